Source: an optimization exercise on an open RTL-to-GDS flow (aim: small area). Production flows keep margins and buffers that such runs may drop. RTL that was checked went through simulation tests only; none was proved equivalent to the original. Runs are listed by start time; runs that overlapped did not see each other's results, and the first one shown may already differ from the original design. The series may have gaps, and a smaller design here may also do less where the tests do not look. Only the layout flow was run in runs 1 and 2; the RTL was not checked for function there. Power figures rest on the tool's default switching activity, not on a simulated workload.

File: design/flow/design.v
module flag (
	input [31:0] busOut, busA, busB, 
	input carryOut, 
	output z, o, c, n
);
	assign z = ~|busOut[31:0];
	assign o = (busA[31]~^busB[31]) && (busA[31]^busOut[31]);
	assign c = carryOut;
	assign n = busOut[31];
endmodule
module addition (busADD, busA, busB, zADD, oADD, cADD, nADD);
	output [31:0] busADD;
	input  [31:0] busA, busB;
	output zADD, oADD, cADD, nADD;
	wire carryOut;
	assign {carryOut, busADD} = busA + busB;
	flag test(busADD, busA, busB, carryOut, zADD, oADD, cADD, nADD);
endmodule
module subtract (busSUB, busA, busB, zSUB, oSUB, cSUB, nSUB);
	output [31:0] busSUB;
	input  [31:0] busA, busB;
	output zSUB, oSUB, cSUB, nSUB;
	wire carryOut;
	assign {carryOut, busSUB} = busA - busB;
	flag test(busSUB, busA, busB, carryOut, zSUB, oSUB, cSUB, nSUB);
endmodule
module andGate (busAND, busA, busB, zAND, oAND, cAND, nAND);
	output [31:0] busAND;
	input  [31:0] busA, busB;
	output zAND, oAND, cAND, nAND;
	assign busAND = busA & busB;
	wire o_;
	flag test(busAND, busA, busB, 1'b0, zAND, o_, cAND, nAND);
	assign oAND = 1'b0;
endmodule
module orGate (busOR,  busA, busB, zOR, oOR, cOR, nOR);
	output [31:0] busOR;
	input  [31:0] busA, busB;
	output zOR, oOR, cOR, nOR;
	assign busOR = busA | busB;
	wire o_;
	flag test(busOR, busA, busB, 1'b0, zOR, o_, cOR, nOR);
	assign oOR = 1'b0;
endmodule
module xorGate (busXOR, busA, busB, zXOR, oXOR, cXOR, nXOR);
	output [31:0] busXOR;
	input  [31:0] busA, busB;
	output zXOR, oXOR, cXOR, nXOR;
	assign busXOR = busA ^ busB;
	wire o_;
	flag test(busXOR, busA, busB, 1'b0, zXOR, o_, cXOR, nXOR);
	assign oXOR = 1'b0;
endmodule
module setLT (busSLT, busA, busB, zSLT, oSLT, cSLT, nSLT);
	output [31:0] busSLT;
	input  [31:0] busA, busB;
	output zSLT, oSLT, cSLT, nSLT;
	assign busSLT = (busA < busB) ? 32'b1:32'b0;
	assign zSLT = ~busSLT[0];
	assign oSLT = 1'b0;
	assign cSLT = 1'b0;
	assign nSLT = 1'b0;
endmodule
module shiftll (busSLL, busA, sel, zSLL, oSLL, cSLL, nSLL);
	output [31:0] busSLL;
	input  [31:0] busA, sel;
    output zSLL, nSLL;
    output reg oSLL, cSLL;
    assign busSLL = busA << sel[2:0];
    assign zSLL = ~|busSLL[31:0];
    assign nSLL = busSLL[31];
    always @(*) begin
    	if (sel[2:0] == 3'b0) begin
    		cSLL = 1'b0;
    		oSLL = 1'b0;
    	end else if (sel[2:0] == 3'b1) begin
    		cSLL = busSLL[31];
    		oSLL = busSLL[31];
    	end else if (sel[2:0] == 3'b10) begin
    		cSLL = busSLL[30];
            oSLL = |busSLL[31:30];
        end else if (sel[2:0] == 3'b11) begin
            cSLL = busSLL[29];
            oSLL = |busSLL[31:29];
        end else if (sel[2:0] == 3'b100) begin
            cSLL = busSLL[28];
            oSLL = |busSLL[31:28];
        end else if (sel[2:0] == 3'b101) begin
            cSLL = busSLL[27];
            oSLL = |busSLL[31:27];
        end else if (sel[2:0] == 3'b110) begin
            cSLL = busSLL[26];
            oSLL = |busSLL[31:26];
    	end	else begin
    		cSLL = busSLL[25];
    		oSLL = |busSLL[31:25];
    	end
    end
endmodule
module mux2_1(out, i0, i1, sel);
		output out;
		input i0, i1, sel;
		wire out1, out2, NOTsel;
		not n(NOTsel, sel);
		and a1(out1, i1, sel);
		and a2(out2, i0, NOTsel);
		or o(out, out1, out2);
endmodule
module mux4_1(out, i00, i01, i10, i11, sel0, sel1);
		output out;
		input i00, i01, i10, i11, sel0, sel1;
		wire v0, v1;
		mux2_1 m0(.out(v0), .i0(i00), .i1(i01), .sel(sel0));
		mux2_1 m1(.out(v1), .i0(i10), .i1(i11), .sel(sel0));
		mux2_1 m(.out(out), .i0(v0) , .i1(v1) , .sel(sel1));
endmodule 
module mux8_1(out, i000, i001, i010, i011, i100, i101, i110, i111, sel0, sel1, sel2);
		output out;
		input i000, i001, i010, i011, i100, i101, i110, i111;
		input sel0, sel1, sel2;
		wire v0, v1;
		mux4_1 m0(.out(v0), .i00(i000), .i01(i001), .i10(i010), .i11(i011), .sel0(sel0), .sel1(sel1));
		mux4_1 m1(.out(v1), .i00(i100), .i01(i101), .i10(i110), .i11(i111), .sel0(sel0), .sel1(sel1));
		mux2_1 m(.out(out), .i0(v0) , .i1(v1) , .sel(sel2));
endmodule 
module mux32_1 (
	output out,
	input [31:0] in,
	input [4:0] sel
);
	wire v0, v1, v2, v3;
	mux8_1 m0(v0, in[0], in[1], in[2], in[3], in[4], in[5], in[6], in[7], sel[0], sel[1], sel[2]);
	mux8_1 m1(v1, in[8], in[9], in[10], in[11], in[12], in[13], in[14], in[15], sel[0], sel[1], sel[2]);
	mux8_1 m2(v2, in[16], in[17], in[18], in[19], in[20], in[21], in[22], in[23], sel[0], sel[1], sel[2]);
	mux8_1 m3(v3, in[24], in[25], in[26], in[27], in[28], in[29], in[30], in[31], sel[0], sel[1], sel[2]);
	mux4_1 m(.out(out), .i00(v0), .i01(v1), .i10(v2), .i11(v3), .sel0(sel[3]), .sel1(sel[4]));
endmodule
module mux32bit4_1 (
	output reg [31:0] out,
	input [31:0] i00, i01, i10, i11,
	input [1:0] sel
);
	always @(sel or i00 or i01 or i10 or i11) begin
		case (sel)
			2'b00	: out = i00;
			2'b01	: out = i01;
			2'b10	: out = i10;
			2'b11	: out = i11;
			default : out = 32'bx;
		endcase
	end
endmodule 
module DFlipFlop(q, qBar, D, clk, rst);
	input D, clk, rst;
	output q, qBar;
	reg q;
	not n1 (qBar, q);
	always@ (negedge rst or posedge clk)
	begin
		if(!rst)
			q <= 0;
		else
			q <= D;
	end
endmodule
module registerSingle (
	input clk,
	input rst,     
	input writeEnable,  
	input writeData,  
	output readData
);
	wire qBar;
	wire ns;
	mux2_1 mux(ns, writeData, readData, writeEnable);
	DFlipFlop register (readData, qBar, ns, clk, rst);
endmodule
module register (
	input clk,
	input rst,     
	input writeEnable,  
	input [31:0] writeData,   
	output [31:0] readData
);
	genvar j;
	generate
		for (j = 0; j < 32; j = j + 1) begin: registerLoop
			registerSingle register (clk, rst, writeEnable, writeData[j], readData[j]);
		end
	endgenerate
endmodule
module decoder5_32 (
	input [4:0] in,  
	output [31:0] notOut
);
	wire [31:0] out;
	wire [4:0] no;
	genvar i, j;
	generate		
		for (i = 0; i < 5; i = i + 1) begin: notLineLoop
			not n1(no[i], in[i]);
		end
	endgenerate
	and n00000(out[0], no[0], no[1], no[2], no[3], no[4]);
	and n10000(out[1], in[0], no[1], no[2], no[3], no[4]);
	and n01000(out[2], no[0], in[1], no[2], no[3], no[4]);
	and n11000(out[3], in[0], in[1], no[2], no[3], no[4]);
	and n00100(out[4], no[0], no[1], in[2], no[3], no[4]);
	and n10100(out[5], in[0], no[1], in[2], no[3], no[4]);
	and n01100(out[6], no[0], in[1], in[2], no[3], no[4]);
	and n11100(out[7], in[0], in[1], in[2], no[3], no[4]);
	and n00010(out[8], no[0], no[1], no[2], in[3], no[4]);
	and n10010(out[9], in[0], no[1], no[2], in[3], no[4]);
	and n01010(out[10], no[0], in[1], no[2], in[3], no[4]);	
	and n11010(out[11], in[0], in[1], no[2], in[3], no[4]);	
	and n00110(out[12], no[0], no[1], in[2], in[3], no[4]);
	and n10110(out[13], in[0], no[1], in[2], in[3], no[4]);	
	and n01110(out[14], no[0], in[1], in[2], in[3], no[4]);	
	and n11110(out[15], in[0], in[1], in[2], in[3], no[4]);
	and n00001(out[16], no[0], no[1], no[2], no[3], in[4]);
	and n10001(out[17], in[0], no[1], no[2], no[3], in[4]);
	and n01001(out[18], no[0], in[1], no[2], no[3], in[4]);
	and n11001(out[19], in[0], in[1], no[2], no[3], in[4]);
	and n00101(out[20], no[0], no[1], in[2], no[3], in[4]);
	and n10101(out[21], in[0], no[1], in[2], no[3], in[4]);
	and n01101(out[22], no[0], in[1], in[2], no[3], in[4]);
	and n11101(out[23], in[0], in[1], in[2], no[3], in[4]);
	and n00011(out[24], no[0], no[1], no[2], in[3], in[4]);
	and n10011(out[25], in[0], no[1], no[2], in[3], in[4]);
	and n01011(out[26], no[0], in[1], no[2], in[3], in[4]);	
	and n11011(out[27], in[0], in[1], no[2], in[3], in[4]);	
	and n00111(out[28], no[0], no[1], in[2], in[3], in[4]);
	and n10111(out[29], in[0], no[1], in[2], in[3], in[4]);	
	and n01111(out[30], no[0], in[1], in[2], in[3], in[4]);	
	and n11111(out[31], in[0], in[1], in[2], in[3], in[4]);	
	generate
		for (j = 0; j < 32; j = j + 1) begin: outLineLoop
			not n2(notOut[j], out[j]);
		end
	endgenerate
endmodule
module registerFile (
	input clk, 
	input [4:0] read0, read1, write,
	input wrEn,  
	input [31:0] writeData, 
	output [31:0] readOutput0, readOutput1
);
	wire regReadIndex;
	wire [31:0] wrEnDecoded;
	wire  [31:0] written;
	wire [31:0] RF [31:0];
	wire rst = 1'b0;
	decoder5_32 writeDecode(write, wrEnDecoded);
	genvar i;
	generate
		for (i = 0; i < 32; i = i + 1) begin: writtenEnableLoop
			or writtenEnableAnd(written[i], wrEn, wrEnDecoded[i]);
		end
	endgenerate
	register reg0(clk, rst, written[0], 32'b0, RF[0]);
	genvar j;
	generate
		for (j = 1; j < 32; j = j + 1) begin: registerLoopj
			register regj (clk, ~rst, written[j], writeData, RF[j]);
		end
	endgenerate
	genvar k, l;
	generate
		for (l = 0; l < 32; l = l + 1) begin: muxLoop
			wire [31:0] bitCompare;
			for (k = 0; k < 32; k = k + 1) begin: formARow
				buf e1(bitCompare[k], RF[k][l]);
			end
			mux32_1 mux (readOutput0[l], bitCompare, read0);
		end
	endgenerate
	generate
		for (l = 0; l < 32; l = l + 1) begin: muxLoop2
			wire [31:0] bitCompare;
			for (k = 0; k < 32; k = k + 1) begin: formARow
				buf e1(bitCompare[k], RF[k][l]);
			end
			mux32_1 mux (readOutput1[l], bitCompare, read1);
		end
	endgenerate
endmodule
module ProgCountReg (clk, reset, jAdx, JRAdx, brAdx, j, JR, br, z, out, PCWr);
	input clk, reset, j, JR, br, z, PCWr;
	input [31:0] jAdx, JRAdx, brAdx;
	output [6:0] out;
	reg [6:0] prgCount;
	wire [31:0] r0, r1, r2, r3, r4;
	wire z0, o0, c0, n0, z1, o1, c1, n1, brT, nCon;
	assign out = r3[5:0];
	addition prgAdd(r4, r3, 1, z0, o0, c0, n0);
	addition branchAdd(r1, {25'b0, prgCount}, brAdx, z1, o1, c1, n1);
	assign r0 = JR ? JRAdx : jAdx;
	assign brT = br & ~z;
	assign r2 = brT ? r1 : r0;
	assign nCon = j | JR | brT;
	assign r3 =  nCon ? r2 : {25'b0, prgCount};
	always @(posedge clk) begin
		if(reset)
			prgCount <= 0;
		else if(PCWr)
			prgCount <= r4[6:0];
	end
endmodule
module IFIDReg (clk,flush,IFIDWr,instr, progCD, progCQ, instrReg);
  input clk,flush,IFIDWr;
  input [31:0] instr;
  input [6:0] progCD;
  output reg [6:0] progCQ;
  output reg [31:0] instrReg;
  always @(posedge clk)
  begin
	progCQ <= progCD;
    if(flush)
      instrReg<=0;
    else if(IFIDWr)
      instrReg <= instr;
  end
endmodule
module IDEXReg (clk,Rs, Rt,Rd, WB, M, EX, busA, busB, imd,
  RsReg, RtReg,RdReg,WBReg,MReg,EXReg, busAReg, busBReg, imdReg);
  input clk;
  input [1:0] WB;  
  input [2:0] M;
  input [3:0] EX;
  input [4:0] Rs, Rt, Rd;
  input [31:0] busA, busB, imd;  
  output reg [1:0] WBReg;
  output reg [2:0] MReg;
  output reg [3:0] EXReg;
  output reg [4:0] RsReg,RtReg,RdReg;
  output reg [31:0] busAReg, busBReg, imdReg;
  always @(posedge clk) begin
  WBReg <= WB;
  MReg <= M;
  EXReg <= EX;
  RsReg <= Rs;
  RtReg <= Rt;
  RdReg <= Rd;
  busAReg <= busA;
  busBReg <= busB;
  imdReg <= imd;
  end
endmodule
module EXMEMReg(clk,WB, M, DataIn,ALURes,RdRt,
  WBReg, MReg, DataOut,ALUReg, RdRtReg);
  input clk;
  input [1:0] WB;
  input [2:0] M;
  input [4:0] RdRt;
  input [31:0] DataIn,ALURes;
  output reg [1:0] WBReg;
  output reg [2:0] MReg;
  output reg [4:0] RdRtReg;
  output reg [31:0] DataOut,ALUReg;
  always @(posedge clk)
  begin  
    WBReg <= WB;
    MReg <= M;
    ALUReg <= ALURes;
    DataOut <= DataIn;
    RdRtReg <= RdRt;
  end
endmodule
module MEMWBReg (clk,WB,Rd, MemOut, ALURes,WBReg,RdReg,MemReg,ALUReg);
  input clk;
  input [1:0] WB;
  input [4:0] Rd;
  input [31:0] MemOut, ALURes;
  output reg [1:0] WBReg;
  output reg [4:0] RdReg;
  output reg [31:0] MemReg, ALUReg;
  always @(posedge clk)
  begin
  WBReg <= WB;
  RdReg <= Rd;
  MemReg <= MemOut;
  ALUReg <= ALURes;
  end
endmodule
module InstrucDecoder (instr, j, br, Mem2Reg, ALUop, MemWrEn, ALUsrc, RegDst, regWR, JR);
input [31:26] instr;
output reg regWR, j, br, Mem2Reg, MemWrEn, ALUsrc, RegDst, JR;
output reg [1:0] ALUop;
parameter nop=6'b101100,add=6'b100000, sub=6'b100010, AND=6'b100100, OR=6'b100101, XOR=6'b100110, slt=6'b101010,
				sll=6'b000000, lw=6'b100011, sw=6'b101011, jmp=6'b000010, jr=6'b001000, bne=6'b000101;
always @(*)
	begin
		case(instr)
			nop:	begin
						RegDst = 1;
						j = 0; 
						br = 0;
						Mem2Reg = 0;
						ALUop = 2;
						MemWrEn = 1;
						ALUsrc = 0;
						regWR = 0;
						JR = 0;
						end
			add:	begin
						RegDst = 1;
						j = 0;
						br = 0;
						Mem2Reg = 0;
						ALUop = 2;
						MemWrEn = 1;
						ALUsrc = 0;
						regWR = 0;
						JR = 0;
						end			
			sub:	begin
						RegDst = 1;
						j = 0;
						br = 0;
						Mem2Reg = 0;
						ALUop = 2;
						MemWrEn = 1;
						ALUsrc = 0;
						regWR = 0;
						JR = 0;
						end
			AND:	begin
						RegDst = 1;
						j = 0;
						br = 0;
						Mem2Reg = 0;
						ALUop = 2;
						MemWrEn = 1;
						ALUsrc = 0;
						regWR = 0;
						JR = 0;
						end
			OR:		begin
						RegDst = 1;
						j = 0;
						br = 0;
						Mem2Reg = 0;
						ALUop = 2;
						MemWrEn = 1;
						ALUsrc = 0;
						regWR = 0;
						JR = 0;
						end
			XOR:	begin
						RegDst = 1;
						j = 0;
						br = 0;
						Mem2Reg = 0;
						ALUop = 2;
						MemWrEn = 1;
						ALUsrc = 0;
						regWR = 0;
						JR = 0;
						end
			slt:	begin
						RegDst = 1;
						j = 0;
						br = 0;
						Mem2Reg = 0;
						ALUop = 2;
						MemWrEn = 1;
						ALUsrc = 0;
						regWR = 0;
						JR = 0;
						end
			sll:	begin
						RegDst = 1;
						j = 0;
						br = 0;
						Mem2Reg = 0;
						ALUop = 2;
						MemWrEn = 1;
						ALUsrc = 0;
						regWR = 0;
						JR = 0;
						end
			lw:		begin
						RegDst = 0;
						j = 0;
						br = 0;
						Mem2Reg = 1;
						ALUop = 0;
						MemWrEn = 1;
						ALUsrc = 1;
						regWR = 0;
						JR = 0;
						end
			sw:		begin
						RegDst = 0;
						j = 0;
						br = 0;
						Mem2Reg = 1;
						ALUop = 0;
						MemWrEn = 0;
						ALUsrc = 1;
						regWR = 1;
						JR = 0;
						end
			jmp:		begin
						RegDst = 0;
						j = 1;
						br = 0;
						Mem2Reg = 1;
						ALUop = 0;
						MemWrEn = 1;
						ALUsrc = 1;
						regWR = 1;
						JR = 0;
						end
			jr:		begin
						RegDst = 0;
						j = 1;
						br = 0;
						Mem2Reg = 1;
						ALUop = 2;
						MemWrEn = 1;
						ALUsrc = 1;
						regWR = 1;
						JR = 1;
						end
			bne:	begin
						RegDst = 0;
						j = 0;
						br = 1;
						Mem2Reg = 1;
						ALUop = 1;
						MemWrEn = 1;
						ALUsrc = 0;
						regWR = 0;
						JR = 0;
						end
			default: begin 
						RegDst = 1'b0;
						j = 1'b0;
						br = 1'b0;
						Mem2Reg = 1'b0;
						ALUop = 1'b0;
						MemWrEn = 1'b1;
						ALUsrc = 1'b0;
						regWR = 1'b1;
						JR = 0;
						end 
		endcase
	end
endmodule
module ALUcontrol (ALUop, instr, ALUin);
	input [1:0] ALUop;
	input [5:0] instr;
	output reg [2:0] ALUin;
	parameter [2:0] NOP = 3'b000, ADD = 3'b001, SUB = 3'b010, AND = 3'b011, OR = 3'b100, XOR = 3'b101, SLT = 3'b110, SLL = 3'b111;
	always @(*) begin
		if (ALUop[1]) begin
			case (instr)
				6'b100000: ALUin = ADD;
				6'b100010: ALUin = SUB;
				6'b100100: ALUin = AND;
				6'b100101: ALUin = OR;
				6'b100110: ALUin = XOR;
				6'b101010: ALUin = SLT;
				6'b000000: ALUin = SLL;
				default :  ALUin = NOP;
			endcase
		end else begin
			if(ALUop[0])
				ALUin = SUB;
			else
				ALUin = ADD;
		end
	end
endmodule
module ALUnit (
	input [2:0]  control,
	input [31:0] busA, busB,
	output [31:0] busOut,
	output zero, overflow, carryout, negative
);
	parameter [31:0] nul = 32'b0;  
	parameter [2:0] NOP = 3'b000, ADD = 3'b001, SUB = 3'b010, AND = 3'b011, OR = 3'b100, XOR = 3'b101, SLT = 3'b110, SLL = 3'b111;
	wire [31:0] busADD, busSUB, busAND, busOR, busXOR, busSLT, busSLL;
	wire zADD, oADD, cADD, nADD;
	wire zSUB, oSUB, cSUB, nSUB;
	wire zAND, oAND, cAND, nAND;
	wire zOR,  oOR,  cOR,  nOR ;
	wire zXOR, oXOR, cXOR, nXOR;
	wire zSLT, oSLT, cSLT, nSLT;
	wire zSLL, oSLL, cSLL, nSLL;
	reg zns, ons, cns, nns;
	reg [31:0] outps, outns;
	assign zero = zns;
	assign overflow = ons;
	assign carryout = cns;
	assign negative = nns;
	assign busOut = outns;
	addition add1  (busADD, busA, busB, zADD, oADD, cADD, nADD);
	subtract sub1  (busSUB, busA, busB, zSUB, oSUB, cSUB, nSUB);
	andGate  and1  (busAND, busA, busB, zAND, oAND, cAND, nAND);
	orGate   or1   (busOR,  busA, busB, zOR,  oOR,  cOR,  nOR );
	xorGate  xor1  (busXOR, busA, busB, zXOR, oXOR, cXOR, nXOR);
	setLT    slt1  (busSLT, busA, busB, zSLT, oSLT, cSLT, nSLT);  
	shiftll  sll1  (busSLL, busA, busB, zSLL, oSLL, cSLL, nSLL);  
	always @(*) begin
		if (control == NOP) begin
			zns = 1'b1;
			ons = 1'b0;
			cns = 1'b0;
			nns = 1'b0;
			outns = nul;
		end else if (control == ADD) begin
			zns = zADD;
			ons = oADD;
			cns = cADD;
			nns = nADD;
			outns = busADD;
		end else if (control == SUB) begin
			zns = zSUB;
			ons = oSUB;
			cns = cSUB;
			nns = nSUB;
			outns = busSUB;
		end else if (control == AND) begin
			zns = zAND;
			ons = oAND;
			cns = cAND;
			nns = nAND;
			outns = busAND;
		end else if (control == OR) begin
			zns = zOR;
			ons = oOR;
			cns = cOR;
			nns = nOR;
			outns = busOR;
		end else if (control == XOR) begin
			zns = zXOR;
			ons = oXOR;
			cns = cXOR;
			nns = nXOR;
			outns = busXOR;
		end else if (control == SLT) begin
			zns = zSLT;
			ons = oSLT;
			cns = cSLT;
			nns = nSLT;
			outns = busSLT;
		end else if (control == SLL) begin
			zns = zSLL;
			ons = oSLL;
			cns = cSLL;
			nns = nSLL;
			outns = busSLL;
		end else begin
			zns = 1'b0;
			ons = 1'b0;
			cns = 1'b0;
			nns = 1'b0;
			outns = nul;
		end
	end
endmodule
module hazardDetectU(IFIDRegRs,IFIDRegRt,IDEXRegRt,IDEXMemRead,IFIDWr,PCWr,hazCtrl);
  input [4:0]IFIDRegRs,IFIDRegRt,IDEXRegRt;
  input IDEXMemRead;
  output reg IFIDWr,PCWr, hazCtrl;
  always @(IFIDRegRs,IFIDRegRt,IDEXRegRt,IDEXMemRead)
    if (~IDEXMemRead & ((IDEXRegRt == IFIDRegRs) | (IDEXRegRt == IFIDRegRt)))
      begin
        IFIDWr = 0;
        PCWr = 0;
        hazCtrl = 1;
      end
    else
      begin
        IFIDWr = 1;
        PCWr = 1;
        hazCtrl= 0;
      end
endmodule
module forwardUnit (IDEXRs, IDEXRt, EXMEMRd, MEMWBRd, EXMEMRegWrite, MEMWBRegWrite,ForwardA, ForwardB);
	input [4:0] IDEXRs, IDEXRt, EXMEMRd, MEMWBRd;
	input EXMEMRegWrite, MEMWBRegWrite;
	output reg [1:0] ForwardA, ForwardB;
	always @(EXMEMRegWrite or MEMWBRegWrite or EXMEMRd or MEMWBRd or IDEXRs)
		begin
			if (EXMEMRegWrite && (EXMEMRd != 0) && (EXMEMRd == IDEXRs))
				ForwardA = 2'b10;
			else if (MEMWBRegWrite && (MEMWBRd != 0) &&  ~(EXMEMRegWrite && (EXMEMRd != 0) && (EXMEMRd == IDEXRs)) && (MEMWBRd == IDEXRs))
				ForwardA = 2'b01;
			else
				ForwardA = 2'b00;
		end
	always @(EXMEMRegWrite or MEMWBRegWrite or EXMEMRd or MEMWBRd or IDEXRt)
		begin
			if (EXMEMRegWrite && (EXMEMRd != 0) && (EXMEMRd == IDEXRt))
				ForwardB = 2'b10;
			else if (MEMWBRegWrite && (MEMWBRd != 0) &&  ~(EXMEMRegWrite && (EXMEMRd != 0) && (EXMEMRd == IDEXRt)) && (MEMWBRd == IDEXRt))
				ForwardB = 2'b01;
			else
				ForwardB = 2'b00;
		end
endmodule
module pipes (clk, rst, imem_addr, imem_data, dmem_addr, dmem_we, dmem_wdata, dmem_rdata);
	input clk;
	input rst;
	output [5:0] imem_addr;
	input [31:0] imem_data;
	output [10:0] dmem_addr;
	output dmem_we;
	output [15:0] dmem_wdata;
	input [15:0] dmem_rdata;
	wire [31:0] jAdx, JRAdx, brAdx, instrD, instrQ, IDbusA, IDbusB, writeData, EXbusA, EXbusB, EXbusOut, ALUB, busA, busB, busALU, WrData, busALUWB;
	wire [15:0] IDimd, EXimd, data, ReadData;
	wire [6:0] prgCD, prgCQ;
	wire [4:0] RsID, RtID, RdID, RsEX, RtEX, RdEX, dstReg, RdRtEX, RdRtME;
	wire [3:0] IDEX, EX;
	wire [2:0] control;
	wire [1:0] ALUop, IDWB, WBEX, WBME, WB, fwdA, fwdB;
	wire IFIDWr, PCWr, hazCtrl, flush, JR, regWR, RegDst, ALUsrc, MemWrEn, Mem2Reg, br, j, IDM, MEX, ME, zero, overflow, carryout, negative;
	assign flush = rst;
	assign jAdx = instrQ[25:0];
	assign JRAdx = IDbusA;
	assign brAdx = {{16{instrQ[15]}}, instrQ[15:0]};
	hazardDetectU hazItAll(instrQ[25:21], instrQ[20:16], RtEX, ME, IFIDWr, PCWr, hazCtrl);
	ProgCountReg pc(clk, rst, jAdx, JRAdx, brAdx, j, JR, br, zero, prgCD, PCWr);
	assign imem_addr = prgCD[5:0];
	assign instrD = imem_data;
	IFIDReg IFID (clk, flush, IFIDWr, instrD, prgCD, prgCQ, instrQ);
	registerFile regs(clk, instrQ[25:21], instrQ[20:16], dstReg, WB[0], writeData, IDbusA, IDbusB);
	InstrucDecoder decoder(instrQ[31:26], j, br, Mem2Reg, ALUop, MemWrEn, ALUsrc, RegDst, regWR, JR);
	assign {IDWB, IDM, IDEX} = hazCtrl ? 7'b0110000 : {{Mem2Reg, regWR}, MemWrEn, {ALUop, ALUsrc, RegDst}};
	assign RsID  = instrQ[25:21];
	assign RtID  = instrQ[20:16];
	assign RdID  = instrQ[15:11];
	assign IDimd = instrQ[15:0];
	IDEXReg IDEXReg (clk, RsID, RtID, RdID, IDWB, IDM, IDEX, IDbusA, IDbusB, IDimd, 
							 RsEX, RtEX, RdEX, WBEX, MEX, EX,   EXbusA, EXbusB, EXimd);
	assign ALUB = (ALUsrc) ? EXimd : busB;
	assign RdRtEX = EX[0] ? RdEX : RtEX;
	mux32bit4_1 busAfwd(busA, EXbusA, writeData, busALU, 0, fwdA);
	mux32bit4_1 busBfwd(busB, EXbusB, writeData, busALU, 0, fwdB);
	forwardUnit movinFWD(RsEX, RtEX, RdRtME, dstReg, ~WBME[0], ~WB[0], fwdA, fwdB);
	ALUcontrol translate(EX[3:2], EXimd[5:0], control);
	ALUnit logicUnit(control, busA, ALUB, EXbusOut, zero, overflow, carryout, negative);
	EXMEMReg EXMEM(clk, WBEX, MEX, busB, EXbusOut, RdRtEX, WBME, ME, WrData, busALU, RdRtME);
	assign data = ME ? dmem_rdata : WrData[15:0];
	assign dmem_addr = busALU[10:0];
	assign dmem_we = ~ME;
	assign dmem_wdata = WrData[15:0];
	MEMWBReg MEMWB(clk, WBME, RdRtME, data, busALU, WB, dstReg, ReadData, busALUWB);
	assign writeData = WB[1] ? {{16{ReadData[15]}}, ReadData[15:0]} : busALUWB;
endmodule
File: design/flow/run.sh
#!/bin/bash
# synth_recipe.tcl (not shown) runs the flow's synth.tcl, then flattens the netlist and writes it again
# the make line also repeats each setting of config.mk as NAME=value (left out here)
make -C /OpenROAD-flow-scripts/flow DESIGN_CONFIG=/design/flow/config.mk WORK_HOME=/design/flow/orfs CLKGATE_MAP_FILE= SYNTH_SCRIPT=/design/flow/synth_recipe.tcl finish
File: design/flow/config.mk
export PLATFORM = sky130hd
export DESIGN_NAME = pipes
export DESIGN_NICKNAME = pipes
export VERILOG_FILES = /design/flow/design.v
export SDC_FILE = /design/flow/constraint.sdc
export NUM_CORES = 4
export LEC_CHECK = 0
export CAP_MARGIN = 20
export CORE_MARGIN = 2
export CORE_UTILIZATION = 40
export PLACE_DENSITY = 0.6
export SLEW_MARGIN = 20
File: design/flow/constraint.sdc
create_clock -name core_clock -period 9.0 [get_ports {clk}]
set_input_delay 1.8000 -clock core_clock [delete_from_list [all_inputs] [get_ports {clk}]]
set_output_delay 1.8000 -clock core_clock [all_outputs]
set_load 0.01 [all_outputs]
==> flow_metrics.env, run 1 <==
export IMPL_power_internal_mw=12.0
export IMPL_fin_crit_sh_pct=97.9
export IMPL_min_delay_path_class="flip-flop to flip-flop"
export IMPL_dp_hpwl_um=132000
export IMPL_r2r_start="EXMEM.RdRtReg[2]$_DFF_P_"
export IMPL_drive_gt1_share_pct=33.3
export IMPL_crit_fanout=7
export IMPL_core_mm2=0.154
export IMPL_syn2layout_area_growth_pct=15.9
export IMPL_ant_nets=0
export IMPL_drtPass1Iterations=6
export IMPL_cts_root_buf="clkbuf_16"
export IMPL_place_area_mm2=0.0669
export IMPL_synth_cell_types=96
export IMPL_maxClockFrequency_mhz=113
export IMPL_die_area_mm2=0.159
export IMPL_synth_edff_count=992
export IMPL_finalSetupViolations=0
export IMPL_clockBufferDepth=3
export IMPL_design_area_mm2=0.0722
export IMPL_crit_path_start_kind="flip-flop"
export IMPL_synthTopCellsByArea="edfxtp_1 48%, mux4_2 21%, dfxtp_1 8.2%"
export IMPL_synthArstFlopShare_pct=0
export IMPL_hold_viol_final=0
export IMPL_yosys_warnings=22
export IMPL_syn_inst=4050
export IMPL_fin_cells=6408
export IMPL_synth_top_cells_by_count="992 x edfxtp_1, 580 x mux4_2, 254 x dfxtp_1, 197 x clkbuf_1, 177 x nor2_1"
export IMPL_filler_cell_count=13300
export IMPL_cp_arrival_ps=7020
export IMPL_clkPwrFrac_pct=31.6
export IMPL_ir_worst_vdd_v=0.000190
export IMPL_clock_sinks=1246
export IMPL_syn_avg_cell_area_um2=15.4
export IMPL_dp_cells=6124
export IMPL_synth_seq_area_share_pct=55.9
export IMPL_drtIter0Drc=4866
export IMPL_min_period_ps=8820
export IMPL_grt_pass1_vias=40300
export IMPL_drc=0
export IMPL_clock_skew_final_ps=34.3
export IMPL_grt_max_degree=90
export IMPL_tightest_slew_ps=1240
export IMPL_p_comb_share_pct=26.4
export IMPL_net_switching_power_mw=5.60
export IMPL_grt_first_pass_wirelength_um=297000
export IMPL_max_slew_margin_pct=17.1
export IMPL_initial_utilization_pct=40.4
export IMPL_tritoncts="done"
export IMPL_maxCapViolations=0
export IMPL_seqCellArea_mm2=0.0349
export IMPL_status="timing/DRC/antenna clean"
export IMPL_htree_num_levels=4
export IMPL_power_mw=17.6
export IMPL_power_leakage_nw=24.0
export IMPL_synth_largest_area_cell="edfxtp_1"
export IMPL_crit_start="EXMEM.RdRtReg[2]$_DFF_P_"
export IMPL_die_h_um=399
export IMPL_synth_top_area_share_pct=47.8
export IMPL_antenna_found_initial=5
export IMPL_required_ps=7200
export IMPL_vias=40800
export IMPL_layout_nets=4388
export IMPL_std_cell_rows=144
export IMPL_clk_transition_reported_paths_ps=60
export IMPL_crit_path_end_kind="output pin"
export IMPL_synth_fp_nets=4185
export IMPL_pwr_density_cell_mw_per_mm2=244
export IMPL_criticalPathCategory="flip-flop to output pin"
export IMPL_report_final_slew_viol_count=0
export IMPL_viasPerCell=6.37
export IMPL_ios=84
export IMPL_routedWlPerCell_um=32.8
export IMPL_yosys_register_bits=1246
export IMPL_portBuffers=83
export IMPL_grt_overflow=0
export IMPL_wl_um=210000
export IMPL_multi_input_area_mm2=0.0268
export IMPL_p_seq_share_pct=42.0
export IMPL_p_sw_share_pct=31.8
export IMPL_yosysMostFrequentCell="edfxtp_1"
export IMPL_place_gp_congestion=0.994
export IMPL_hold_buffers=0
export IMPL_cts_made_buffers=136
export IMPL_fp_dieW_um=399
export IMPL_min_delay_start="IDEXReg.WBReg[1]$_SDFF_PP0_"
export IMPL_grt_total_usage_pct=26.2
export IMPL_worst_skew_pair_late_latency_ps=790
export IMPL_syn_area_mm2=0.0623
export IMPL_synth_flop_cell="edfxtp_1"
## what timing repair did
item / CTS / global route
setup endpoints to repair: 6 / 6
cloned: 1 / 0
pin swaps: 13 / 30
gates resized for setup: 69 / 82
buffers inserted: 14 / 20
## critical path, cell delays in order, from the launching register on
cell           delay, ps
dfxtp_2              350
or4_4                570
o21bai_4             190
nor3_4               100
buf_4                150
buf_4                130
o311ai_4             480
nand2_2              170
ha_4                 330
nor2_1                50
a211oi_2             260
o21a_1               240
a41oi_4              140
a31o_4               280
o311ai_4             390
a211oi_2             130
a311o_1              330
or4_4                560
nor4_4               360
and3_4               250
a31oi_4              140
mux2_4               340
dlygate4sd2_1        280
## placed cells by master (no fill, tap or decap), types with 15 or more instances in the layout
cell / instances
edfxtp_1: 992
mux4_2: 580
buf_4: 268
dfxtp_1: 238
mux2_2: 164
nand2_1: 156
a21oi_1: 151
nor2_1: 144
clkbuf_16: 144
o21ai_0: 128
inv_1: 113
nor3_1: 108
mux2i_1: 99
clkdlybuf4s50_1: 76
ha_1: 70
a22o_1: 66
nand4_1: 57
xnor2_1: 51
clkbuf_1: 41
xor2_1: 36
nor2_4: 31
nand3_1: 30
a21o_1: 23
o211ai_1: 23
or2_2: 20
nor4_1: 20
a211oi_1: 19
o21ai_2: 18
o31ai_1: 18
clkinv_2: 18
clkbuf_8: 17
nor2b_1: 15
o22ai_1: 15
## stage by stage
stage | setup TNS, ps | hold WS, ps | setup slack (ps) | util (%)
2_1_floorplan | 0 | 310 | 476 | -
3_3_place_gp | 0 | 312 | 141 | 43.3
3_5_place_dp | 0 | 312 | 118 | 43.3
4_1_cts | 0 | 332 | 53.0 | 46.4
5_1_grt | -58.5 | 334 | -27.5 | 46.8
6_report | 0 | 327 | 185 | 46.8
## path summary, 6_finish.rpt
kind | to | slack (ps) | depth (start not counted)
hold reg to reg | EXMEM.WBReg[1]$_DFF_P_ | 330 | 0
setup reg to reg | pc.prgCount[2]$_SDFFE_PP0N_ | 2560 | 23
hold / removal | EXMEM.WBReg[1]$_DFF_P_ | 330 | 0
setup / recovery | imem_addr[4] | 180 | 22
## cell type report
type | instances | area share, %
antenna | 3 | 0.0104
clock buffer | 202 | 5.53
clock inverter | 44 | 0.565
inverter | 118 | 0.613
multi-input combinational | 2382 | 37.1
sequential | 1246 | 48.3
tap | 2044 | 3.54
timing repair buffer | 369 | 4.35
## routing by layer
| layer | global-route usage (%) | wire, µm | vias up |
|---|---|---|---|
| li1 | - | - | 16900 |
| met1 | 34.6 | 81700 | 21400 |
| met2 | 43.4 | 102000 | 2149 |
| met3 | 4.64 | 17500 | 369 |
| met4 | 9.41 | 8270 | 2 |
| met5 | 0 | 11 | - |
## power by group through the flow
stage	sequential [mW]	combinational [mW]	clock (mW)
after floorplan	7.35	2.59	0
after global placement	7.50	4.34	0
after detailed placement	7.50	4.33	0
after CTS	7.39	4.43	5.64
after global routing	7.41	4.89	5.85
final	7.39	4.64	5.55
## kinds of logic (layout without fill, tap and decap cells)
kind of cell	count (synthesis)	in the layout	share of synthesized area [%]
flops	1246	1246	55.9
mux	849	849	25.6
simple gates	688	688	5.41
compound gates	667	667	7.31
buf+inv	422	733	2.69
xor+xnor	92	92	1.29
fa+ha+maj	86	86	1.76
other cells	0	3	0
==> run 2, diff against run 1 <==
==> design/flow/design.v (replaced) <==
module pipes (clk, rst, imem_addr, imem_data, dmem_addr, dmem_we, dmem_wdata, dmem_rdata);
	input clk;
	input rst;
	output [5:0] imem_addr;
	input [31:0] imem_data;
	output [10:0] dmem_addr;
	output dmem_we;
	output [15:0] dmem_wdata;
	input [15:0] dmem_rdata;
	reg [6:0]  pc;           
	reg [31:0] ir;           
	reg [4:0]  ex_rs, ex_rt;
	reg [15:0] ex_imm;       
	reg [31:0] ex_a, ex_b;   
	reg        ex_we;        
	reg        ex_st;        
	reg        ex_m2r;       
	reg [1:0]  ex_aluop;
	reg        ex_rdst;      
	reg [31:0] me_alu;
	reg [15:0] me_wd;
	reg [4:0]  me_dst;
	reg        me_we, me_st, me_m2r;
	reg [31:0] wb_val;
	reg [4:0]  wb_dst;
	reg        wb_we;
	wire [5:0] op = ir[31:26];
	wire [4:0] rs = ir[25:21];
	wire [4:0] rt = ir[20:16];
	wire [4:0] rd = ir[15:11];
	wire d_bne  = ~op[5] & op[0];
	wire d_jmp  = ~op[5] & (op[1] | op[3]);           
	wire d_jr   = ~op[5] & op[3];
	wire d_st   = op[3] & op[0];
	wire d_src  = (op[1] & (op[0] | ~op[5])) | d_jr;  
	wire d_rdst = ~(op[0] & (op[1] | ~op[5]));        
	wire d_wr   = op[5] ? ~(op[3] & op[0]) : ~(op[1] | op[3]);
	wire d_m2r  = op[0] & (op[1] | ~op[5]);           
	wire d_alu1 = op[5] ? ~(op[1] & op[0]) : ~(op[1] | op[0]);  
	wire [4:0] d_dst = d_rdst ? rd : rt;
	wire [31:0] rf_a, rf_b;
	wire [31:0] rf_q [0:31];
	assign rf_q[0] = 32'b0;
	genvar gi;
	generate
		for (gi = 1; gi < 32; gi = gi + 1) begin: rfr
			reg [31:0] q;
			wire wen  = wb_we & (wb_dst == gi);
			wire keep = ~wen;
			always @(posedge clk)
				q <= (q & {32{keep}}) | (wb_val & {32{wen}});
			assign rf_q[gi] = q;
		end
	endgenerate
	wire [31:0] sel_a, sel_b;
	generate
		for (gi = 0; gi < 32; gi = gi + 1) begin: rfdec
			assign sel_a[gi] = (rs == gi);
			assign sel_b[gi] = (rt == gi);
		end
	endgenerate
	reg [31:0] ra, rb;
	integer k;
	always @(*) begin
		ra = 32'b0;
		rb = 32'b0;
		for (k = 1; k < 32; k = k + 1) begin
			ra = ra | (rf_q[k] & {32{sel_a[k]}});
			rb = rb | (rf_q[k] & {32{sel_b[k]}});
		end
	end
	assign rf_a = ra;
	assign rf_b = rb;
	wire stall = me_st & ((ex_rt == rs) | (ex_rt == rt));
	wire fa_me = me_we & (me_dst == ex_rs);
	wire fa_wb = wb_we & (wb_dst == ex_rs);
	wire fb_me = me_we & (me_dst == ex_rt);
	wire fb_wb = wb_we & (wb_dst == ex_rt);
	wire [31:0] A  = fa_me ? me_alu : fa_wb ? wb_val : ex_a;
	wire [31:0] Bf = fb_me ? me_alu : fb_wb ? wb_val : ex_b;
	wire [31:0] B  = d_src ? {16'b0, ex_imm} : Bf;
	wire [5:0] fn = ex_imm[5:0];
	wire f_add = ex_aluop[1] ? (fn == 6'b100000) : ~ex_aluop[0];
	wire f_sub = ex_aluop[1] ? (fn == 6'b100010) :  ex_aluop[0];
	wire f_and = ex_aluop[1] & (fn == 6'b100100);
	wire f_or  = ex_aluop[1] & (fn == 6'b100101);
	wire f_xor = ex_aluop[1] & (fn == 6'b100110);
	wire f_slt = ex_aluop[1] & (fn == 6'b101010);
	wire f_sll = ex_aluop[1] & (fn == 6'b000000);
	wire sub = f_sub | f_slt;
	wire [32:0] sum = {1'b0, A} + {1'b0, B ^ {32{sub}}} + {32'b0, sub};
	wire [31:0] shl = A << B[2:0];
	wire [31:0] alu = ({32{f_add | f_sub}} & sum[31:0])
	                | ({32{f_and}} & (A & B))
	                | ({32{f_or}}  & (A | B))
	                | ({32{f_xor}} & (A ^ B))
	                | ({32{f_sll}} & shl)
	                | {31'b0, f_slt & ~sum[32]};
	wire zero = ~|alu;
	wire brT = d_bne & ~zero;
	wire [6:0] jt = d_jr ? rf_a[6:0] : ir[6:0];
	wire [6:0] bt = pc + ir[6:0];
	wire [6:0] fa = brT ? bt : d_jmp ? jt : pc;
	assign imem_addr = fa[5:0];
	assign dmem_addr  = me_alu[10:0];
	assign dmem_we    = me_st;
	assign dmem_wdata = me_wd;
	always @(posedge clk) begin
		if (rst)
			pc <= 7'd0;
		else if (!stall)
			pc <= fa + 7'd1;
		if (rst)
			ir <= 32'b0;
		else if (!stall)
			ir <= imem_data;
		ex_rs    <= rs;
		ex_rt    <= rt;
		ex_imm   <= ir[15:0];
		ex_a     <= rf_a;
		ex_b     <= rf_b;
		ex_we    <= ~stall & d_wr & (d_dst != 5'd0);
		ex_st    <= ~stall & d_st;
		ex_m2r   <= d_m2r;
		ex_aluop <= stall ? 2'b00 : {d_alu1, d_bne};
		ex_rdst  <= ~stall & d_rdst;
		me_alu <= alu;
		me_wd  <= Bf[15:0];
		me_dst <= ex_rdst ? ex_imm[15:11] : ex_rt;
		me_we  <= ex_we;
		me_st  <= ex_st;
		me_m2r <= ex_m2r;
		wb_val <= me_m2r ? {{16{dmem_rdata[15]}}, dmem_rdata} : me_alu;
		wb_dst <= me_dst;
		wb_we  <= me_we;
	end
endmodule
==> run 2 against run 1 <==
Compared with the run above: synthesized cell count increased by 8.2%; global-route usage is 9.9 points higher; register-to-register slack lost 760 ps; largest power group unchanged.
==> flow_metrics.env, run 2 <==
export IMPL_status="timing/DRC/antenna clean"
export IMPL_synth_seq_area_share_pct=62.6
export IMPL_grt_pass1_vias=44200
export IMPL_design_area_mm2=0.0642
export IMPL_clock_sinks=1218
export IMPL_grt_first_pass_wirelength_um=352000
export IMPL_grt_total_usage_pct=36.0
export IMPL_synth_edff_count=992
export IMPL_clockBufferDepth=3
export IMPL_routedWlPerCell_um=40.4
export IMPL_yosysMostFrequentCell="edfxtp_1"
export IMPL_p_comb_share_pct=20.0
export IMPL_yosys_warnings=1
export IMPL_min_period_ps=8750
export IMPL_die_area_mm2=0.140
export IMPL_ant_nets=0
export IMPL_synth_largest_area_cell="edfxtp_1"
export IMPL_power_internal_mw=11.2
export IMPL_fin_crit_sh_pct=97.2
export IMPL_syn2layout_area_growth_pct=17.1
export IMPL_required_ps=7200
export IMPL_crit_path_end_kind="output pin"
export IMPL_dp_cells=6201
export IMPL_place_area_mm2=0.0594
export IMPL_clk_transition_reported_paths_ps=60
export IMPL_hold_viol_final=0
export IMPL_crit_fanout=7
export IMPL_drc=0
export IMPL_synth_cell_types=91
export IMPL_clock_skew_final_ps=49.9
export IMPL_maxCapViolations=0
export IMPL_layout_nets=4722
export IMPL_tritoncts="done"
export IMPL_synth_top_area_share_pct=54.4
export IMPL_critical_path_top_delay_family="simple AND/OR/NAND/NOR gates"
export IMPL_ios=84
export IMPL_p_sw_share_pct=30.1
export IMPL_net_switching_power_mw=4.84
export IMPL_core_mm2=0.136
export IMPL_syn_inst=4383
export IMPL_drtPass1Iterations=12
export IMPL_dp_hpwl_um=146000
export IMPL_std_cell_rows=135
export IMPL_viasPerCell=7.23
export IMPL_cts_made_buffers=130
export IMPL_filler_cell_count=12000
export IMPL_min_delay_path_class="flip-flop to flip-flop"
export IMPL_fin_cells=6460
export IMPL_power_mw=16.1
export IMPL_p_seq_share_pct=44.6
export IMPL_crit_path_frequent_cell="buf_4"
export IMPL_antenna_found_initial=12
export IMPL_crit_slowest_cell="or4_1"
export IMPL_drtIter0Drc=11300
export IMPL_layout_common_cells="992 x edfxtp_1, 745 x a22oi_1, 320 x nand2_1"
export IMPL_initial_utilization_pct=40.4
export IMPL_synth_top_cells_by_count="992 x edfxtp_1, 746 x a22oi_1, 320 x nand2_1, 247 x clkbuf_1, 235 x nor2_1"
export IMPL_synthTopCellsByArea="edfxtp_1 54%, a22oi_1 10%, dfxtp_1 8.3%"
export IMPL_syn_avg_cell_area_um2=12.5
export IMPL_htree_num_levels=4
export IMPL_drive_gt1_share_pct=15.0
export IMPL_grt_max_degree=57
export IMPL_yosys_register_bits=1218
export IMPL_tightest_slew_ps=1260
export IMPL_regToRegSetupSlack_ps=1800
export IMPL_slowest_delay_ps=550
export IMPL_ir_worst_vdd_v=0.000218
export IMPL_holdWs_ps=326
export IMPL_wl_um=261000
export IMPL_cts_root_buf="clkbuf_16"
export IMPL_vias=46700
export IMPL_cp_arrival_ps=6950
export IMPL_portBuffers=81
export IMPL_mostFrequentLayoutCell="edfxtp_1"
export IMPL_fp_dieW_um=374
export IMPL_pwr_density_cell_mw_per_mm2=250
export IMPL_grt_overflow=0
export IMPL_power_leakage_nw=22.1
export IMPL_synth_fp_nets=4537
export IMPL_syn_area_mm2=0.0548
export IMPL_path_buf_inv=5
export IMPL_crit_path_start_kind="flip-flop"
export IMPL_synthArstFlopShare_pct=0
export IMPL_hold_buffers=0
export IMPL_criticalPathCategory="flip-flop to output pin"
export IMPL_max_slew_margin_pct=15.5
export IMPL_clkPwrFrac_pct=35.4
export IMPL_place_gp_congestion=0.991
export IMPL_report_final_slew_viol_count=0
export IMPL_finalSetupViolations=0
export IMPL_maxClockFrequency_mhz=114
export IMPL_die_h_um=374
export IMPL_synth_flop_cell="edfxtp_1"
export IMPL_worst_skew_pair_late_latency_ps=790
-- run 2: changes by cell type in the layout (fill, tap and decap cells not counted), moves of 60 or more --
cell / delta
a22oi_1: +736
mux4_2: -580
nand2_1: +164
mux2_2: -140
nor3_1: -83
a221oi_1: +82
nand3_1: +76
nand4_1: +74
a222oi_1: +63
nor2_4: +60
-- run 2: layout make-up --
cell class,instances,area (µm²),area share [%]
Multi-Input combinational cell,2724,19600,30.5
Timing Repair Buffer,378,3100,4.83
Clock inverter,76,955,1.49
Clock buffer,164,3510,5.47
Antenna cell,3,7.51,0.0117
Sequential cell,1218,34300,53.5
Tap cell,1781,2230,3.47
Inverter,116,440,0.686
-- run 2: repair_timing --
action                                  CTS  global route
gates cloned                              0             1
pin swaps                                 7            10
gates resized for setup                  38            30
buffers inserted                          9             6
endpoints found under the setup margin    6             6
-- run 2: cell families after synthesis --
logic type / Yosys count / share of synthesized area, %
compound gates: 1414 / 19.2
xor+xnor: 87 / 1.40
fa+ha+maj: 104 / 2.40
buf+inv: 441 / 3.23
flops: 1218 / 62.6
mux: 114 / 2.14
simple gates: 1005 / 8.99
-- run 2: per-layer routing --
| layer | part of all wire (%) | routed length, µm | track usage (%) |
|---|---|---|---|
| met5 | 0.15 | 380 | 0.515 |
| met3 | 18 | 46100 | 16.8 |
| met1 | 34 | 87700 | 44.2 |
| met4 | 8.0 | 21000 | 22.7 |
| met2 | 41 | 106000 | 50.9 |
-- run 2: worst register-to-register path: cells and delay by family, from the launching register on --
family          cells  cell delay (ps)
simple gates       10             2280
compound gates     10             2200
buf+inv             4              680
fa+ha+maj           2              640
xor+xnor            3              540
flops               1              370
mux                 2              350
-- run 2: through the flow --
step | util [%] | setup WS, ps | setup TNS, ps
final | 47.3 | 254 | 0
after detailed placement | 43.8 | 384 | 0
after global routing | 47.3 | -43.6 | -78.8
after floorplan | - | 1420 | 0
after CTS | 47.2 | 32.8 | 0
after global placement | 43.8 | 394 | 0
-- run 2: worst paths after layout --
path,startpoint,endpoint,cells past startpoint
hold / removal,ex_st$_DFF_P_,me_st$_DFF_P_,0
setup / recovery,wb_dst[0]$_DFF_P_,imem_addr[5],26
setup reg to reg,wb_dst[0]$_DFF_P_,pc[4]$_SDFFE_PP0N_,31
hold reg to reg,ex_st$_DFF_P_,me_st$_DFF_P_,0
-- run 2: power groups by stage --
stage | sequential (mW) | combinational, mW | clock (mW)
global placement | 7.25 | 3.00 | 0
floorplan | 7.35 | 1.43 | 0
global route | 7.17 | 3.36 | 5.90
CTS | 7.13 | 3.05 | 5.66
detailed placement | 7.25 | 3.01 | 0
finish | 7.15 | 3.21 | 5.69
==> run 3, diff against run 2 <==
--- a/design/flow/design.v
+++ b/design/flow/design.v
@@ -9,7 +9,7 @@
 	input [15:0] dmem_rdata;
 	reg [6:0]  pc;           
 	reg [31:0] ir;           
-	reg [4:0]  ex_rs, ex_rt;
+	reg [4:0]  ex_rt;
 	reg [15:0] ex_imm;       
 	reg [31:0] ex_a, ex_b;   
 	reg        ex_we;        
@@ -24,6 +24,7 @@
 	reg [31:0] wb_val;
 	reg [4:0]  wb_dst;
 	reg        wb_we;
+	reg        wb_keep;      
 	wire [5:0] op = ir[31:26];
 	wire [4:0] rs = ir[25:21];
 	wire [4:0] rt = ir[20:16];
@@ -46,7 +47,7 @@
 		for (gi = 1; gi < 32; gi = gi + 1) begin: rfr
 			reg [31:0] q;
 			wire wen  = wb_we & (wb_dst == gi);
-			wire keep = ~wen;
+			wire keep = wb_keep | (wb_dst != gi);
 			always @(posedge clk)
 				q <= (q & {32{keep}}) | (wb_val & {32{wen}});
 			assign rf_q[gi] = q;
@@ -72,12 +73,9 @@
 	assign rf_a = ra;
 	assign rf_b = rb;
 	wire stall = me_st & ((ex_rt == rs) | (ex_rt == rt));
-	wire fa_me = me_we & (me_dst == ex_rs);
-	wire fa_wb = wb_we & (wb_dst == ex_rs);
-	wire fb_me = me_we & (me_dst == ex_rt);
-	wire fb_wb = wb_we & (wb_dst == ex_rt);
-	wire [31:0] A  = fa_me ? me_alu : fa_wb ? wb_val : ex_a;
-	wire [31:0] Bf = fb_me ? me_alu : fb_wb ? wb_val : ex_b;
+	wire [4:0] ex_dst = ex_rdst ? ex_imm[15:11] : ex_rt;
+	wire [31:0] A  = ex_a;
+	wire [31:0] Bf = ex_b;
 	wire [31:0] B  = d_src ? {16'b0, ex_imm} : Bf;
 	wire [5:0] fn = ex_imm[5:0];
 	wire f_add = ex_aluop[1] ? (fn == 6'b100000) : ~ex_aluop[0];
@@ -97,6 +95,11 @@
 	                | ({32{f_sll}} & shl)
 	                | {31'b0, f_slt & ~sum[32]};
 	wire zero = ~|alu;
+	wire [31:0] wb_next = me_m2r ? {{16{dmem_rdata[15]}}, dmem_rdata} : me_alu;
+	wire fa_me = ex_we & (ex_dst == rs);
+	wire fa_wb = me_we & (me_dst == rs);
+	wire fb_me = ex_we & (ex_dst == rt);
+	wire fb_wb = me_we & (me_dst == rt);
 	wire brT = d_bne & ~zero;
 	wire [6:0] jt = d_jr ? rf_a[6:0] : ir[6:0];
 	wire [6:0] bt = pc + ir[6:0];
@@ -114,11 +117,10 @@
 			ir <= 32'b0;
 		else if (!stall)
 			ir <= imem_data;
-		ex_rs    <= rs;
 		ex_rt    <= rt;
 		ex_imm   <= ir[15:0];
-		ex_a     <= rf_a;
-		ex_b     <= rf_b;
+		ex_a     <= fa_me ? alu : fa_wb ? wb_next : rf_a;
+		ex_b     <= fb_me ? alu : fb_wb ? wb_next : rf_b;
 		ex_we    <= ~stall & d_wr & (d_dst != 5'd0);
 		ex_st    <= ~stall & d_st;
 		ex_m2r   <= d_m2r;
@@ -126,12 +128,13 @@
 		ex_rdst  <= ~stall & d_rdst;
 		me_alu <= alu;
 		me_wd  <= Bf[15:0];
-		me_dst <= ex_rdst ? ex_imm[15:11] : ex_rt;
+		me_dst <= ex_dst;
 		me_we  <= ex_we;
 		me_st  <= ex_st;
 		me_m2r <= ex_m2r;
-		wb_val <= me_m2r ? {{16{dmem_rdata[15]}}, dmem_rdata} : me_alu;
+		wb_val <= wb_next;
 		wb_dst <= me_dst;
 		wb_we  <= me_we;
+		wb_keep <= ~me_we;
 	end
 endmodule
==> run 3 against run 2 <==
Compared with the run above: clock power decreased by 3.9%; clock skew increased by 43 ps; sequential power increased by 13%; synthesized cell count increased by 30%; first-iteration DRC count increased by 35%; routed wire length increased by 23%; combinational power increased by about 10%; maximum frequency increased by 1.7%; sequential share of layout area decreased by 14 points; final cell count increased by 14%; die area decreased by 0.52%; critical path depth decreased by 4.
==> flow_metrics.env, run 3 <==
export IMPL_status="timing/DRC/antenna clean"
export IMPL_syn_area_mm2=0.0545
export IMPL_wl_um=322000
export IMPL_portBuffers=81
export IMPL_yosysMostFrequentCell="dfxtp_1"
export IMPL_dp_cells=7116
export IMPL_rsz0062_at_grt="false"
export IMPL_min_period_ps=8600
export IMPL_synthArstFlopShare_pct=0
export IMPL_largest_register="rfr.q"
export IMPL_core_mm2=0.135
export IMPL_synth_top_cells_by_count="1,214 x dfxtp_1, 1,116 x a22o_1, 663 x a22oi_1, 534 x clkbuf_1, 316 x nor2_1"
export IMPL_clockBufferDepth=3
export IMPL_place_worst_setup_slack_ps=823
export IMPL_grt_first_pass_wirelength_um=433000
export IMPL_grt_total_usage_pct=43.9
export IMPL_post_cts_setup_buffers=0
export IMPL_drc=0
export IMPL_std_cell_rows=135
export IMPL_syn_inst=5682
export IMPL_htree_num_levels=3
export IMPL_initial_utilization_pct=40.3
export IMPL_synth_largest_area_cell="dfxtp_1"
export IMPL_drtIter0Drc=15200
export IMPL_fin_cells=7375
export IMPL_place_gp_congestion=0.992
export IMPL_ios=84
export IMPL_holdWs_ps=327
export IMPL_synth_cell_types=79
export IMPL_worst_skew_pair_late_latency_ps=820
export IMPL_cts_root_buf="clkbuf_16"
export IMPL_mostFrequentLayoutCell="dfxtp_1"
export IMPL_grt_overflow=0
export IMPL_clkPwrFrac_pct=32.0
export IMPL_yosys_register_bits=1214
export IMPL_largest_reg_flops=992
export IMPL_maxClockFrequency_mhz=116
export IMPL_clk_transition_reported_paths_ps=60
export IMPL_die_area_mm2=0.139
export IMPL_yosys_warnings=1
export IMPL_tritoncts="done"
export IMPL_synth_fa_ha_area_share_pct=2.42
export IMPL_crit_fanout=9
export IMPL_synth_mux_area_share_pct=2.18
export IMPL_dp_hpwl_um=176000
export IMPL_crit_path_end_kind="output pin"
export IMPL_filler_cell_count=12800
export IMPL_finalSetupViolations=0
export IMPL_synth_simple_area_share_pct=8.76
export IMPL_maxCapViolations=0
export IMPL_finalSetupTns_ps=0
export IMPL_syn_avg_cell_area_um2=9.59
export IMPL_fin_crit_sh_pct=95.6
export IMPL_pwr_density_cell_mw_per_mm2=276
export IMPL_criticalPathCategory="flip-flop to output pin"
export IMPL_cts_made_buffers=120
export IMPL_synth_xor_area_share_pct=1.45
export IMPL_power_internal_mw=11.1
export IMPL_ir_worst_vdd_v=0.000187
export IMPL_required_ps=7200
export IMPL_crit_path_start_kind="flip-flop"
export IMPL_grt_max_degree=65
export IMPL_synth_seq_area_share_pct=44.6
export IMPL_p_comb_share_pct=20.6
export IMPL_drive_gt1_share_pct=10.3
export IMPL_viasPerCell=8.06
export IMPL_min_delay_path_class="flip-flop to flip-flop"
export IMPL_fin_ws_ps=398
export IMPL_ant_nets=0
export IMPL_design_area_mm2=0.0618
export IMPL_report_final_slew_viol_count=0
export IMPL_layout_nets=5613
export IMPL_p_sw_share_pct=35.1
export IMPL_synth_top_family_by_area="compound AO/OA/AOI/OAI gates"
export IMPL_cp_arrival_ps=6800
export IMPL_p_seq_share_pct=47.4
export IMPL_tightest_slew_ps=1350
export IMPL_synth_flop_cell="dfxtp_1"
export IMPL_synthTopCellsByArea="dfxtp_1 45%, a22o_1 18%, a22oi_1 9.1%"
export IMPL_syn2layout_area_growth_pct=13.5
export IMPL_synth_top_area_share_pct=44.6
export IMPL_clock_skew_final_ps=92.6
export IMPL_die_h_um=373
export IMPL_place_area_mm2=0.0574
export IMPL_layout_common_cells="1,188 x dfxtp_1, 1,116 x a22o_1, 663 x a22oi_1"
export IMPL_vias=59400
export IMPL_fp_dieW_um=373
export IMPL_synth_edff_count=0
export IMPL_synth_compound_area_share_pct=35.4
export IMPL_clock_sinks=1214
export IMPL_max_slew_margin_pct=10.0
export IMPL_power_leakage_nw=24.4
export IMPL_routedWlPerCell_um=43.7
export IMPL_net_switching_power_mw=6.00
export IMPL_drtPass1Iterations=15
export IMPL_synth_fp_nets=5836
export IMPL_hold_buffers=0
export IMPL_hold_viol_final=0
export IMPL_antenna_found_initial=36
export IMPL_grt_pass1_vias=52800
-- run 3: metal layers --
| metal | track usage, % | vias up | part of all wire [%] |
|---|---|---|---|
| met5 | 0.769 | - | 0.16 |
| met4 | 33.8 | 42 | 10 |
| met3 | 24.7 | 2482 | 18 |
| met2 | 57.7 | 7133 | 37 |
| met1 | 52.0 | 28000 | 34 |
| li1 | - | 21800 | - |
-- run 3: cell families (layout without fill, tap and decap cells) --
kind of cell,after synthesis,after routing
buffers and inverters,726,601
AO/OA/AOI/OAI,2419,2419
flip-flops,1214,1214
XOR/XNOR,90,90
adder cells (fa/ha/maj),104,104
multiplexers,117,117
other,0,37
AND/OR/NAND/NOR,1012,1012
-- run 3: worst paths after layout --
kind | slack (ps) | start | to | cells past startpoint
worst max-delay path | 400 | ir[26]$_SDFFE_PP0N_ | imem_addr[3] | 22
worst max register to register | 2740 | ir[26]$_SDFFE_PP0N_ | pc[4]$_SDFFE_PP0N_ | 26
worst min-delay path | 330 | ex_st$_DFF_P_ | me_st$_DFF_P_ | 0
worst min register to register | 330 | ex_st$_DFF_P_ | me_st$_DFF_P_ | 0
-- run 3: cell type report --
class	instances	area, µm²	share of cell area [%]
inverters	119	447	0.722
well taps	1781	2230	3.60
flip-flops and latches	1214	24300	39.4
clock inverters	43	727	1.18
clock buffers	177	3480	5.62
repair buffers	262	2210	3.57
multi-input cells	3742	28300	45.8
diodes	37	92.6	0.150
-- run 3: repair_timing --
action,4_1_cts,5_1_grt
setup endpoints to repair,2,6
resized for setup,1,11
pin swaps,0,0
-- run 3: power groups by stage --
| stage | registers (mW) | clock network (mW) | logic (mW) |
|---|---|---|---|
| CTS | 7.97 | 5.41 | 3.33 |
| finish | 8.10 | 5.47 | 3.53 |
| global placement | 8.08 | 0 | 3.27 |
| detailed placement | 8.06 | 0 | 3.31 |
| global route | 8.17 | 5.62 | 3.68 |
| floorplan | 7.29 | 0 | 2.50 |
-- run 3: per-stage QoR --
step / total power, mW / util (%)
finish: 17.1 / 45.7
global route: 17.5 / 45.6
CTS: 16.7 / 45.6
detailed placement: 11.4 / 42.4
global placement: 11.3 / 42.4
floorplan: 9.79 / -
-- run 3: critical path: stages, from the launching register on --
cell and delay (ps):
dfxtp_1 470, nand2_1 250, nand2_4 190, buf_4 210, mux2i_2 320, xnor2_1 180, ha_1 360, a21oi_1 280
o21ai_0 190, a2111oi_0 430, buf_4 210, a2111oi_0 100, or3_1 460, a31oi_1 300, xnor2_1 100, a21oi_1 280
nand3_1 110, nor3_1 200, buf_4 220, a21o_1 190, buf_4 180, mux2i_1 190, clkdlybuf4s50_1 590
==> run 4, diff against run 3 <==
==> design/flow/config.mk (replaced) <==
export PLATFORM = sky130hd
export DESIGN_NAME = pipes
export DESIGN_NICKNAME = pipes
export VERILOG_FILES = /design/flow/design.v
export SDC_FILE = /design/flow/constraint.sdc
export NUM_CORES = 4
export LEC_CHECK = 0
export CAP_MARGIN = 10
export CORE_MARGIN = 2
export CORE_UTILIZATION = 40
export CTS_CLUSTER_DIAMETER = 80
export CTS_CLUSTER_SIZE = 25
export PLACE_DENSITY = 0.6
export SLEW_MARGIN = 10
==> run 4 against run 3 <==
Compared with the run above: the layout now fails its checks (max-capacitance violations, max-slew violations); first-iteration DRC count down 3.1%; sequential power about the same; total power down 13%; die area unchanged; critical path depth down 1; synthesized cell count unchanged; sequential share of layout area up 1.6 points; via count down 1.9%; critical path type unchanged; critical endpoint unchanged.
==> flow_metrics.env, run 4 <==
export IMPL_hold_buffers=0
export IMPL_synth_largest_area_cell="dfxtp_1"
export IMPL_htree_num_levels=2
export IMPL_syn_avg_cell_area_um2=9.59
export IMPL_synth_flop_cell="dfxtp_1"
export IMPL_crit_path_start_kind="flip-flop"
export IMPL_maxCapViolations=2
export IMPL_portBuffers=81
export IMPL_drive_gt1_share_pct=8.21
export IMPL_largest_reg_flops=992
export IMPL_crit_path_frequent_cell="buf_4"
export IMPL_crit_fanout=14
export IMPL_die_area_mm2=0.139
export IMPL_ir_worst_vdd_v=0.000186
export IMPL_crit_path_end_kind="output pin"
export IMPL_synth_compound_area_share_pct=35.4
export IMPL_std_cell_rows=135
export IMPL_synth_seq_area_share_pct=44.6
export IMPL_crit_slowest_cell="clkdlybuf4s50_1"
export IMPL_criticalPathCategory="flip-flop to output pin"
export IMPL_antenna_found_initial=22
export IMPL_synth_mux_area_share_pct=2.18
export IMPL_grt_pass1_vias=52100
export IMPL_ios=84
export IMPL_finalSetupViolations=0
export IMPL_grt_max_degree=65
export IMPL_fin_util_pct=43.8
export IMPL_synth_top_area_share_pct=44.6
export IMPL_synth_xor_area_share_pct=1.45
export IMPL_net_switching_power_mw=5.63
export IMPL_power_internal_mw=9.26
export IMPL_yosys_register_bits=1214
export IMPL_synth_fp_nets=5836
export IMPL_syn_inst=5682
export IMPL_so_faults="max-capacitance violations, max-slew violations"
export IMPL_viasPerCell=8.07
export IMPL_die_h_um=373
export IMPL_power_leakage_nw=23.1
export IMPL_clock_sinks=1214
export IMPL_synth_top_family_by_area="compound AO/OA/AOI/OAI gates"
export IMPL_dp_hpwl_um=176000
export IMPL_worst_skew_pair_late_latency_ps=810
export IMPL_drc=0
export IMPL_tightest_slew_ps=1500
export IMPL_synth_fa_ha_area_share_pct=2.42
export IMPL_fin_crit_sh_pct=95.6
export IMPL_synth_simple_area_share_pct=8.76
export IMPL_synthArstFlopShare_pct=0
export IMPL_min_delay_path_class="flip-flop to flip-flop"
export IMPL_drtPass1Iterations=14
export IMPL_p_comb_share_pct=23.6
export IMPL_syn_area_mm2=0.0545
export IMPL_synthTopCellsByArea="dfxtp_1 45%, a22o_1 18%, a22oi_1 9.1%"
export IMPL_core_mm2=0.135
export IMPL_clkPwrFrac_pct=22.1
export IMPL_p_sw_share_pct=37.8
export IMPL_power_mw=14.9
export IMPL_wl_um=320000
export IMPL_cp_cell_sequence="o21bai_1 > buf_4 > nand2_4 > buf_4 > mux2i_1 > xnor2_1 > ha_1 > a21oi_1 > o211ai_1 > a21oi_1 > nor4_1 > a311o_1 > a221o_1 > nor2_1 > nand2_1 > nor4_1 > and4b_1 > a21o_1 > buf_4 > mux2i_1 > clkdlybuf4s50_1"
export IMPL_layout_nets=5551
export IMPL_fp_dieW_um=373
export IMPL_max_slew_margin_pct=-0.300
export IMPL_pwr_density_cell_mw_per_mm2=251
export IMPL_filler_cell_count=13000
export IMPL_syn2layout_area_growth_pct=8.87
export IMPL_ant_nets=0
export IMPL_cts_made_buffers=60
export IMPL_synth_edff_count=0
export IMPL_maxClockFrequency_mhz=116
export IMPL_cp_arrival_ps=6810
export IMPL_grt_total_usage_pct=43.5
export IMPL_tritoncts="done"
export IMPL_p_seq_share_pct=54.3
export IMPL_hold_viol_final=0
export IMPL_fin_cells=7225
export IMPL_yosysMostFrequentCell="dfxtp_1"
export IMPL_place_gp_congestion=0.992
export IMPL_clk_transition_reported_paths_ps=90
export IMPL_synth_top_cells_by_count="1,214 x dfxtp_1, 1,116 x a22o_1, 663 x a22oi_1, 534 x clkbuf_1, 316 x nor2_1"
export IMPL_min_period_ps=8610
export IMPL_report_final_slew_viol_count=18
export IMPL_clock_skew_final_ps=83.3
export IMPL_yosys_warnings=1
export IMPL_synth_cell_types=79
export IMPL_clockBufferDepth=3
export IMPL_grt_first_pass_wirelength_um=430000
export IMPL_layout_common_cells="1,210 x dfxtp_1, 1,116 x a22o_1, 663 x a22oi_1"
export IMPL_drtIter0Drc=14700
export IMPL_required_ps=7200
export IMPL_cts_root_buf="clkbuf_16"
export IMPL_vias=58300
export IMPL_mostFrequentLayoutCell="dfxtp_1"
export IMPL_largest_register="rfr.q"
export IMPL_finalSetupTns_ps=0
export IMPL_routedWlPerCell_um=44.4
export IMPL_status="complete, but fails checks"
export IMPL_grt_overflow=0
export IMPL_slowest_delay_ps=590
export IMPL_initial_utilization_pct=40.3
export IMPL_dp_cells=7116
export IMPL_rsz0062_at_grt="false"
## run 4: area by class of cell
| cell class | count | area, µm² | share of cell area, % |
|---|---|---|---|
| antenna | 26 | 65.1 | 0.110 |
| clock buffer | 62 | 1530 | 2.58 |
| clock inverter | 21 | 255 | 0.430 |
| inverter | 119 | 447 | 0.753 |
| multi-input combinational | 3742 | 28300 | 47.7 |
| sequential | 1214 | 24300 | 41.0 |
| tap | 1781 | 2230 | 3.76 |
| timing repair buffer | 260 | 2170 | 3.65 |
## run 4: cell families after synthesis
group                      after synthesis
AOI/OAI and AO/OA                     2419
and+or+nand+nor                       1012
DFF                                   1214
xor gates and xnor gates                90
buffers and inverters                  726
adders and majority gates              104
muxes                                  117
## run 4: per-stage QoR
step	cell area [µm²]	setup WS [ps]	hold WS [ps]
2_1_floorplan	54500	2050	310
3_3_place_gp	57400	846	314
3_5_place_dp	57400	828	317
4_1_cts	59200	28.4	336
5_1_grt	59300	23.2	346
6_report	59300	395	334
## run 4: final timing paths
| kind | from | end | slack (ps) | depth (start not counted) |
|---|---|---|---|---|
| max | ir[31]$_SDFFE_PP0N_ | imem_addr[3] | 390 | 21 |
| min | ex_m2r$_DFF_P_ | me_m2r$_DFF_P_ | 330 | 0 |
| max reg2reg | ir[31]$_SDFFE_PP0N_ | pc[4]$_SDFFE_PP0N_ | 2690 | 25 |
| min reg2reg | ex_m2r$_DFF_P_ | me_m2r$_DFF_P_ | 330 | 0 |
## run 4: what timing repair did
action	4_1_cts	5_1_grt
hold endpoints to repair	0	0
pin swaps	0	0
setup buffers	0	0
resized for setup	1	12
setup endpoints to repair	1	6
## run 4: power by group through the flow
stage	combinational (mW)	sequential, mW	clock (mW)
4_1_cts	3.32	7.96	3.22
2_1_floorplan	2.50	7.29	0
6_report	3.52	8.09	3.29
3_5_place_dp	3.31	8.06	0
5_1_grt	3.67	8.16	3.39
3_3_place_gp	3.27	8.08	0
## run 4: routing by layer
layer / wire length (µm) / GRT usage (%) / up-vias
met5: 750 / 2.59 / -
met4: 33200 / 33.3 / 36
met3: 57800 / 23.2 / 2340
met2: 119000 / 57.6 / 6757
met1: 110000 / 51.8 / 27600
li1: - / - / 21600
## run 4: worst max-delay path: cells and delay by family, from the launching register on
family,cells,cell delay (ps)
DFF,1,400
muxes,2,580
AOI/OAI and AO/OA,7,2010
and+or+nand+nor,6,1330
buffers and inverters,4,1170
xor gates and xnor gates,1,110
adders and majority gates,1,400
==> run 5, diff against run 4 <==
--- a/design/flow/design.v
+++ b/design/flow/design.v
@@ -9,6 +9,7 @@
 	input [15:0] dmem_rdata;
 	reg [6:0]  pc;           
 	reg [31:0] ir;           
+	reg        ir_src;       
 	reg [4:0]  ex_rt;
 	reg [15:0] ex_imm;       
 	reg [31:0] ex_a, ex_b;   
@@ -33,7 +34,8 @@
 	wire d_jmp  = ~op[5] & (op[1] | op[3]);           
 	wire d_jr   = ~op[5] & op[3];
 	wire d_st   = op[3] & op[0];
-	wire d_src  = (op[1] & (op[0] | ~op[5])) | d_jr;  
+	wire [5:0] iop = imem_data[31:26];
+	wire i_src = (iop[1] & (iop[0] | ~iop[5])) | (~iop[5] & iop[3]);  
 	wire d_rdst = ~(op[0] & (op[1] | ~op[5]));        
 	wire d_wr   = op[5] ? ~(op[3] & op[0]) : ~(op[1] | op[3]);
 	wire d_m2r  = op[0] & (op[1] | ~op[5]);           
@@ -60,23 +62,32 @@
 			assign sel_b[gi] = (rt == gi);
 		end
 	endgenerate
-	reg [31:0] ra, rb;
-	integer k;
-	always @(*) begin
-		ra = 32'b0;
-		rb = 32'b0;
-		for (k = 1; k < 32; k = k + 1) begin
-			ra = ra | (rf_q[k] & {32{sel_a[k]}});
-			rb = rb | (rf_q[k] & {32{sel_b[k]}});
+	wire [31:0] ga [0:10];
+	wire [31:0] gb [0:10];
+	genvar gk;
+	generate
+		for (gi = 0; gi < 10; gi = gi + 1) begin: grp
+			for (gk = 0; gk < 32; gk = gk + 1) begin: bit_
+				aoi222 ua (.y(ga[gi][gk]),
+					.a(rf_q[3*gi+1][gk]), .sa(sel_a[3*gi+1]),
+					.b(rf_q[3*gi+2][gk]), .sb(sel_a[3*gi+2]),
+					.c(rf_q[3*gi+3][gk]), .sc(sel_a[3*gi+3]));
+				aoi222 ub (.y(gb[gi][gk]),
+					.a(rf_q[3*gi+1][gk]), .sa(sel_b[3*gi+1]),
+					.b(rf_q[3*gi+2][gk]), .sb(sel_b[3*gi+2]),
+					.c(rf_q[3*gi+3][gk]), .sc(sel_b[3*gi+3]));
+			end
 		end
-	end
-	assign rf_a = ra;
-	assign rf_b = rb;
+	endgenerate
+	assign ga[10] = ~(rf_q[31] & {32{sel_a[31]}});
+	assign gb[10] = ~(rf_q[31] & {32{sel_b[31]}});
+	assign rf_a = ~(ga[0] & ga[1] & ga[2] & ga[3]) | ~(ga[4] & ga[5] & ga[6] & ga[7]) | ~(ga[8] & ga[9] & ga[10]);
+	assign rf_b = ~(gb[0] & gb[1] & gb[2] & gb[3]) | ~(gb[4] & gb[5] & gb[6] & gb[7]) | ~(gb[8] & gb[9] & gb[10]);
 	wire stall = me_st & ((ex_rt == rs) | (ex_rt == rt));
 	wire [4:0] ex_dst = ex_rdst ? ex_imm[15:11] : ex_rt;
 	wire [31:0] A  = ex_a;
 	wire [31:0] Bf = ex_b;
-	wire [31:0] B  = d_src ? {16'b0, ex_imm} : Bf;
+	wire [31:0] B  = ir_src ? {16'b0, ex_imm} : Bf;
 	wire [5:0] fn = ex_imm[5:0];
 	wire f_add = ex_aluop[1] ? (fn == 6'b100000) : ~ex_aluop[0];
 	wire f_sub = ex_aluop[1] ? (fn == 6'b100010) :  ex_aluop[0];
@@ -86,15 +97,45 @@
 	wire f_slt = ex_aluop[1] & (fn == 6'b101010);
 	wire f_sll = ex_aluop[1] & (fn == 6'b000000);
 	wire sub = f_sub | f_slt;
-	wire [32:0] sum = {1'b0, A} + {1'b0, B ^ {32{sub}}} + {32'b0, sub};
+	wire [31:0] bx = B ^ {32{sub}};
+	wire [31:0] p  = A ^ bx;
+	wire [31:0] g  = A & bx;
+	wire [32:0] c;
+	wire [8:0]  cg;
+	wire [7:0]  GG, PP;      
+	assign cg[0] = sub;
+	genvar gj;
+	generate
+		for (gj = 0; gj < 8; gj = gj + 1) begin: cla
+			wire [3:0] gp = p[4*gj+3:4*gj];
+			wire [3:0] gg = g[4*gj+3:4*gj];
+			assign GG[gj] = gg[3] | (gp[3] & (gg[2] | (gp[2] & (gg[1] | (gp[1] & gg[0])))));
+			assign PP[gj] = &gp;
+			assign cg[gj+1] = GG[gj] | (PP[gj] & cg[gj]);
+			assign c[4*gj]   = cg[gj];
+			assign c[4*gj+1] = gg[0] | (gp[0] & cg[gj]);
+			assign c[4*gj+2] = gg[1] | (gp[1] & c[4*gj+1]);
+			assign c[4*gj+3] = gg[2] | (gp[2] & c[4*gj+2]);
+		end
+	endgenerate
+	assign c[32] = cg[8];
+	wire [31:0] sum = p ^ c[31:0];
 	wire [31:0] shl = A << B[2:0];
-	wire [31:0] alu = ({32{f_add | f_sub}} & sum[31:0])
-	                | ({32{f_and}} & (A & B))
-	                | ({32{f_or}}  & (A | B))
-	                | ({32{f_xor}} & (A ^ B))
-	                | ({32{f_sll}} & shl)
-	                | {31'b0, f_slt & ~sum[32]};
-	wire zero = ~|alu;
+	wire [31:0] alu = ({32{f_add | f_sub}} & sum)
+	           | ({32{f_and}} & g)
+	           | ({32{f_or}}  & (p | g))
+	           | ({32{f_xor}} & p)
+	           | ({32{f_sll}} & shl)
+	           | {31'b0, f_slt & ~c[32]};
+	wire [31:0] xy = p | g;
+	wire zero_as = ~(p[0] ^ sub) & ~|(p[31:1] ^ xy[30:0]);
+	wire [3:0] G2 = {GG[7] | (PP[7] & GG[6]), GG[5] | (PP[5] & GG[4]), GG[3] | (PP[3] & GG[2]), GG[1] | (PP[1] & GG[0])};
+	wire [3:0] P2 = {PP[7] & PP[6], PP[5] & PP[4], PP[3] & PP[2], PP[1] & PP[0]};
+	wire [1:0] G4 = {G2[3] | (P2[3] & G2[2]), G2[1] | (P2[1] & G2[0])};
+	wire [1:0] P4 = {P2[3] & P2[2], P2[1] & P2[0]};
+	wire cout_f = G4[1] | (P4[1] & (G4[0] | (P4[0] & sub)));
+	wire zero_lg = ~|(({32{f_and}} & g) | ({32{f_or}} & xy) | ({32{f_xor}} & p) | ({32{f_sll}} & shl));
+	wire zero = ((f_add | f_sub) & zero_as) | (f_slt & cout_f) | (~(f_add | f_sub | f_slt) & zero_lg);
 	wire [31:0] wb_next = me_m2r ? {{16{dmem_rdata[15]}}, dmem_rdata} : me_alu;
 	wire fa_me = ex_we & (ex_dst == rs);
 	wire fa_wb = me_we & (me_dst == rs);
@@ -113,10 +154,13 @@
 			pc <= 7'd0;
 		else if (!stall)
 			pc <= fa + 7'd1;
-		if (rst)
+		if (rst) begin
 			ir <= 32'b0;
-		else if (!stall)
+			ir_src <= 1'b0;
+		end else if (!stall) begin
 			ir <= imem_data;
+			ir_src <= i_src;
+		end
 		ex_rt    <= rt;
 		ex_imm   <= ir[15:0];
 		ex_a     <= fa_me ? alu : fa_wb ? wb_next : rf_a;
@@ -138,3 +182,6 @@
 		wb_keep <= ~me_we;
 	end
 endmodule
+module aoi222 (output y, input a, sa, b, sb, c, sc);
+	assign y = ~((a & sa) | (b & sb) | (c & sc));
+endmodule
==> design/flow/config.mk (replaced) <==
export PLATFORM = sky130hd
export DESIGN_NAME = pipes
export DESIGN_NICKNAME = pipes
export VERILOG_FILES = /design/flow/design.v
export SDC_FILE = /design/flow/constraint.sdc
export NUM_CORES = 4
export LEC_CHECK = 0
export CAP_MARGIN = 20
export CORE_MARGIN = 2
export CORE_UTILIZATION = 40
export CTS_CLUSTER_DIAMETER = 80
export CTS_CLUSTER_SIZE = 25
export PLACE_DENSITY = 0.6
export SLEW_MARGIN = 20
export SYNTH_HIERARCHICAL = 1
export SYNTH_MINIMUM_KEEP_SIZE = 0
==> run 5 against run 4 <==
Compared with the run above: sequential power is 9.9% lower; highest routed layer unchanged; die area is 4.9% lower; total power is 4.4% lower; setup slack better by 450 ps; global-route usage is 9.8 points lower; largest power group unchanged; sequential share of layout area is 1.5 points higher; critical path depth is 4 lower; now clean on timing, DRC and antenna; first-iteration DRC count is 31% lower.
==> flow_metrics.env, run 5 <==
export IMPL_syn_inst=4918
export IMPL_post_cts_setup_buffers=0
export IMPL_tritoncts="done"
export IMPL_synth_largest_area_cell="dfxtp_1"
export IMPL_grt_overflow=0
export IMPL_die_h_um=364
export IMPL_max_slew_margin_pct=19.8
export IMPL_layout_nets=4989
export IMPL_syn2layout_area_growth_pct=10.6
export IMPL_criticalPathCategory="flip-flop to output pin"
export IMPL_std_cell_rows=132
export IMPL_place_worst_setup_slack_ps=1670
export IMPL_maxCapViolations=0
export IMPL_htree_num_levels=2
export IMPL_fp_dieW_um=364
export IMPL_p_seq_share_pct=51.2
export IMPL_mostFrequentLayoutCell="dfxtp_1"
export IMPL_synth_top_cells_by_count="1,215 x dfxtp_1, 993 x a22o_1, 643 x a222oi_1, 371 x clkbuf_1, 272 x nand2_1"
export IMPL_cts_root_buf="clkbuf_16"
export IMPL_worst_skew_pair_late_latency_ps=730
export IMPL_ios=84
export IMPL_initial_utilization_pct=40.2
export IMPL_r2r_end="pc[4]$_SDFFE_PP0N_"
export IMPL_antenna_found_initial=10
export IMPL_holdWs_ps=335
export IMPL_grt_first_pass_wirelength_um=329000
export IMPL_synth_top_area_share_pct=46.9
export IMPL_net_switching_power_mw=5.02
export IMPL_regToRegSetupSlack_ps=2930
export IMPL_grt_pass1_vias=44900
export IMPL_drive_gt1_share_pct=9.06
export IMPL_clkPwrFrac_pct=22.9
export IMPL_ir_worst_vdd_v=0.000166
export IMPL_synth_fp_nets=5062
export IMPL_fin_ws_ps=841
export IMPL_place_gp_congestion=0.999
export IMPL_cp_arrival_ps=6360
export IMPL_layout_common_cells="1,211 x dfxtp_1, 993 x a22o_1, 643 x a222oi_1"
export IMPL_drtPass1Iterations=13
export IMPL_endpoint="imem_addr[5]"
export IMPL_synth_seq_area_share_pct=46.9
export IMPL_dp_hpwl_um=139000
export IMPL_multi_input_area_mm2=0.0261
export IMPL_portBuffers=81
export IMPL_yosysMostFrequentCell="dfxtp_1"
export IMPL_rsz0062_at_grt="false"
export IMPL_hold_viol_final=0
export IMPL_largest_register="rfr.q"
export IMPL_synth_edff_count=0
export IMPL_maxClockFrequency_mhz=123
export IMPL_grt_max_degree=69
export IMPL_pwr_density_cell_mw_per_mm2=249
export IMPL_crit_path_end_kind="output pin"
export IMPL_finalSetupTns_ps=0
export IMPL_routedWlPerCell_um=35.1
export IMPL_r2r_start="ex_aluop[1]$_SDFF_PP0_"
export IMPL_clk_transition_reported_paths_ps=90
export IMPL_clockBufferDepth=3
export IMPL_required_ps=7200
export IMPL_cts_made_buffers=60
export IMPL_die_area_mm2=0.132
export IMPL_synth_cell_types=61
export IMPL_core_mm2=0.129
export IMPL_min_delay_path_class="flip-flop to flip-flop"
export IMPL_yosys_warnings=7
export IMPL_fin_util_pct=44.4
export IMPL_crit_fanout=23
export IMPL_clock_sinks=1215
export IMPL_crit_path_start_kind="flip-flop"
export IMPL_finalSetupViolations=0
export IMPL_fin_crit_sh_pct=90.7
export IMPL_syn_avg_cell_area_um2=10.5
export IMPL_design_area_mm2=0.0573
export IMPL_drtIter0Drc=10100
export IMPL_vias=48300
export IMPL_synthArstFlopShare_pct=0
export IMPL_seqCellArea_mm2=0.0243
export IMPL_place_area_mm2=0.0554
export IMPL_yosys_register_bits=1215
export IMPL_ctsResizeCount=0
export IMPL_power_leakage_nw=21.6
export IMPL_synthTopCellsByArea="dfxtp_1 47%, a22o_1 17%, a222oi_1 12%"
export IMPL_largest_reg_flops=992
export IMPL_power_internal_mw=9.23
export IMPL_r2r_worst_path_cells=21
export IMPL_min_period_ps=8160
export IMPL_grt_total_usage_pct=33.7
export IMPL_status="timing/DRC/antenna clean"
export IMPL_p_sw_share_pct=35.2
export IMPL_crit_start="ex_aluop[1]$_SDFF_PP0_"
export IMPL_drc=0
export IMPL_viasPerCell=7.31
export IMPL_filler_cell_count=12100
export IMPL_hold_buffers=0
export IMPL_ant_nets=0
export IMPL_tightest_slew_ps=1200
export IMPL_clock_skew_final_ps=38.8
export IMPL_report_final_slew_viol_count=0
export IMPL_synth_flop_cell="dfxtp_1"
export IMPL_syn_area_mm2=0.0518
export IMPL_p_comb_share_pct=25.9
export IMPL_wl_um=232000
run 5: changes by cell type after synthesis, moves of 60 or more:
cell	change
a21oi_1	-60
a22o_1	-123
a22oi_1	-642
nor2_1	-134
o21ai_0	+63
clkbuf_1	-163
a221oi_1	-127
a222oi_1	+579
nand3_1	-110
run 5: worst min path at each step:
stage / startpoint / endpoint / cells after the start
floorplan: ex_m2r$_DFF_P_ / me_m2r$_DFF_P_ / 0
global placement: ex_st$_DFF_P_ / me_st$_DFF_P_ / 0
detailed placement: ex_st$_DFF_P_ / me_st$_DFF_P_ / 0
CTS: ex_st$_DFF_P_ / me_st$_DFF_P_ / 0
global route: ex_st$_DFF_P_ / me_st$_DFF_P_ / 0
finish: ex_st$_DFF_P_ / me_st$_DFF_P_ / 0
run 5: per-module statistics from Yosys, one instance, submodules excluded:
| module | cell area, µm² | cells inside |
|---|---|---|
| pipes | 45400 | 4278 |
| aoi222 | 10.0 | 1 |
run 5: per-stage QoR:
step | instances | power [mW]
finish | 6614 | 14.2
global route | 6612 | 14.8
CTS | 6610 | 14.1
detailed placement | 6523 | 10.9
global placement | 6519 | 10.8
floorplan | 4918 | 9.46
run 5: cell type report:
class	count	share of cell area, %
inverters	111	0.727
repair buffers	275	4.13
clock inverters	19	0.465
diodes	2	0.00874
clock buffers	68	2.76
well taps	1742	3.80
multi-input cells	3182	45.6
flip-flops and latches	1215	42.5
run 5: cell families (layout without fill, tap and decap cells):
| logic type | Yosys count | after routing | synth area share [%] |
|---|---|---|---|
| other | 0 | 2 | 0 |
| xor gates and xnor gates | 114 | 114 | 1.93 |
| and+or+nand+nor | 800 | 800 | 7.47 |
| AOI/OAI and AO/OA | 2064 | 2064 | 34.3 |
| buffers and inverters | 521 | 473 | 3.90 |
| muxes | 110 | 110 | 2.80 |
| DFF | 1215 | 1215 | 46.9 |
| adders and majority gates | 94 | 94 | 2.62 |
run 5: critical path, stage by stage, from the launching register on:
cell             delay (ps)
dfxtp_1                 430
nor4b_1                 360
and3_1                  250
a21o_2                  650
buf_4                   370
xor2_1                  310
inv_1                    80
ha_1                    340
a21o_1                  180
a21o_1                  160
a21oi_1                 150
o21ai_0                 150
a22o_1                  280
o211ai_1                350
nand2_1                 260
nor2_1                  400
mux2i_1                 260
clkdlybuf4s50_1         630
run 5: per-layer routing:
metal / vias up / GRT usage (%) / part of all wire [%]
li1: 20000 / - / -
met1: 23600 / 44.2 / 37
met2: 3928 / 48.2 / 41
met3: 782 / 9.51 / 14
met4: 12 / 22.3 / 7.8
met5: - / 0 / 0.064
run 5: power groups by stage:
stage               sequential, mW  clock (mW)  combinational [mW]
floorplan                     7.10           0                2.36
global placement              7.33           0                3.50
detailed placement            7.35           0                3.55
CTS                           7.25        3.28                3.56
global route                  7.41        3.45                3.89
finish                        7.29        3.26                3.69
==> run 6, diff against run 5 <==
==> design/flow/flow/run.sh (new file) <==
#!/bin/bash
# The standard layout, with two changes: the clock tree gets no dummy
# loads (and larger leaf clusters), and the port buffers are buf_1 cells.
# The full make output goes to flow_make.log in this folder; each ORFS step
# also writes its own log under orfs/logs.
set -euo pipefail
bash standard.sh \
  "CTS_ARGS=-sink_clustering_enable -repair_clock_nets -dont_use_dummy_load -sink_clustering_size 25 -sink_clustering_max_diameter 80" \
  "BUFFER_PORTS_ARGS=-buffer_cell sky130_fd_sc_hd__buf_1" \
  finish > flow_make.log 2>&1
==> design/flow/standard.sh (new file) <==
#!/bin/bash
# synth_recipe.tcl (not shown) runs the flow's synth.tcl, then flattens the netlist and writes it again
# the make line also repeats each setting of config.mk as NAME=value (left out here)
make -C /OpenROAD-flow-scripts/flow DESIGN_CONFIG=/design/flow/config.mk WORK_HOME=/design/flow/orfs CLKGATE_MAP_FILE= SYNTH_SCRIPT=/design/flow/synth_recipe.tcl "${@:-finish}"
removed: design/flow/run.sh
==> run 6 against run 5 <==
Compared with the run above: still clean on timing, DRC and antenna; total power shrank 1.7%; core utilization down 0.56 points; clock-buffer cell count shrank 2; die area did not move; clock skew grew 65 ps; sequential cell count did not move; hold slack improved by 4.7 ps; final area is 1.3% lower; final cell count down 0.42%; routed wire length down 2.2%; maximum frequency rose by 4.5%; critical path depth unchanged; highest routed layer unchanged.
==> flow_metrics.env, run 6 <==
export IMPL_cts_made_buffers=66
export IMPL_tightest_slew_ps=1250
export IMPL_required_ps=7200
export IMPL_status="timing/DRC/antenna clean"
export IMPL_yosys_warnings=7
export IMPL_dp_hpwl_um=136000
export IMPL_hold_buffers=0
export IMPL_criticalPathCategory="flip-flop to output pin"
export IMPL_grt_total_usage_pct=33.0
export IMPL_crit_path_start_kind="flip-flop"
export IMPL_crit_fanout=40
export IMPL_drive_gt1_share_pct=8.46
export IMPL_drtIter0Drc=10200
export IMPL_maxCapViolations=0
export IMPL_pwr_density_cell_mw_per_mm2=247
export IMPL_synth_top_area_share_pct=46.9
export IMPL_synth_flop_cell="dfxtp_1"
export IMPL_fp_dieW_um=364
export IMPL_portBuffers=81
export IMPL_design_area_mm2=0.0566
export IMPL_syn_inst=4918
export IMPL_synthTopCellsByArea="dfxtp_1 47%, a22o_1 17%, a222oi_1 12%"
export IMPL_p_comb_share_pct=25.5
export IMPL_drc=0
export IMPL_finalSetupTns_ps=0
export IMPL_synth_edff_count=0
export IMPL_viasPerCell=7.29
export IMPL_layout_nets=4978
export IMPL_place_area_mm2=0.0548
export IMPL_synthArstFlopShare_pct=0
export IMPL_fin_crit_sh_pct=86.7
export IMPL_vias=48000
export IMPL_largest_register="rfr.q"
export IMPL_synth_seq_area_share_pct=46.9
export IMPL_layout_common_cells="1,211 x dfxtp_1, 993 x a22o_1, 643 x a222oi_1"
export IMPL_initial_utilization_pct=40.2
export IMPL_mostFrequentLayoutCell="dfxtp_1"
export IMPL_yosysMostFrequentCell="dfxtp_1"
export IMPL_crit_slowest_cell="buf_4"
export IMPL_cts_root_buf="clkbuf_16"
export IMPL_syn_avg_cell_area_um2=10.5
export IMPL_grt_overflow=0
export IMPL_place_gp_congestion=1.04
export IMPL_die_area_mm2=0.132
export IMPL_cp_arrival_ps=6000
export IMPL_post_cts_setup_buffers=0
export IMPL_report_final_slew_viol_count=0
export IMPL_clockBufferDepth=3
export IMPL_power_internal_mw=9.11
export IMPL_synth_fp_nets=5062
export IMPL_htree_num_levels=3
export IMPL_grt_max_degree=69
export IMPL_ios=84
export IMPL_max_slew_margin_pct=16.2
export IMPL_min_delay_path_class="flip-flop to flip-flop"
export IMPL_maxClockFrequency_mhz=128
export IMPL_clk_transition_reported_paths_ps=100
export IMPL_syn_area_mm2=0.0518
export IMPL_antenna_found_initial=16
export IMPL_yosys_register_bits=1215
export IMPL_std_cell_rows=132
export IMPL_synth_top_cells_by_count="1,215 x dfxtp_1, 993 x a22o_1, 643 x a222oi_1, 371 x clkbuf_1, 272 x nand2_1"
export IMPL_ir_worst_vdd_v=0.000153
export IMPL_die_h_um=364
export IMPL_crit_path_end_kind="output pin"
export IMPL_p_sw_share_pct=34.9
export IMPL_ant_nets=0
export IMPL_core_mm2=0.129
export IMPL_worst_skew_pair_late_latency_ps=740
export IMPL_largest_reg_flops=992
export IMPL_grt_pass1_vias=45300
export IMPL_net_switching_power_mw=4.89
export IMPL_clkPwrFrac_pct=22.4
export IMPL_syn2layout_area_growth_pct=9.16
export IMPL_drtPass1Iterations=13
export IMPL_clock_sinks=1215
export IMPL_finalSetupViolations=0
export IMPL_hold_viol_final=0
export IMPL_power_leakage_nw=21.2
export IMPL_wl_um=227000
export IMPL_clock_skew_final_ps=104
export IMPL_tritoncts="done"
export IMPL_rsz0062_at_grt="false"
export IMPL_slowest_delay_ps=470
export IMPL_p_seq_share_pct=52.0
export IMPL_min_period_ps=7800
export IMPL_routedWlPerCell_um=34.5
export IMPL_ctsResizeCount=0
export IMPL_synth_largest_area_cell="dfxtp_1"
export IMPL_synth_cell_types=61
export IMPL_cp_cell_sequence="buf_4 > and3_1 > a21o_2 > buf_4 > xor2_1 > inv_1 > ha_1 > a21o_1 > a21o_1 > a21oi_1 > o21ai_0 > a22o_1 > o211ai_1 > nand2_1 > nor2_1 > mux2_1 > buf_1"
export IMPL_grt_first_pass_wirelength_um=322000
export IMPL_filler_cell_count=12100
==> run 6: cell count changes in the layout (fill, tap and decap cells not counted), sizes merged <==
cell           before  now
clkinv              6    0
clkdlybuf4s50      81    0
bufinv              2    0
dlymetal6s2s        1    0
buf               193  258
inv               121  111
diode               2   12
clkinvlp            1    0
clkbuf             68   66
==> run 6: cell type report <==
type / instances / area [µm²] / area share, %
multi-input combinational: 3182 / 26200 / 46.3
sequential: 1215 / 24300 / 43.0
tap: 1742 / 2180 / 3.85
timing repair buffer: 258 / 1790 / 3.16
clock buffer: 66 / 1650 / 2.92
inverter: 111 / 417 / 0.737
antenna: 12 / 30.0 / 0.0531
==> run 6: stage by stage <==
step | setup WS [ps] | instances | hold WS [ps] | utilization (%) | total power, mW
6_report | 1200 | 6586 | 340 | 43.8 | 14.0
5_1_grt | 955 | 6574 | 345 | 43.8 | 14.5
4_1_cts | 1290 | 6572 | 341 | 43.8 | 13.8
3_5_place_dp | 2050 | 6506 | 321 | 42.5 | 10.8
3_3_place_gp | 2070 | 6500 | 311 | 42.4 | 10.7
2_1_floorplan | 2850 | 4918 | 310 | - | 9.46
==> run 6: kinds of logic after synthesis <==
| group | share of synthesized area (%) |
|---|---|
| multiplexers | 2.80 |
| AND/OR/NAND/NOR | 7.47 |
| flip-flops | 46.9 |
| XOR/XNOR | 1.93 |
| AO/OA/AOI/OAI | 34.3 |
| adder cells (fa/ha/maj) | 2.62 |
| buffers and inverters | 3.90 |
==> run 6: layer usage <==
| layer | share of wire, % | routed length, µm | track usage (%) | vias to the layer above |
|---|---|---|---|---|
| met4 | 7.0 | 16000 | 20.9 | 8 |
| li1 | - | - | - | 20000 |
| met1 | 39 | 87500 | 42.9 | 23400 |
| met3 | 14 | 32100 | 11.6 | 749 |
| met2 | 40 | 91400 | 46.1 | 3816 |
| met5 | 0.021 | 47 | 0.182 | - |
==> run 6: worst paths after layout <==
check                          from            endpoint  slack (ps)  cells past startpoint
setup / recovery  ex_imm[1]$_DFF_P_        imem_addr[4]        1200                     17
hold / removal        ex_st$_DFF_P_       me_st$_DFF_P_         340                      0
setup reg to reg  ex_imm[1]$_DFF_P_  pc[4]$_SDFFE_PP0N_        2930                     22
hold reg to reg       ex_st$_DFF_P_       me_st$_DFF_P_         340                      0
==> run 6: per-module statistics from Yosys (local to each module, per instance) <==
module	copies in the design	cells	cell area (µm²)
aoi222	640	1	10.0
pipes	1	4278	45400
==> run 6: critical path, delay by kind of cell (launching register included) <==
kind | cells | cell delay [ps]
buffers and inverters | 4 | 1170
adders and majority gates | 1 | 350
and+or+nand+nor | 3 | 930
DFF | 1 | 320
xor gates and xnor gates | 1 | 350
muxes | 1 | 400
AOI/OAI and AO/OA | 7 | 1760
==> run 6: power by group through the flow <==
stage | logic (mW) | registers, mW | clock network [mW]
after floorplan | 2.36 | 7.10 | 0
after global placement | 3.40 | 7.33 | 0
after detailed placement | 3.44 | 7.34 | 0
after CTS | 3.46 | 7.25 | 3.14
after global routing | 3.78 | 7.40 | 3.33
final | 3.58 | 7.28 | 3.14
==> run 7, diff against run 6 <==
--- a/design/flow/design.v
+++ b/design/flow/design.v
@@ -12,7 +12,7 @@
 	reg        ir_src;       
 	reg [4:0]  ex_rt;
 	reg [15:0] ex_imm;       
-	reg [31:0] ex_a, ex_b;   
+	reg [31:0] ex_an, ex_bn;  
 	reg        ex_we;        
 	reg        ex_st;        
 	reg        ex_m2r;       
@@ -85,8 +85,8 @@
 	assign rf_b = ~(gb[0] & gb[1] & gb[2] & gb[3]) | ~(gb[4] & gb[5] & gb[6] & gb[7]) | ~(gb[8] & gb[9] & gb[10]);
 	wire stall = me_st & ((ex_rt == rs) | (ex_rt == rt));
 	wire [4:0] ex_dst = ex_rdst ? ex_imm[15:11] : ex_rt;
-	wire [31:0] A  = ex_a;
-	wire [31:0] Bf = ex_b;
+	wire [31:0] A  = ~ex_an;
+	wire [31:0] Bf = ~ex_bn;
 	wire [31:0] B  = ir_src ? {16'b0, ex_imm} : Bf;
 	wire [5:0] fn = ex_imm[5:0];
 	wire f_add = ex_aluop[1] ? (fn == 6'b100000) : ~ex_aluop[0];
@@ -149,22 +149,36 @@
 	assign dmem_addr  = me_alu[10:0];
 	assign dmem_we    = me_st;
 	assign dmem_wdata = me_wd;
+	wire fa_w = fa_wb & ~fa_me;
+	wire fb_w = fb_wb & ~fb_me;
+	wire fa_r = ~(fa_me | fa_wb);
+	wire fb_r = ~(fb_me | fb_wb);
+	wire [31:0] fwd_an, fwd_bn;
+	generate
+		for (gi = 0; gi < 32; gi = gi + 1) begin: fwd
+			aoi222 ua (.y(fwd_an[gi]), .a(alu[gi]), .sa(fa_me), .b(wb_next[gi]), .sb(fa_w), .c(rf_a[gi]), .sc(fa_r));
+			aoi222 ub (.y(fwd_bn[gi]), .a(alu[gi]), .sa(fb_me), .b(wb_next[gi]), .sb(fb_w), .c(rf_b[gi]), .sc(fb_r));
+		end
+	endgenerate
+	wire ir_hold = ~rst & stall;
+	wire ir_load = ~rst & ~stall;
+	wire [31:0] ir_d;
+	generate
+		for (gi = 0; gi < 32; gi = gi + 1) begin: ifid
+			ao22 u (.y(ir_d[gi]), .a(ir[gi]), .sa(ir_hold), .b(imem_data[gi]), .sb(ir_load));
+		end
+	endgenerate
 	always @(posedge clk) begin
 		if (rst)
 			pc <= 7'd0;
 		else if (!stall)
 			pc <= fa + 7'd1;
-		if (rst) begin
-			ir <= 32'b0;
-			ir_src <= 1'b0;
-		end else if (!stall) begin
-			ir <= imem_data;
-			ir_src <= i_src;
-		end
+		ir     <= ir_d;
+		ir_src <= (ir_src & ir_hold) | (i_src & ir_load);
 		ex_rt    <= rt;
 		ex_imm   <= ir[15:0];
-		ex_a     <= fa_me ? alu : fa_wb ? wb_next : rf_a;
-		ex_b     <= fb_me ? alu : fb_wb ? wb_next : rf_b;
+		ex_an    <= fwd_an;
+		ex_bn    <= fwd_bn;
 		ex_we    <= ~stall & d_wr & (d_dst != 5'd0);
 		ex_st    <= ~stall & d_st;
 		ex_m2r   <= d_m2r;
@@ -185,3 +199,6 @@
 module aoi222 (output y, input a, sa, b, sb, c, sc);
 	assign y = ~((a & sa) | (b & sb) | (c & sc));
 endmodule
+module ao22 (output y, input a, sa, b, sb);
+	assign y = (a & sa) | (b & sb);
+endmodule
==> run 7 against run 6 <==
Compared with the run above: critical path type unchanged; maximum frequency grew 4.2%; via count up 0.60%; largest power group unchanged; still clean on timing, DRC and antenna; sequential power shrank 3%; first-iteration DRC count increased by 6.7%; global-route usage up 1.1 points; routed wire length increased by 3.6%; register-to-register slack improved by 60 ps; highest routed layer unchanged.
==> flow_metrics.env, run 7 <==
export IMPL_synth_seq_area_share_pct=47.5
export IMPL_clockBufferDepth=3
export IMPL_viasPerCell=7.66
export IMPL_place_gp_congestion=1.02
export IMPL_crit_path_frequent_cell="a21oi_2"
export IMPL_crit_path_end_kind="output pin"
export IMPL_min_period_ps=7490
export IMPL_clock_skew_final_ps=108
export IMPL_ios=84
export IMPL_yosys_warnings=7
export IMPL_largest_reg_flops=992
export IMPL_synth_top_area_share_pct=47.5
export IMPL_dr_max_layer_used="met5"
export IMPL_power_mw=13.3
export IMPL_status="timing/DRC/antenna clean"
export IMPL_dr_wl_met2_um=94900
export IMPL_synth_top_cells_by_count="1,215 x dfxtp_1, 1,022 x a22o_1, 704 x a222oi_1, 350 x clkbuf_1, 165 x nor2_1"
export IMPL_grt_first_pass_wirelength_um=330000
export IMPL_fin_util_pct=43.8
export IMPL_yosys_register_bits=1215
export IMPL_grt_total_usage_pct=34.1
export IMPL_ctsResizeCount=0
export IMPL_cp_cell_sequence="or4b_4 > o22ai_4 > buf_4 > xnor2_1 > ha_1 > nand2_1 > o21ai_0 > a21oi_2 > o21bai_4 > a21oi_2 > o21a_1 > o31a_1 > nor4_1 > nor3_1 > or2_2 > buf_1"
export IMPL_largest_register="rfr.q"
export IMPL_synth_edff_count=0
export IMPL_crit_fanout=20
export IMPL_finalSetupTns_ps=0
export IMPL_std_cell_rows=131
export IMPL_pwr_density_cell_mw_per_mm2=239
export IMPL_hold_buffers=0
export IMPL_routedWlPerCell_um=37.3
export IMPL_required_ps=7200
export IMPL_antenna_found_initial=23
export IMPL_power_leakage_nw=21.0
export IMPL_fin_crit_sh_pct=83.3
export IMPL_die_h_um=362
export IMPL_crit_slowest_cell="nor4_1"
export IMPL_synthTopCellsByArea="dfxtp_1 48%, a22o_1 17%, a222oi_1 14%"
export IMPL_vias=48300
export IMPL_synth_largest_area_cell="dfxtp_1"
export IMPL_grt_pass1_vias=45000
export IMPL_layout_nets=4788
export IMPL_maxCapViolations=0
export IMPL_htree_num_levels=2
export IMPL_met3_length_um=34100
export IMPL_cts_root_buf="clkbuf_16"
export IMPL_syn_inst=4689
export IMPL_drtIter0Drc=10900
export IMPL_die_area_mm2=0.131
export IMPL_met1_length_um=87400
export IMPL_synth_fp_nets=4833
export IMPL_cts_made_buffers=58
export IMPL_yosysMostFrequentCell="dfxtp_1"
export IMPL_drc=0
export IMPL_core_mm2=0.127
export IMPL_grt_max_degree=57
export IMPL_grt_overflow=0
export IMPL_worst_skew_pair_late_latency_ps=760
export IMPL_hold_viol_final=0
export IMPL_clk_transition_reported_paths_ps=90
export IMPL_wl_um=235000
export IMPL_initial_utilization_pct=40.2
export IMPL_criticalPathCategory="flip-flop to output pin"
export IMPL_ir_worst_vdd_v=0.000182
export IMPL_synth_cell_types=66
export IMPL_tritoncts="done"
export IMPL_finalSetupViolations=0
export IMPL_crit_path_start_kind="flip-flop"
export IMPL_post_cts_setup_buffers=0
export IMPL_max_slew_margin_pct=16.1
export IMPL_syn2layout_area_growth_pct=8.75
export IMPL_ant_nets=0
export IMPL_tightest_slew_ps=1250
export IMPL_clock_sinks=1215
export IMPL_maxClockFrequency_mhz=133
export IMPL_layout_common_cells="1,213 x dfxtp_1, 1,022 x a22o_1, 704 x a222oi_1"
export IMPL_synth_flop_cell="dfxtp_1"
export IMPL_mostFrequentLayoutCell="dfxtp_1"
export IMPL_syn_area_mm2=0.0512
export IMPL_cp_arrival_ps=5690
export IMPL_syn_avg_cell_area_um2=10.9
export IMPL_rsz0062_at_grt="false"
export IMPL_min_delay_path_class="flip-flop to flip-flop"
export IMPL_report_final_slew_viol_count=0
export IMPL_slowest_delay_ps=800
export IMPL_dp_hpwl_um=145000
export IMPL_synthArstFlopShare_pct=0
export IMPL_drtPass1Iterations=22
export IMPL_portBuffers=81
export IMPL_fp_dieW_um=362
export IMPL_drive_gt1_share_pct=8.77
[run 7: cell types whose count changed in the layout (fill, tap and decap cells not counted), sizes merged, moves of 29 or more]
cell / before / now
o21ai: 183 / 68
nand2: 272 / 160
a2111o: 2 / 64
a222oi: 643 / 704
a2111oi: 60 / 0
mux2i: 66 / 18
a22o: 993 / 1022
[run 7: logic make-up after synthesis]
group,after synthesis,share of synthesized area (%)
xor+xnor,111,1.90
mux,57,1.72
fa+ha+maj,94,2.65
compound gates,2055,36.0
buf+inv,494,3.74
flops,1215,47.5
simple gates,663,6.50
[run 7: worst max-delay path: cells and delay by family (launching register included)]
| family | cells | cell delay, ps |
|---|---|---|
| and+or+nand+nor | 5 | 1930 |
| AOI/OAI and AO/OA | 7 | 1470 |
| buffers and inverters | 2 | 540 |
| DFF | 1 | 440 |
| adders and majority gates | 1 | 430 |
| xor gates and xnor gates | 1 | 170 |
[run 7: path summary, 6_finish.rpt]
check / startpoint / to / slack [ps] / depth (start not counted)
hold reg to reg: ex_st$_DFF_P_ / me_st$_DFF_P_ / 330 / 0
setup reg to reg: ex_imm[5]$_DFF_P_ / ex_bn[30]$_DFF_P_ / 2990 / 19
setup / recovery: ex_imm[5]$_DFF_P_ / imem_addr[4] / 1510 / 16
hold / removal: ex_st$_DFF_P_ / me_st$_DFF_P_ / 330 / 0
[run 7: Yosys stat by module (local to each module, per instance)]
module	cell area, µm²	cells	copies in the design
aoi222	10.0	1	704
ao22	8.76	1	30
pipes	43900	3955	1
[run 7: cell type report]
class | count | area (µm²)
fill | 11900 | 71500
multi-input combinational | 2980 | 25600
sequential | 1215 | 24300
tap | 1662 | 2080
timing repair buffer | 269 | 1750
clock buffer | 58 | 1450
inverter | 120 | 450
antenna | 6 | 15.0
[run 7: power breakdown]
| group | internal (mW) | switching, mW | total, mW |
|---|---|---|---|
| registers | 6.30 | 0.794 | 7.09 |
| clock network | 1.15 | 1.77 | 2.92 |
| logic | 1.25 | 2.05 | 3.30 |
[run 7: metrics by stage]
| stage | cells | area, µm² | setup WS [ps] | hold slack (ps) |
|---|---|---|---|---|
| 6_report | 6310 | 55700 | 1510 | 334 |
| 3_5_place_dp | 6244 | 54100 | 2310 | 312 |
| 4_1_cts | 6302 | 55600 | 1570 | 335 |
| 2_1_floorplan | 4689 | 51200 | 2930 | 310 |
| 3_3_place_gp | 6244 | 54100 | 2290 | 310 |
| 5_1_grt | 6304 | 55600 | 1310 | 339 |
[run 7: layer usage]
metal | global-route usage (%) | up-vias
met5 | 0 | -
met4 | 23.5 | 24
met3 | 10.9 | 891
met2 | 48.2 | 4168
met1 | 44.0 | 23600
li1 | - | 19600
==> run 8, diff against run 7 <==
==> design/flow/flow/run.sh (replaced) <==
#!/bin/bash
# The standard layout, with three changes: the clock tree gets no dummy
# loads (and larger leaf clusters), the port buffers are buf_1 cells, and
# after global routing gates off the critical paths are sized down
# (RECOVER_POWER). The full make output goes to flow_make.log in this
# folder; each ORFS step also writes its own log under orfs/logs.
set -euo pipefail
bash standard.sh \
  "CTS_ARGS=-sink_clustering_enable -repair_clock_nets -dont_use_dummy_load -sink_clustering_size 25 -sink_clustering_max_diameter 80" \
  "BUFFER_PORTS_ARGS=-buffer_cell sky130_fd_sc_hd__buf_1" \
  "RECOVER_POWER=100" \
  finish > flow_make.log 2>&1
==> run 8 against run 7 <==
Compared with the run above: now fails the layout checks on max-capacitance violations, max-slew violations; clock skew is 5.6 ps lower; register-to-register slack worse by 470 ps; first-iteration DRC count is 1.7% lower; critical path depth is 6 lower; sequential share of layout area is 0.18 points higher; combinational power hardly changed; sequential cell count stayed put; area after synthesis stayed put; final area is 0.42% lower; global-route usage stayed put; clock-buffer cell count stayed put; critical path type unchanged; largest power group unchanged.
==> flow_metrics.env, run 8 <==
export IMPL_status="complete, but fails checks"
export IMPL_so_faults="max-capacitance violations, max-slew violations"
export IMPL_finalSetupViolations=0
export IMPL_ios=84
export IMPL_synth_largest_area_cell="dfxtp_1"
export IMPL_synthArstFlopShare_pct=0
export IMPL_clk_transition_reported_paths_ps=100
export IMPL_ctsResizeCount=0
export IMPL_min_period_ps=8450
export IMPL_core_mm2=0.127
export IMPL_power_mw=13.3
export IMPL_maxCapViolations=36
export IMPL_syn_avg_cell_area_um2=10.9
export IMPL_power_leakage_nw=20.8
export IMPL_clock_skew_final_ps=103
export IMPL_syn2layout_area_growth_pct=8.29
export IMPL_worst_skew_pair_late_latency_ps=760
export IMPL_report_final_slew_viol_count=1100
export IMPL_drive_gt1_share_pct=7.41
export IMPL_drtIter0Drc=10700
export IMPL_min_delay_path_class="flip-flop to flip-flop"
export IMPL_tightest_slew_ps=3600
export IMPL_ir_worst_vdd_v=0.000177
export IMPL_required_ps=7200
export IMPL_yosys_warnings=7
export IMPL_grt_first_pass_wirelength_um=330000
export IMPL_yosysMostFrequentCell="dfxtp_1"
export IMPL_ant_nets=0
export IMPL_regToRegSetupSlack_ps=2520
export IMPL_syn_inst=4689
export IMPL_maxClockFrequency_mhz=118
export IMPL_grt_pass1_vias=45000
export IMPL_die_area_mm2=0.131
export IMPL_drtPass1Iterations=14
export IMPL_tritoncts="done"
export IMPL_viasPerCell=7.63
export IMPL_dp_hpwl_um=145000
export IMPL_clockBufferDepth=3
export IMPL_layout_nets=4788
export IMPL_fp_dieW_um=362
export IMPL_synth_edff_count=0
export IMPL_htree_num_levels=2
export IMPL_synth_flop_cell="dfxtp_1"
export IMPL_hold_end="me_st$_DFF_P_"
export IMPL_synth_fp_nets=4833
export IMPL_rsz0062_at_grt="false"
export IMPL_cts_made_buffers=58
export IMPL_synth_top_cells_by_count="1,215 x dfxtp_1, 1,022 x a22o_1, 704 x a222oi_1, 350 x clkbuf_1, 165 x nor2_1"
export IMPL_cp_arrival_ps=6650
export IMPL_place_gp_congestion=1.02
export IMPL_pwr_density_cell_mw_per_mm2=240
export IMPL_r2r_start="ir[21]$_DFF_P_"
export IMPL_std_cell_rows=131
export IMPL_cts_root_buf="clkbuf_16"
export IMPL_grt_max_degree=57
export IMPL_syn_area_mm2=0.0512
export IMPL_largest_register="rfr.q"
export IMPL_die_h_um=362
export IMPL_layout_common_cells="1,213 x dfxtp_1, 1,022 x a22o_1, 704 x a222oi_1"
export IMPL_post_cts_setup_buffers=0
export IMPL_synthTopCellsByArea="dfxtp_1 48%, a22o_1 17%, a222oi_1 14%"
export IMPL_vias=48100
export IMPL_grt_total_usage_pct=34.1
export IMPL_grt_overflow=0
export IMPL_min_delay_start="ex_st$_DFF_P_"
export IMPL_yosys_register_bits=1215
export IMPL_fin_util_pct=43.6
export IMPL_crit_path_end_kind="output pin"
export IMPL_holdWs_ps=334
export IMPL_finalSetupTns_ps=0
export IMPL_fin_crit_sh_pct=93.9
export IMPL_hold_viol_final=0
export IMPL_crit_fanout=22
export IMPL_crit_path_start_kind="flip-flop"
export IMPL_synth_cell_types=66
export IMPL_r2r_worst_path_cells=14
export IMPL_hold_buffers=0
export IMPL_whs_path_depth=0
export IMPL_mostFrequentLayoutCell="dfxtp_1"
export IMPL_routedWlPerCell_um=37.3
export IMPL_drc=0
export IMPL_synth_seq_area_share_pct=47.5
export IMPL_wl_um=235000
export IMPL_max_slew_margin_pct=-141
export IMPL_clock_sinks=1215
export IMPL_largest_reg_flops=992
export IMPL_synth_top_area_share_pct=47.5
export IMPL_antenna_found_initial=23
export IMPL_criticalPathCategory="flip-flop to output pin"
export IMPL_portBuffers=81
export IMPL_initial_utilization_pct=40.2
export IMPL_r2r_end="pc[5]$_SDFFE_PP0N_"
## run 8: cell counts after synthesis
Identical to the previous run, type by type.
## run 8: report_power, final
group	internal (mW)	switching [mW]
Sequential	6.30	0.791
Clock	1.15	1.78
Combinational	1.24	2.05
## run 8: per-stage QoR
step / instances / instance area [µm²] / setup WS [ps]
CTS: 6302 / 55600 / 1570
global route: 6304 / 55400 / 743
floorplan: 4689 / 51200 / 2930
detailed placement: 6244 / 54100 / 2310
finish: 6308 / 55400 / 549
global placement: 6244 / 54100 / 2290
## run 8: layer usage
metal	track usage [%]	wire, µm	up-vias
met5	0	190	-
met4	23.5	18700	26
met3	10.9	34200	909
met2	48.2	94900	4113
met1	44.0	87100	23500
li1	-	-	19600
## run 8: worst max path at each step
stage / to / startpoint / cells after the start
finish: imem_addr[1] / ir[21]$_DFF_P_ / 10
global route: imem_addr[1] / ir[21]$_DFF_P_ / 10
CTS: imem_addr[4] / ex_imm[5]$_DFF_P_ / 16
detailed placement: imem_addr[4] / ex_imm[5]$_DFF_P_ / 16
global placement: imem_addr[5] / ex_imm[5]$_DFF_P_ / 16
floorplan: imem_addr[1] / ex_imm[5]$_DFF_P_ / 17
## run 8: final cells by class
class                           count  area (µm²)
Multi-Input combinational cell   2980       25500
Tap cell                         1662        2080
Clock buffer                       58        1450
Sequential cell                  1215       24300
Fill cell                       12000       71800
Inverter                          120         450
Antenna cell                        4        10.0
Timing Repair Buffer              269        1600
## run 8: modules after synthesis, one instance, submodules excluded
module,cells,cell area [µm²]
aoi222,1,10.0
ao22,1,8.76
pipes,3955,43900
## run 8: cells by family after synthesis
group / after synthesis / synth area share (%)
AOI/OAI and AO/OA: 2055 / 36.0
DFF: 1215 / 47.5
and+or+nand+nor: 663 / 6.50
buffers and inverters: 494 / 3.74
xor gates and xnor gates: 111 / 1.90
adders and majority gates: 94 / 2.65
muxes: 57 / 1.72
## run 8: worst max-delay path, stage by stage (launching register included)
cell	delay (ps)
dfxtp_1	530
nand2b_1	690
nor2_1	1240
clkbuf_1	1410
a222oi_1	390
nand4_1	520
a2111o_1	340
o22a_1	200
o22ai_1	110
a21oi_1	250
buf_1	260
==> run 9, diff against run 8 <==
--- a/design/flow/config.mk
+++ b/design/flow/config.mk
@@ -7,10 +7,10 @@
 export LEC_CHECK = 0
 export CAP_MARGIN = 20
 export CORE_MARGIN = 2
-export CORE_UTILIZATION = 40
+export CORE_UTILIZATION = 45
 export CTS_CLUSTER_DIAMETER = 80
 export CTS_CLUSTER_SIZE = 25
-export PLACE_DENSITY = 0.6
+export PLACE_DENSITY = 0.62
 export SLEW_MARGIN = 20
 export SYNTH_HIERARCHICAL = 1
 export SYNTH_MINIMUM_KEEP_SIZE = 0
==> run 9 against run 8 <==
Compared with the run above: the layout still fails its checks (max-capacitance violations, max-slew violations); core utilization up 5.6 points; combinational power about the same; critical path depth up 7; routed wire length down 2.1%; final cell count down 2.5%; register-to-register slack about the same; hold slack about the same; critical endpoint unchanged; largest cell class unchanged; highest routed layer unchanged.
==> flow_metrics.env, run 9 <==
export IMPL_r2r_worst_path_cells=20
export IMPL_power_internal_mw=8.72
export IMPL_net_switching_power_mw=4.59
export IMPL_crit_path_end_kind="output pin"
export IMPL_fin_cells=6150
export IMPL_synth_edff_count=0
export IMPL_rsz0062_at_grt="false"
export IMPL_drtIter0Drc=10500
export IMPL_maxClockFrequency_mhz=121
export IMPL_hold_end="me_m2r$_DFF_P_"
export IMPL_layout_nets=4794
export IMPL_place_area_mm2=0.0540
export IMPL_min_period_ps=8280
export IMPL_layout_common_cells="1,212 x dfxtp_1, 1,022 x a22o_1, 704 x a222oi_1"
export IMPL_critical_path_top_delay_family="compound AO/OA/AOI/OAI gates"
export IMPL_power_leakage_nw=20.9
export IMPL_p_sw_share_pct=34.5
export IMPL_routedWlPerCell_um=37.4
export IMPL_wl_um=230000
export IMPL_synthTopCellsByArea="dfxtp_1 48%, a22o_1 17%, a222oi_1 14%"
export IMPL_std_cell_rows=123
export IMPL_htree_num_levels=2
export IMPL_clockBufferDepth=3
export IMPL_grt_first_pass_wirelength_um=326000
export IMPL_synth_top_area_share_pct=47.5
export IMPL_path_buf_inv=2
export IMPL_clkPwrFrac_pct=22.2
export IMPL_largest_reg_flops=992
export IMPL_crit_slowest_cell="or4_1"
export IMPL_largest_register="rfr.q"
export IMPL_cts_made_buffers=60
export IMPL_ios=84
export IMPL_drtPass1Iterations=14
export IMPL_mostFrequentLayoutCell="dfxtp_1"
export IMPL_drc=0
export IMPL_syn_avg_cell_area_um2=10.9
export IMPL_tightest_slew_ps=3430
export IMPL_maxCapViolations=33
export IMPL_ant_nets=0
export IMPL_crit_path_start_kind="flip-flop"
export IMPL_post_cts_setup_buffers=0
export IMPL_yosys_register_bits=1215
export IMPL_criticalPathCategory="flip-flop to output pin"
export IMPL_pwr_density_cell_mw_per_mm2=240
export IMPL_status="complete, but fails checks"
export IMPL_syn_area_mm2=0.0512
export IMPL_drive_gt1_share_pct=7.38
export IMPL_syn2layout_area_growth_pct=8.24
export IMPL_so_faults="max-capacitance violations, max-slew violations"
export IMPL_vias=47900
export IMPL_clk_transition_reported_paths_ps=90
export IMPL_min_delay_start="ex_m2r$_DFF_P_"
export IMPL_slowest_delay_ps=670
export IMPL_ctsResizeCount=0
export IMPL_grt_pass1_vias=45500
export IMPL_crit_start="ex_imm[5]$_DFF_P_"
export IMPL_worst_skew_pair_late_latency_ps=770
export IMPL_whs_path_depth=0
export IMPL_min_delay_path_class="flip-flop to flip-flop"
export IMPL_design_area_mm2=0.0554
export IMPL_grt_max_degree=57
export IMPL_crit_fanout=13
export IMPL_core_mm2=0.113
export IMPL_synth_seq_area_share_pct=47.5
export IMPL_initial_utilization_pct=45.4
export IMPL_fin_util_pct=49.2
export IMPL_portBuffers=81
export IMPL_finalSetupViolations=0
export IMPL_tritoncts="done"
export IMPL_r2r_end="ex_an[31]$_DFF_P_"
export IMPL_r2r_start="ex_imm[5]$_DFF_P_"
export IMPL_cp_cell_sequence="or4b_1 > o22ai_4 > buf_4 > xnor2_1 > ha_1 > a21oi_1 > o21ai_0 > a21oi_1 > o21bai_1 > a21oi_1 > o21a_1 > o31a_1 > or4_1 > nand2_1 > nor2_1 > a21oi_1 > buf_1"
export IMPL_synth_flop_cell="dfxtp_1"
export IMPL_synthArstFlopShare_pct=0
export IMPL_yosysMostFrequentCell="dfxtp_1"
export IMPL_viasPerCell=7.79
export IMPL_dp_hpwl_um=136000
export IMPL_cp_arrival_ps=6480
export IMPL_dp_cells=6077
export IMPL_hold_viol_final=0
export IMPL_required_ps=7200
export IMPL_yosys_warnings=7
export IMPL_die_h_um=341
export IMPL_max_slew_margin_pct=-129
export IMPL_hold_buffers=0
export IMPL_finalSetupTns_ps=0
export IMPL_synth_fp_nets=4833
export IMPL_clock_skew_final_ps=111
export IMPL_report_final_slew_viol_count=895
export IMPL_fp_dieW_um=341
export IMPL_crit_path_frequent_cell="a21oi_1"
export IMPL_place_gp_congestion=1.04
export IMPL_synth_largest_area_cell="dfxtp_1"
export IMPL_grt_total_usage_pct=37.8
export IMPL_p_seq_share_pct=53.2
export IMPL_regToRegSetupSlack_ps=2510
export IMPL_synth_top_cells_by_count="1,215 x dfxtp_1, 1,022 x a22o_1, 704 x a222oi_1, 350 x clkbuf_1, 165 x nor2_1"
export IMPL_fin_crit_sh_pct=92.0
export IMPL_syn_inst=4689
export IMPL_antenna_found_initial=8
export IMPL_clock_sinks=1215
export IMPL_filler_cell_count=10300
export IMPL_synth_cell_types=66
export IMPL_ir_worst_vdd_v=0.000171
export IMPL_grt_overflow=0
export IMPL_cts_root_buf="clkbuf_16"
export IMPL_p_comb_share_pct=24.5
export IMPL_die_area_mm2=0.116
## run 9: cell count changes in the layout (fill, tap and decap cells not counted), sizes merged
cell / before / now
diode: 4 / 2
clkbuf: 93 / 95
buf: 234 / 238
clkinv: 0 / 1
inv: 120 / 119
## run 9: how the worst max path moves through the flow
stage | cells after the start | slack (ps) | to
after floorplan | 17 | 2930 | imem_addr[1]
after global placement | 16 | 2010 | imem_addr[4]
after detailed placement | 16 | 1990 | imem_addr[4]
after CTS | 16 | 1190 | imem_addr[4]
after global routing | 17 | 470 | imem_addr[1]
final | 17 | 720 | imem_addr[1]
## run 9: Yosys stat by module (local to each module, per instance)
module  flip-flops and latches  area (µm²)
pipes                     1215       43900
aoi222                       0        10.0
ao22                         0        8.76
## run 9: layout make-up
class | instances | area, µm² | area share (%)
flip-flops and latches | 1215 | 24300 | 43.9
repair buffers | 273 | 1780 | 3.21
clock buffers | 60 | 1500 | 2.71
inverters | 120 | 450 | 0.813
diodes | 2 | 5.00 | 0.00903
multi-input cells | 2980 | 25500 | 46.0
well taps | 1500 | 1880 | 3.39
## run 9: layer usage
metal	GRT usage [%]	vias up	share of wire [%]
met4	25.6	6	7.9
met5	0	-	0.015
met1	48.9	23400	37
li1	-	19600	-
met2	53.1	4041	40
met3	12.7	906	15
## run 9: cell families (layout without fill, tap and decap cells)
group                    after synthesis  after routing  synth area share, %
adder cells (fa/ha/maj)               94             94                 2.65
multiplexers                          57             57                 1.72
other                                  0              2                    0
buffers and inverters                494            453                 3.74
flip-flops                          1215           1215                 47.5
AO/OA/AOI/OAI                       2055           2055                 36.0
XOR/XNOR                             111            111                 1.90
AND/OR/NAND/NOR                      663            663                 6.50
## run 9: power groups by stage
stage	Sequential, mW	Clock (mW)	Combinational, mW
after floorplan	6.93	0	2.11
after global placement	7.13	0	3.10
after detailed placement	7.15	0	3.14
after CTS	7.04	2.97	3.15
after global routing	7.18	3.15	3.41
final	7.08	2.96	3.27
## run 9: metrics by stage
stage	power, mW	setup slack (ps)	hold WS, ps
after floorplan	9.05	2930	310
after global placement	10.2	2010	310
after detailed placement	10.3	1990	318
after CTS	13.2	1190	338
after global routing	13.7	472	343
final	13.3	719	334
==> run 10, diff against run 9 <==
==> design/flow/flow/run.sh (replaced) <==
#!/bin/bash
# The standard layout, with these changes: the clock tree gets no dummy
# loads (and larger leaf clusters), the port buffers are buf_1 cells, gates
# off the critical paths are sized down after global routing (RECOVER_POWER),
# and max slew and capacitance are repaired again after that (post_grt.tcl).
# The full make output goes to flow_make.log in this folder; each ORFS step
# also writes its own log under orfs/logs.
set -euo pipefail
here=$(pwd)
bash standard.sh \
  "CTS_ARGS=-sink_clustering_enable -repair_clock_nets -dont_use_dummy_load -sink_clustering_size 25 -sink_clustering_max_diameter 80" \
  "BUFFER_PORTS_ARGS=-buffer_cell sky130_fd_sc_hd__buf_1" \
  "RECOVER_POWER=100" \
  "POST_GLOBAL_ROUTE_TCL=$here/flow/post_grt.tcl" \
  finish > flow_make.log 2>&1
==> design/flow/flow/post_grt.tcl (new file) <==
# Runs at the end of ORFS's global route step (POST_GLOBAL_ROUTE_TCL), after
# the power recovery that RECOVER_POWER turns on: that recovery sizes gates
# down without regard to max slew or capacitance, so repair those again, with
# the same margins as the rest of the flow, and reroute the nets it touched.
estimate_parasitics -global_routing
repair_design_helper
global_route -start_incremental
detailed_placement
global_route -end_incremental \
  -congestion_report_file $::env(REPORTS_DIR)/congestion_post_grt_hook.rpt
estimate_parasitics -global_routing
report_check_types -max_slew -max_capacitance -violators
write_guides $::env(RESULTS_DIR)/route.guide
--- a/design/flow/config.mk
+++ b/design/flow/config.mk
@@ -7,10 +7,10 @@
 export LEC_CHECK = 0
 export CAP_MARGIN = 20
 export CORE_MARGIN = 2
-export CORE_UTILIZATION = 45
+export CORE_UTILIZATION = 40
 export CTS_CLUSTER_DIAMETER = 80
 export CTS_CLUSTER_SIZE = 25
-export PLACE_DENSITY = 0.62
+export PLACE_DENSITY = 0.6
 export SLEW_MARGIN = 20
 export SYNTH_HIERARCHICAL = 1
 export SYNTH_MINIMUM_KEEP_SIZE = 0
==> run 10 against run 9 <==
Compared with the run above: now clean on timing, DRC and antenna; clock power down 1%; setup slack better by 450 ps; die area up 12%; core utilization down 5.0 points; critical endpoint is now imem_addr[5].
==> flow_metrics.env, run 10 <==
export IMPL_worst_skew_pair_late_latency_ps=760
export IMPL_synth_fp_nets=4833
export IMPL_htree_num_levels=2
export IMPL_syn_area_mm2=0.0512
export IMPL_cts_root_buf="clkbuf_16"
export IMPL_ant_nets=0
export IMPL_clk_transition_reported_paths_ps=90
export IMPL_synth_largest_area_cell="dfxtp_1"
export IMPL_initial_utilization_pct=40.2
export IMPL_power_internal_mw=8.69
export IMPL_filler_cell_count=11900
export IMPL_status="timing/DRC/antenna clean"
export IMPL_layout_nets=4818
export IMPL_maxCapViolations=0
export IMPL_cp_arrival_ps=6030
export IMPL_synth_cell_types=66
export IMPL_die_area_mm2=0.131
export IMPL_synth_edff_count=0
export IMPL_hold_buffers=0
export IMPL_ios=84
export IMPL_ctsResizeCount=0
export IMPL_max_slew_margin_pct=25.0
export IMPL_syn_avg_cell_area_um2=10.9
export IMPL_largest_register="rfr.q"
export IMPL_grt_total_usage_pct=34.1
export IMPL_post_cts_setup_buffers=0
export IMPL_viasPerCell=7.62
export IMPL_vias=48300
export IMPL_dp_hpwl_um=145000
export IMPL_synth_top_area_share_pct=47.5
export IMPL_core_mm2=0.127
export IMPL_report_final_slew_viol_count=0
export IMPL_pwr_density_cell_mw_per_mm2=237
export IMPL_power_mw=13.3
export IMPL_yosysMostFrequentCell="dfxtp_1"
export IMPL_tightest_slew_ps=1120
export IMPL_clkPwrFrac_pct=22.0
export IMPL_grt_pass1_vias=45000
export IMPL_syn2layout_area_growth_pct=9.72
export IMPL_power_leakage_nw=21.2
export IMPL_synth_seq_area_share_pct=47.5
export IMPL_drive_gt1_share_pct=8.82
export IMPL_drtPass1Iterations=14
export IMPL_min_period_ps=7830
export IMPL_synth_flop_cell="dfxtp_1"
export IMPL_grt_overflow=0
export IMPL_p_comb_share_pct=24.8
export IMPL_clock_skew_final_ps=108
export IMPL_maxClockFrequency_mhz=128
export IMPL_synthTopCellsByArea="dfxtp_1 48%, a22o_1 17%, a222oi_1 14%"
export IMPL_whs_path_depth=0
export IMPL_place_gp_congestion=1.02
export IMPL_layout_common_cells="1,213 x dfxtp_1, 1,022 x a22o_1, 704 x a222oi_1"
export IMPL_yosys_warnings=7
export IMPL_synth_top_cells_by_count="1,215 x dfxtp_1, 1,022 x a22o_1, 704 x a222oi_1, 350 x clkbuf_1, 165 x nor2_1"
export IMPL_p_seq_share_pct=53.3
export IMPL_cts_made_buffers=58
export IMPL_yosys_register_bits=1215
export IMPL_ir_worst_vdd_v=0.000182
export IMPL_mostFrequentLayoutCell="dfxtp_1"
export IMPL_synthArstFlopShare_pct=0
export IMPL_crit_fanout=20
export IMPL_std_cell_rows=131
export IMPL_finalSetupViolations=0
export IMPL_fin_crit_sh_pct=87.0
export IMPL_antenna_found_initial=23
export IMPL_clock_sinks=1215
export IMPL_net_switching_power_mw=4.62
export IMPL_drc=0
export IMPL_syn_inst=4689
export IMPL_routedWlPerCell_um=37.1
export IMPL_grt_max_degree=57
export IMPL_tritoncts="done"
export IMPL_required_ps=7200
export IMPL_criticalPathCategory="flip-flop to output pin"
export IMPL_crit_path_end_kind="output pin"
export IMPL_finalSetupTns_ps=0
export IMPL_hold_viol_final=0
export IMPL_wl_um=235000
export IMPL_drtIter0Drc=10600
export IMPL_portBuffers=81
export IMPL_fp_dieW_um=362
export IMPL_clockBufferDepth=3
export IMPL_largest_reg_flops=992
export IMPL_grt_first_pass_wirelength_um=330000
export IMPL_die_h_um=362
export IMPL_crit_path_start_kind="flip-flop"
export IMPL_r2r_worst_path_cells=18
export IMPL_p_sw_share_pct=34.7
export IMPL_min_delay_path_class="flip-flop to flip-flop"
## run 10: cell types whose count changed in the layout (fill, tap and decap cells not counted), moves of 2 or more
cell,before,now
nor2_4,61,69
clkbuf_1,35,2
clkbuf_2,0,24
o21ai_0,65,67
buf_2,0,9
diode_2,2,7
nor2_2,17,21
clkbuf_16,60,58
buf_16,6,10
buf_12,3,20
o21ai_1,2,0
nor2_1,88,76
buf_4,149,153
## run 10: through the flow
step | instance area, µm² | hold slack, ps | utilization (%) | setup WS (ps) | cells
2_1_floorplan | 51200 | 310 | - | 2930 | 4689
3_3_place_gp | 54100 | 310 | 42.6 | 2290 | 6244
3_5_place_dp | 54100 | 312 | 42.6 | 2310 | 6244
4_1_cts | 55600 | 335 | 43.7 | 1570 | 6302
6_report | 56200 | 334 | 44.2 | 1170 | 6341
## run 10: cell families (layout without fill, tap and decap cells)
group | Yosys count | count (layout) | synth area share (%)
AOI/OAI and AO/OA | 2055 | 2055 | 36.0
xor gates and xnor gates | 111 | 111 | 1.90
adders and majority gates | 94 | 94 | 2.65
buffers and inverters | 494 | 477 | 3.74
DFF | 1215 | 1215 | 47.5
muxes | 57 | 57 | 1.72
other | 0 | 7 | 0
and+or+nand+nor | 663 | 663 | 6.50
## run 10: critical path, stage by stage (launching register included)
cell,delay (ps)
dfxtp_1,440
or4b_1,580
o22ai_1,220
buf_4,390
xnor2_1,160
ha_1,430
and4_1,220
a21oi_1,150
o21bai_4,190
a21oi_1,140
o21a_1,310
o31a_1,470
or4_1,640
nand2_1,380
mux2i_1,390
buf_1,200
## run 10: power groups by stage
stage                     clock network, mW  registers (mW)  logic (mW)
final                                  2.92            7.09        3.30
after CTS                              2.93            7.05        3.18
after detailed placement                  0            7.15        3.17
after global placement                    0            7.14        3.14
after floorplan                           0            6.93        2.11
## run 10: final cells by class
class                   instances  area, µm²  area share, %
clock buffers                  58       1450           2.58
repair buffers                299       2300           4.10
multi-input cells            2980      25500           45.5
diodes                          7       17.5         0.0312
flip-flops and latches       1215      24300           43.3
inverters                     120        450          0.802
well taps                    1662       2080           3.70
## run 10: per-layer routing
layer / global-route usage (%) / wire [µm]
met3: 10.9 / 33900
met1: 44.0 / 87400
met5: 0 / 161
met2: 48.2 / 95000
met4: 23.5 / 18500
## run 10: worst paths after layout
check               startpoint                 to  slack (ps)
max          ex_imm[5]$_DFF_P_       imem_addr[5]        1170
min              ex_st$_DFF_P_      me_st$_DFF_P_         330
max reg2reg  ex_imm[5]$_DFF_P_  ex_bn[30]$_DFF_P_        2810
min reg2reg      ex_st$_DFF_P_      me_st$_DFF_P_         330
## run 10: Yosys stat by module (local to each module, per instance)
module | copies in the design | flip-flops and latches | cells inside | area (µm²)
ao22 | 30 | 0 | 1 | 8.76
aoi222 | 704 | 0 | 1 | 10.0
pipes | 1 | 1215 | 3955 | 43900

## re-timing with driven ports
No port has a modelled driver above. Below, the same layouts with a new extraction and two added sets of constraints.
Step 1: set_driving_cell puts a clkbuf_16 on clk and a buf_2 on each other input, an assumption about the parent block.
Step 2 times the ports against the registers' clock, not the clock port: input delays grow and output delays shrink by t, the midpoint of the rising clock arrivals with the driver on.
Slacks: ideal / step 1 / step 2; pairs: ideal / step 1.
| run | shift t [ns] | slack for setup (ns) | worst setup path after step 2 | worst data-port slew with drivers (ns) |
|---|---|---|---|---|
| run 1 | 0.855 | 0.185 / 0.099 / 0.953 | register to output | 0.06 |
| run 2 | 0.845 | 0.254 / 0.170 / 1.015 | register to output | 0.05 |
| run 3 | 0.855 | 0.398 / 0.318 / 1.173 | register to output | 0.06 |
| run 4 | 0.857 | 0.395 / 0.313 / 1.170 | register to output | 0.06 |
| run 5 | 0.794 | 0.841 / 0.767 / 1.561 | register to output | 0.06 |
| run 6 | 0.765 | 1.195 / 1.114 / 1.880 | register to output | 0.07 |
| run 7 | 0.778 | 1.507 / 1.432 / 2.211 | register to output | 0.05 |
| run 8 | 0.774 | 0.549 / 0.473 / 1.248 | register to output | 0.05 |
| run 9 | 0.786 | 0.719 / 0.648 / 1.434 | register to output | 0.05 |
| run 10 | 0.774 | 1.169 / 1.094 / 1.868 | register to output | 0.05 |
